This design comes from an exercise in tuning for small area and a short achievable clock period on the open sky130 flow, not from production work. RTL that was checked went through simulation tests only; none was proved equivalent to the original. Order is by start time. A run may have started before the one above it ended, and the first run may already hold edits. Some runs may be left out. An edit can pass the tests and still lose a function that they never use. For runs 3 to 5, 7 and 9, only the layout was checked, not whether the RTL still works. Power and IR drop assume default switching activity.

$ cat flow/design.v
`timescale 1ns / 1ns
module regfile(
    input clk,
    input rst, 
    input [1:0] writeEn,
    input writeFlag,
    input [3:0] rdReg1,
    output [7:0] rdData1,
    output [7:0] rdData1Lo,
    input [3:0] rdReg2,
    output [7:0] rdData2,
    output [7:0] rdData2Lo,
    input [7:0] flagData,
    output [7:0] rdFlag,
    input [3:0] wrReg,
    input [15:0] wrData
);
    reg [7:0] regs [10:0];
    reg [7:0] flags;
    assign rdData1 = (rdReg1 < 4'd11) ? regs[rdReg1] : 8'h00;
    assign rdData1Lo = (rdReg1 < 4'd10) ? regs[rdReg1+1] : 8'h00;
    assign rdData2 = (rdReg2 < 4'd11) ? regs[rdReg2] : 8'h00;
    assign rdData2Lo = (rdReg2 < 4'd10) ? regs[rdReg2+1] : 8'h00;
    assign rdFlag = flags;
    always @(posedge clk) begin
        if (rst) begin
            for (int i = 0; i < 11; i=i+1) begin
                regs[i] <= 0;
            end
        end else begin
            case(writeEn)
                1: if (wrReg < 4'd11) regs[wrReg] <= wrData[7:0];
                2: begin
                    if (wrReg < 4'd11) regs[wrReg] <= wrData[15:8];
                    if (wrReg < 4'd10) regs[wrReg+1] <= wrData[7:0];
                end
                default: begin end
            endcase  
            if (writeFlag) begin
                flags <= flagData;
            end
        end
    end
endmodule
$ cat flow/run.sh
#!/bin/bash
# synth_recipe.tcl (not shown) runs the flow's synth.tcl, then flattens the netlist and writes it again
# the make line also repeats each setting of config.mk as NAME=value (left out here)
make -C /OpenROAD-flow-scripts/flow DESIGN_CONFIG=/design/flow/config.mk WORK_HOME=/design/flow/orfs CLKGATE_MAP_FILE= SYNTH_SCRIPT=/design/flow/synth_recipe.tcl finish
$ cat flow/config.mk
export PLATFORM = sky130hd
export DESIGN_NAME = regfile
export DESIGN_NICKNAME = regfile
export VERILOG_FILES = /design/flow/design.v
export SDC_FILE = /design/flow/constraint.sdc
export NUM_CORES = 4
export LEC_CHECK = 0
export CAP_MARGIN = 20
export CORE_MARGIN = 2
export CORE_UTILIZATION = 40
export SLEW_MARGIN = 20
$ cat flow/constraint.sdc
create_clock -name core_clock -period 6.0 [get_ports {clk}]
set_input_delay 1.2000 -clock core_clock [delete_from_list [all_inputs] [get_ports {clk}]]
set_output_delay 1.2000 -clock core_clock [all_outputs]
set_load 0.01 [all_outputs]
==> results of run 1 <==
[where the power goes]
group	total (mW)	switching, mW	internal [mW]
sequential	1.16	0.0636	1.09
combinational	0.567	0.291	0.276
clock	1.13	0.395	0.730
total	2.85	0.749	2.10
[cell usage after synthesis, drive strengths merged (3+ instances only)]
library cell	count
a211o	7
a21oi	7
and2	3
and4b	3
buf	45
clkbuf	27
edfxtp	136
ha	3
inv	5
mux2i	112
mux4	80
nand2	69
nand3	62
nand3b	14
nor2	5
nor2b	5
nor4b	5
o2111ai	16
o21ai	35
o22a	16
o22ai	72
or2	6
or3b	3
xnor2	5
xor2	3
[layout make-up]
class,count,area (µm²)
fill,2058,12290
inverter,5,18.77
multi-input combinational,549,5151
timing repair buffer,96,900.9
clock buffer,17,425.4
sequential,136,4084
tap,319,399.1
clock inverter,13,203.9
[cell families after synthesis]
kind of cell / synth area share
flops: 0.4280
buf+inv: 0.03671
fa+ha+maj: 0.003934
compound gates: 0.1156
mux: 0.3063
xor+xnor: 0.007343
simple gates: 0.1021
[flip-flops by register name (all words and copies together), names as in the netlist]
name,count
flags,8
regs,128
[per-stage QoR]
stage | worst slack (ps) | cell area [µm²] | hold WS, ps | util
after floorplan | 2026 | 9543 | 1299 | -
after CTS | 815.9 | 11180 | 1317 | 0.4764
after global placement | 787.8 | 10550 | 1760 | 0.4496
final | 734.0 | 11180 | 1333 | 0.4764
after detailed placement | 841.1 | 10550 | 1759 | 0.4496
after global routing | 675.1 | 11180 | 1313 | 0.4764
[worst max-delay path, cell delays in order]
cell	delay, ps
clkdlybuf4s50_1	520
buf_4	270
a31oi_1	850
o2111ai_1	490
nand3_1	170
clkdlybuf4s50_1	550
[worst min-delay path by stage]
stage / from / to / slack (ps) / cells after the start
final: flagData[4] / flags[4] / 1330 / 1
after floorplan: flagData[0] / flags[0] / 1300 / 0
after CTS: flagData[3] / flags[3] / 1320 / 1
after global routing: flagData[4] / flags[4] / 1310 / 1
after detailed placement: flagData[7] / flags[7] / 1760 / 1
after global placement: flagData[2] / flags[2] / 1760 / 1
[layer usage]
layer / GRT usage / share of wire / vias up
met5: 0 / 0 / -
met4: 0.1042 / 0.032 / 0
met3: 0.05770 / 0.12 / 69
met2: 0.3700 / 0.43 / 565
met1: 0.3777 / 0.42 / 3864
li1: - / - / 3218
==> key figures, run 1 <==
Routing
  – Final ANT Viol Nets: 0
  – WL final: 31.73 mm
  – First-iteration detailed-routing DRC count: roughly 900
  – Post-DR vias/cell: between 6 and 7
  – DR pass1 iterations: 6
  – Vias: 7716
  – Routed len/inst: between 20 and 30 µm
  – DRC Markers: 0

Clock tree
  – CTS tree: yes
  – Hold-fix buffer count after cts: 0
  – Root buffer cell: clkbuf_16
  – Setup Fix Bufs, Post-CTS: 0
  – H-Tree Depth: 4
  – Num CTS Buffers: 17
  – Sink Count: between 100 and 150
  – Post-CTS Resized: 0
  – Clock buffer depth: 2
  – Worst-path clk slew: approximately 60 ps

Layout
  – Layout cells sized above 1: 0.1826
  – Commonest non-fill, non-tap cell in the layout: edfxtp_1
  – N_diodes: 0
  – Total Nets Final: roughly 850
  – Most frequent cells in the layout: edfxtp_1 (136), mux2i_1 (112), mux4_2 (80)
  – Fin cells: between 1000 and 1500
  – Area growth from synthesis to layout: 17.19%

Synth
  – Gate count of the mapped netlist: 762
  – Syn_nets: around 810
  – FF+latch count, synth: between 100 and 150
  – Cell taking the most area after synthesis: edfxtp_1
  – Synth Flop Type: edfxtp_1
  – EDFF count, synth: roughly 140
  – Ys Warns: 1
  – Register area share after synthesis: 0.4280
  – Ranking of synthesized cells by area: edfxtp_1 (43%), mux4_2 (19%), mux2i_1 (12%)
  – Yosys top cell area share: 0.4280
  – Post-synth ARST share: 0
  – Library cells used by synthesis: 45
  – Mean area per synthesized cell: roughly 13 µm²
  – Mapped cell area: around 9500 µm²

Setup path
  – Crit path from: rdReg1[2]
  – Critical path peak fanout: 14
  – Worst setup path endpoint: rdData1Lo[7]
  – Critical Path Sink Type: output pin
  – Crit Path Class: input pin to output pin
  – CP Launch Type: input pin
  – Critical Path AT: just over 4000 ps
  – Crit path required time: between 4000 and 5000 ps

GRT
  – Vias in the first global route: 7249
  – Antenna violations before repair: 0
  – Global-route wire length before repair: roughly 47 mm
  – GR Util All Layers: 0.2575
  – Largest net degree at the start of global routing: 52
  – GR Overflow Total: 0

Die
  – Initial Utilization: 0.4066
  – Number of cell rows: 56
  – Die area: around 25000 µm²
  – Die Wd: roughly 160 µm
  – Top Ports: 81
  – Chip height: about 160 µm
  – Core area: ~23000 µm²

Placement
  – RD Place Congestion: 0.9563
  – Buffers on Ports: 80
  – HPWL Detailed: ~24 mm
  – Placed insts: 1105

Timing
  – Final setup violation count: 0
  – Tcrit/Tclk final: 0.8777
  – Slew @ Worst Pin: around 1000 ps
  – Final Hold Fails: 0
  – Fmax achieved: between 150 and 200 MHz
  – Period minus WS final: between 5000 and 6000 ps
  – Slew headroom: 0.3032
  – Setup TNS: 0 ps
  – Max-slew violations: 0
  – RSZ-0062 raised after global routing: false

Power and ir drop
  – P_leak: around 3.6 nW
  – Worst vdd ir: ~0.19 mV
  – Cell Pwr Density: approximately 250 nW/µm²
  – Pwr Total: around 2.8 mW

Outcome
  – Status: no timing/DRC/antenna violations

Run
  – Max-cap viol count: 0

Worst hold path
  – Hold Crit Class: input pin to flip-flop
==> run 2, diff against run 1 <==
==> flow/design.v (replaced) <==
`timescale 1ns / 1ns
module regfile(
    input clk,
    input rst,
    input [1:0] writeEn,
    input writeFlag,
    input [3:0] rdReg1,
    output [7:0] rdData1,
    output [7:0] rdData1Lo,
    input [3:0] rdReg2,
    output [7:0] rdData2,
    output [7:0] rdData2Lo,
    input [7:0] flagData,
    output [7:0] rdFlag,
    input [3:0] wrReg,
    input [15:0] wrData
);
    reg [7:0] ev [0:5];    
    reg [7:0] od [0:4];    
    reg [7:0] flags;
    wire single = (writeEn == 2'd1);
    wire pair   = (writeEn == 2'd2);
    wire [2:0] wj = wrReg[3:1];
    wire w0 = wrReg[0];
    wire       ev_hi  = pair & ~w0;
    wire       ev_wr  = (single & ~w0) | pair;
    wire [3:0] ev_idx = (pair & w0) ? ({1'b0, wj} + 4'd1) : {1'b0, wj};
    wire [7:0] ev_d   = ev_hi ? wrData[15:8] : wrData[7:0];
    wire       od_hi  = pair & w0;
    wire       od_wr  = (single & w0) | pair;
    wire [2:0] od_idx = wj;
    wire [7:0] od_d   = od_hi ? wrData[15:8] : wrData[7:0];
    integer k;
    always @(posedge clk) begin
        if (rst) begin
            for (k = 0; k < 6; k = k + 1) ev[k] <= 8'h00;
            for (k = 0; k < 5; k = k + 1) od[k] <= 8'h00;
        end else begin
            for (k = 0; k < 6; k = k + 1)
                if (ev_wr && ev_idx == k) ev[k] <= ev_d;
            for (k = 0; k < 5; k = k + 1)
                if (od_wr && od_idx == k) od[k] <= od_d;
            if (writeFlag) flags <= flagData;
        end
    end
    assign rdFlag = flags;
    function [15:0] rd_pair(input [3:0] a,
                            input [47:0] evf, input [39:0] odf);
        reg [3:0] je;
        reg [2:0] jo;
        reg [7:0] x, y;
        integer i;
        begin
            je = ({1'b0, a[3:1]}) + {3'b000, a[0]};
            jo = a[3:1];
            x = 8'h00;
            y = 8'h00;
            for (i = 0; i < 6; i = i + 1)
                x = x | (evf[8*i +: 8] & {8{je == i}});
            for (i = 0; i < 5; i = i + 1)
                y = y | (odf[8*i +: 8] & {8{jo == i}});
            rd_pair = a[0] ? {y, x} : {x, y};
        end
    endfunction
    wire [47:0] evf = {ev[5], ev[4], ev[3], ev[2], ev[1], ev[0]};
    wire [39:0] odf = {od[4], od[3], od[2], od[1], od[0]};
    assign {rdData1, rdData1Lo} = rd_pair(rdReg1, evf, odf);
    assign {rdData2, rdData2Lo} = rd_pair(rdReg2, evf, odf);
endmodule
==> key figures, run 2 <==
Layout
  – Largest Register: ev
  – Max reg flops: 48 (-63%)
  – Area growth from synthesis to layout: 21.26%
  – Layout cells sized above 1: 0.1328 (-0.04976)
  – N_diodes: 0 (unchanged)
  – Most frequent cells in the layout: dfxtp_1 (88), mux2i_1 (81), clkdlybuf4s50_1 (79)
  – Fin cells: 854 (-25%)
  – Total Nets Final: 715 (-16%)
  – Fill cells: 1370 (-33%)
  – Regs by FF count: ev: 48 flops, od: 40 flops, flags: 8 flops
  – Fin util: 0.4933 (+0.01688)
  – Commonest non-fill, non-tap cell in the layout: dfxtp_1

Timing
  – Period minus WS final: 5196 ps (-69.85 ps)
  – RSZ-0062 raised after global routing: false
  – Fin worst setup slack: 803.8 ps (+69.85 ps)
  – Slew @ Worst Pin: 1005 ps (-35.15 ps)
  – Fmax achieved: 192.5 MHz (+1.3%)
  – Final setup violation count: 0 (unchanged)
  – Final Hold Fails: 0 (unchanged)
  – Clk_skew: 0 ps
  – Setup TNS: 0 ps (unchanged)
  – Slew headroom: 0.3287 (+0.02544)
  – Tcrit/Tclk final: 0.8660 (-0.01164)
  – Max-slew violations: 0 (unchanged)

Power and ir drop
  – Cell Pwr Density: 213.2 nW/µm² (-16%)
  – Pwr Total: 1.517 mW (-47%)
  – Clock power share: 0.374 (-0.021)
  – Worst vdd ir: 0.1215 mV (-37%)
  – P_leak: 2.460 nW (-32%)
  – Sw power: 0.4129 mW (-45%)
  – Int Pwr: 1.104 mW (-47%)
  – Fraction of power consumed by sequential logic: 0.448 (+0.042)
  – Switching power share of the total: 0.2722 (+0.009318)
  – Part of the power in combinational logic: 0.178 (-0.021)

Placement
  – HPWL Detailed: 13.41 mm (-44%)
  – Buffers on Ports: 80 (unchanged)
  – Pre-CTS setup slack: 794.4 ps (-46.64 ps)
  – Placed insts: 838 (-24%)
  – RD Place Congestion: 0.8577 (-10%)

Clock tree
  – Num CTS Buffers: 9 (-8)
  – Setup Fix Bufs, Post-CTS: 0 (unchanged)
  – Root buffer cell: clkbuf_16
  – Post-CTS Resized: 0 (unchanged)
  – Clock buffer depth: 2 (unchanged)
  – H-Tree Depth: 3 (-1)
  – Sink Count: 96 (-29%)
  – Hold-fix buffer count after cts: 0 (unchanged)
  – Clock Latency Late Sink: 350 ps
  – CTS tree: yes
  – Worst-path clk slew: 60 ps (about the same)

Worst hold path
  – Hold Crit Class: flip-flop to flip-flop
  – Hold path start: ev[2][7]
  – WHS Path Cells: 2 (+1)
  – Worst hold endpoint: ev[2][7]

Routing
  – DR pass1 iterations: 5 (-1)
  – Vias: 5126 (-34%)
  – DRC Markers: 0 (unchanged)
  – Routed len/inst: 21.41 µm (-23%)
  – Final ANT Viol Nets: 0 (unchanged)
  – WL final: 18.28 mm (-42%)
  – First-iteration detailed-routing DRC count: 455 (-48%)
  – Post-DR vias/cell: 6.002 (-12%)

Synth
  – Synth Flop Type: dfxtp_1
  – Mean area per synthesized cell: 9.732 µm² (-22%)
  – Ys Warns: 3 (+2)
  – Yosys top cell area share: 0.3002 (-0.1277)
  – Cell taking the most area after synthesis: dfxtp_1
  – Syn_nets: 653 (-19%)
  – Ranking of synthesized cells by area: dfxtp_1 (30%), mux2i_1 (14%), mux4_2 (7.7%)
  – Library cells used by synthesis: 47 (+4.4%)
  – FF+latch count, synth: 96 (-29%)
  – Commonest cells in the netlist: dfxtp_1 (88), mux2i_1 (81), nor2_1 (57), nand2b_1 (49), nand3_1 (46)
  – EDFF count, synth: 8 (-94%)
  – Top-count cell post-synth: dfxtp_1
  – Mapped cell area: 5868 µm² (-39%)
  – Post-synth ARST share: 0 (unchanged)
  – Gate count of the mapped netlist: 603 (-21%)
  – Register area share after synthesis: 0.3412 (-0.08680)

Setup path
  – Crit Path Class: input pin to output pin
  – Crit path required time: 4800 ps (about the same)
  – R2R Path End: od[2][1]
  – Critical Path AT: 4000 ps (-70 ps)
  – Critical path peak fanout: 10 (-4)
  – Reg2Reg Setup Slack: around 5300 ps
  – Worst r2r path cells: 2
  – Reg2reg start: od[2][1]
  – CP Launch Type: input pin
  – Critical Path Sink Type: output pin

Run
  – Max-cap viol count: 0 (unchanged)

Die
  – Die Wd: 125.1 µm (-21%)
  – Top Ports: 81 (unchanged)
  – Core area: 14420 µm² (-39%)
  – Chip height: 125.1 µm (-21%)
  – Number of cell rows: 44 (-21%)
  – Die area: 15660 µm² (-38%)
  – Initial Utilization: 0.4068 (about the same)

GRT
  – Global-route wire length before repair: 28.36 mm (-39%)
  – GR Util All Layers: 0.2319 (-0.02569)
  – GR Overflow Total: 0 (unchanged)
  – Antenna violations before repair: 0 (unchanged)
  – Largest net degree at the start of global routing: 81 (+56%)
  – Vias in the first global route: 5022 (-31%)

Outcome
  – Status: no timing/DRC/antenna violations
-- run 2: cell count changes in the layout (fill, tap and decap cells not counted), sizes merged, moves of 17 or more --
cell,previous run,this run
o21ai,35,15
nand2,69,5
o22ai,72,12
mux2i,112,82
mux4,80,20
nand2b,2,49
a211oi,0,44
dfxtp,0,88
nor2,5,59
mux2,0,17
edfxtp,136,8
-- run 2: worst max-delay path, stage by stage --
cell,delay (ps)
clkdlybuf4s50_1,590
ha_1,330
or2_2,280
o21ai_1,80
buf_4,200
and2_0,450
a221o_1,300
clkdlybuf4s50_1,560
-- run 2: routing by layer --
metal	GRT usage	wire, µm	up-vias
li1	-	-	2381
met1	0.3202	8335	2521
met2	0.3686	8539	198
met3	0.03937	1047	26
met4	0.08039	361	0
met5	0	0	-
-- run 2: logic make-up after synthesis --
logic type / Yosys count / synth area share
buffers and inverters: 52 / 0.03689
XOR/XNOR: 1 / 0.001493
flip-flops: 96 / 0.3412
adder cells (fa/ha/maj): 9 / 0.01919
AND/OR/NAND/NOR: 199 / 0.1810
multiplexers: 119 / 0.2499
AO/OA/AOI/OAI: 127 / 0.1704
-- run 2: per-stage QoR --
step	hold WS (ps)	area, µm²
final	488.0	7116
after CTS	488.3	7093
after global routing	515.6	7116
after floorplan	455.2	5868
after global placement	475.7	6813
after detailed placement	480.0	6813
-- run 2: worst max path at each step --
stage / from / depth (start not counted) / to
final: rdReg1[2] / 8 / rdData1[6]
after global routing: rdReg1[2] / 8 / rdData1[6]
after CTS: rdReg2[1] / 5 / rdData2[0]
after detailed placement: rdReg2[1] / 5 / rdData2[0]
after global placement: rdReg2[0] / 5 / rdData2[5]
after floorplan: rdReg1[0] / 5 / rdData1[6]
-- run 2: power groups by stage --
| stage | logic [mW] | registers, mW | clock network [mW] |
|---|---|---|---|
| final | 0.270 | 0.680 | 0.567 |
| after detailed placement | 0.266 | 0.693 | 0 |
| after global routing | 0.289 | 0.681 | 0.598 |
| after CTS | 0.266 | 0.679 | 0.575 |
| after floorplan | 0.161 | 0.691 | 0 |
| after global placement | 0.261 | 0.693 | 0 |
-- run 2: layout make-up --
| class | count | area, µm² | share of cell area |
|---|---|---|---|
| multi-input combinational | 455 | 3672 | 0.5161 |
| sequential | 96 | 2002 | 0.2813 |
| timing repair buffer | 93 | 893.4 | 0.1255 |
| clock buffer | 11 | 232.7 | 0.03271 |
| tap | 184 | 230.2 | 0.03235 |
| clock inverter | 5 | 47.55 | 0.006682 |
| inverter | 10 | 37.54 | 0.005275 |
==> run 3, diff against run 2 <==
==> flow/design.v (replaced) <==
`timescale 1ns / 1ns
module regfile(
    input clk,
    input rst,
    input [1:0] writeEn,
    input writeFlag,
    input [3:0] rdReg1,
    output [7:0] rdData1,
    output [7:0] rdData1Lo,
    input [3:0] rdReg2,
    output [7:0] rdData2,
    output [7:0] rdData2Lo,
    input [7:0] flagData,
    output [7:0] rdFlag,
    input [3:0] wrReg,
    input [15:0] wrData
);
    reg [7:0] ev [0:5];    
    reg [7:0] od [0:4];    
    reg [7:0] flags;
    wire [5:0] ev_we, ev_hold;
    wire [4:0] od_we, od_hold;
    wire [7:0] ev_d, od_d;
    wire fl_we, fl_hold;
    wr_ctrl u_wctl(.rst(rst), .writeEn(writeEn), .wrReg(wrReg), .wrData(wrData),
                   .writeFlag(writeFlag),
                   .ev_we(ev_we), .ev_hold(ev_hold), .ev_d(ev_d),
                   .od_we(od_we), .od_hold(od_hold), .od_d(od_d),
                   .fl_we(fl_we), .fl_hold(fl_hold));
    wire [7:0] ev_nx [0:5];
    wire [7:0] od_nx [0:4];
    wire [7:0] fl_nx;
    genvar g;
    generate
        for (g = 0; g < 6; g = g + 1) begin : g_ev
            next8 u_nx(.q(ev[g]), .hold(ev_hold[g]), .d(ev_d), .we(ev_we[g]), .y(ev_nx[g]));
            always @(posedge clk) ev[g] <= ev_nx[g];
        end
        for (g = 0; g < 5; g = g + 1) begin : g_od
            next8 u_nx(.q(od[g]), .hold(od_hold[g]), .d(od_d), .we(od_we[g]), .y(od_nx[g]));
            always @(posedge clk) od[g] <= od_nx[g];
        end
    endgenerate
    next8 u_flnx(.q(flags), .hold(fl_hold), .d(flagData), .we(fl_we), .y(fl_nx));
    always @(posedge clk) flags <= fl_nx;
    assign rdFlag = flags;
    wire [47:0] evf = {ev[5], ev[4], ev[3], ev[2], ev[1], ev[0]};
    wire [39:0] odf = {od[4], od[3], od[2], od[1], od[0]};
    rd_port u_rd1(.a(rdReg1), .evf(evf), .odf(odf), .hi(rdData1), .lo(rdData1Lo));
    rd_port u_rd2(.a(rdReg2), .evf(evf), .odf(odf), .hi(rdData2), .lo(rdData2Lo));
endmodule
module wr_ctrl(
    input rst,
    input [1:0] writeEn,
    input [3:0] wrReg,
    input [15:0] wrData,
    input writeFlag,
    output [5:0] ev_we, output [5:0] ev_hold, output [7:0] ev_d,
    output [4:0] od_we, output [4:0] od_hold, output [7:0] od_d,
    output fl_we, output fl_hold
);
    wire single = ~writeEn[1] & writeEn[0];
    wire pair   = writeEn[1] & ~writeEn[0];
    wire w0 = wrReg[0];
    wire [5:0] dj;
    genvar i;
    generate
        for (i = 0; i < 6; i = i + 1) begin : g_d
            assign dj[i] = (wrReg[3:1] == i);
        end
    endgenerate
    wire ev_same = (single | pair) & ~w0 & ~rst;
    wire ev_next = pair & w0 & ~rst;
    wire od_same = ((single & w0) | pair) & ~rst;
    generate
        for (i = 0; i < 6; i = i + 1) begin : g_e
            wire hit = (dj[i] & ev_same) | ((i > 0) ? (dj[(i > 0) ? i - 1 : 0] & ev_next) : 1'b0);
            assign ev_we[i]   = hit;
            assign ev_hold[i] = ~(hit | rst);
        end
        for (i = 0; i < 5; i = i + 1) begin : g_o
            wire hit = dj[i] & od_same;
            assign od_we[i]   = hit;
            assign od_hold[i] = ~(hit | rst);
        end
    endgenerate
    assign ev_d = (pair & ~w0) ? wrData[15:8] : wrData[7:0];
    assign od_d = (pair & w0) ? wrData[15:8] : wrData[7:0];
    assign fl_we   = writeFlag & ~rst;
    assign fl_hold = ~fl_we;
endmodule
module next8(
    input [7:0] q,
    input hold,
    input [7:0] d,
    input we,
    output [7:0] y
);
    assign y = (q & {8{hold}}) | (d & {8{we}});
endmodule
module aosel6(input [5:0] s, input [47:0] d, output [7:0] y);
    assign y = (d[ 7: 0] & {8{s[0]}}) | (d[15: 8] & {8{s[1]}}) | (d[23:16] & {8{s[2]}})
             | (d[31:24] & {8{s[3]}}) | (d[39:32] & {8{s[4]}}) | (d[47:40] & {8{s[5]}});
endmodule
module aosel5(input [4:0] s, input [39:0] d, output [7:0] y);
    assign y = (d[ 7: 0] & {8{s[0]}}) | (d[15: 8] & {8{s[1]}}) | (d[23:16] & {8{s[2]}})
             | (d[31:24] & {8{s[3]}}) | (d[39:32] & {8{s[4]}});
endmodule
module rd_port(
    input [3:0] a,
    input [47:0] evf,
    input [39:0] odf,
    output [7:0] hi,
    output [7:0] lo
);
    wire [5:0] dj;
    wire [5:0] se;
    wire [4:0] so;
    genvar i;
    generate
        for (i = 0; i < 6; i = i + 1) begin : g_d
            assign dj[i] = (a[3:1] == i);
        end
        for (i = 0; i < 6; i = i + 1) begin : g_se
            if (i == 0) begin : g0
                assign se[i] = dj[0] & ~a[0];
            end else begin : gn
                assign se[i] = a[0] ? dj[i - 1] : dj[i];
            end
        end
        for (i = 0; i < 5; i = i + 1) begin : g_so
            assign so[i] = dj[i];
        end
    endgenerate
    wire [7:0] x, y;
    aosel6 u_x(.s(se), .d(evf), .y(x));
    aosel5 u_y(.s(so), .d(odf), .y(y));
    assign hi = a[0] ? y : x;
    assign lo = a[0] ? x : y;
endmodule
==> flow/flow/run.sh (new file) <==
#!/bin/bash
# Standard ORFS layout, with the port buffers made from plain buffers
# (buf_1, resized later as timing needs) instead of the default delay cells.
set -o pipefail
cp standard.sh standard.sh.log_copy 2>/dev/null
export BUFFER_PORTS_ARGS="-buffer_cell sky130_fd_sc_hd__buf_1"
bash standard.sh > standard_sh.log 2>&1
==> flow/standard.sh (new file) <==
#!/bin/bash
# synth_recipe.tcl (not shown) runs the flow's synth.tcl, then flattens the netlist and writes it again
# the make line also repeats each setting of config.mk as NAME=value (left out here)
make -C /OpenROAD-flow-scripts/flow DESIGN_CONFIG=/design/flow/config.mk WORK_HOME=/design/flow/orfs CLKGATE_MAP_FILE= SYNTH_SCRIPT=/design/flow/synth_recipe.tcl "${@:-finish}"
--- a/flow/config.mk
+++ b/flow/config.mk
@@ -9,3 +9,5 @@
 export CORE_MARGIN = 2
 export CORE_UTILIZATION = 40
 export SLEW_MARGIN = 20
+export SYNTH_HIERARCHICAL = 1
+export SYNTH_MINIMUM_KEEP_SIZE = 0
removed: flow/run.sh
==> key figures, run 3 <==
Outcome
  – Status: no timing/DRC/antenna violations

Synth
  – Gate count of the mapped netlist: 503 (-17%)
  – Cell taking the most area after synthesis: dfxtp_1
  – FF+latch count, synth: 96 (unchanged)
  – Post-synth ARST share: 0 (unchanged)
  – Library cells used by synthesis: 39 (-17%)
  – Syn_nets: 546 (-16%)
  – Commonest cells in the netlist: a22o_1 (96), dfxtp_1 (96), a22oi_1 (64), mux2_2 (48), buf_6 (24)
  – Yosys top cell area share: 0.3748 (+0.07460)
  – Ys Warns: 11 (+8)
  – Synth Flop Type: dfxtp_1
  – Mean area per synthesized cell: 10.19 µm² (+4.7%)
  – Register area share after synthesis: 0.3748 (+0.03367)
  – EDFF count, synth: 0 (-8)
  – Mapped cell area: 5127 µm² (-13%)
  – Ranking of synthesized cells by area: dfxtp_1 (37%), a22o_1 (16%), mux2_2 (11%)

Layout
  – N_diodes: 0 (unchanged)
  – Area growth from synthesis to layout: 6.930%
  – Cell area after layout: 5483 µm² (-23%)
  – Fin util: 0.4362 (-0.05708)
  – Layout cells sized above 1: 0.1506 (+0.01772)
  – Fin cells: 710 (-17%)
  – Regs by FF count: ev: 48 flops, od: 40 flops, flags: 8 flops
  – Most frequent cells in the layout: a22o_1 (96), dfxtp_1 (96), buf_1 (80)
  – Largest Register: ev
  – Total Nets Final: 576 (-19%)
  – Max reg flops: 48 (unchanged)

GRT
  – GR Overflow Total: 0 (unchanged)
  – Vias in the first global route: 4064 (-19%)
  – Largest net degree at the start of global routing: 22 (-73%)
  – Global-route wire length before repair: 22.95 mm (-19%)
  – GR Util All Layers: 0.2244 (-0.007428)
  – Antenna violations before repair: 0 (unchanged)

Setup path
  – Reg2reg start: ev[4][4]
  – Critical Path Sink Type: output pin
  – Worst r2r path cells: 1 (-1)
  – Reg2Reg Setup Slack: 5320 ps (+60 ps)
  – R2R Path End: ev[4][4]
  – CP Launch Type: input pin
  – Critical Path AT: 3370 ps (-630 ps)
  – Crit path required time: 4800 ps (about the same)
  – Crit Path Class: input pin to output pin
  – Critical path peak fanout: 13 (+3)

Placement
  – Buffers on Ports: 80 (unchanged)
  – Cell Area, Placed: 5176 µm² (-24%)
  – Pre-CTS setup slack: 1516 ps (+721.3 ps)
  – HPWL Detailed: 11.38 mm (-15%)
  – Placed insts: 693 (-17%)
  – RD Place Congestion: 0.8545 (-0.37%)

Die
  – Initial Utilization: 0.4080 (+0.001129)
  – Core area: 12570 µm² (-13%)
  – Chip height: 117.2 µm (-6.3%)
  – Die Wd: 117.2 µm (-6.3%)
  – Die area: 13740 µm² (-12%)
  – Number of cell rows: 41 (-6.8%)
  – Top Ports: 81 (unchanged)

Timing
  – Final Hold Fails: 0 (unchanged)
  – Clk_skew: 0 ps (unchanged)
  – Setup TNS: 0 ps (unchanged)
  – Max-slew violations: 0 (unchanged)
  – Period minus WS final: 4570 ps (-626.6 ps)
  – Fmax achieved: 218.8 MHz (+14%)
  – Tcrit/Tclk final: 0.7616 (-0.1044)
  – RSZ-0062 raised after global routing: false
  – Final setup violation count: 0 (unchanged)
  – Fin worst setup slack: 1430 ps (+626.6 ps)
  – Slew @ Worst Pin: 1151 ps (+145.5 ps)
  – Slew headroom: 0.2270 (-0.1017)

Routing
  – Final ANT Viol Nets: 0 (unchanged)
  – WL final: 15.25 mm (-17%)
  – Post-DR vias/cell: 6.389 (+6.4%)
  – DR pass1 iterations: 9 (+4)
  – Routed len/inst: 21.48 µm (+0.34%)
  – Vias: 4536 (-12%)
  – DRC Markers: 0 (unchanged)
  – First-iteration detailed-routing DRC count: 496 (+9.0%)

Worst hold path
  – WHS Path Cells: 1 (-1)
  – Worst hold endpoint: flags[2]
  – Hold path start: flags[2]
  – Hold Crit Class: flip-flop to flip-flop

Clock tree
  – Num CTS Buffers: 9 (unchanged)
  – Post-CTS Resized: 0 (unchanged)
  – Clock buffer depth: 2 (unchanged)
  – Setup Fix Bufs, Post-CTS: 0 (unchanged)
  – H-Tree Depth: 3 (unchanged)
  – Hold-fix buffer count after cts: 0 (unchanged)
  – Root buffer cell: clkbuf_16
  – Sink Count: 96 (unchanged)
  – Worst-path clk slew: 70 ps (about the same)
  – CTS tree: yes
  – Clock Latency Late Sink: 350 ps (about the same)

Power and ir drop
  – Worst vdd ir: 0.1432 mV (+18%)
  – Cell Pwr Density: 253.0 nW/µm² (+19%)
  – P_leak: 2.043 nW (-17%)

Run
  – Max-cap viol count: 0 (unchanged)
## run 3: worst max-delay path by stage
stage / start / to / slack (ps) / depth (start not counted)
final: rdReg2[0] / rdData2[5] / 1430 / 7
after global routing: rdReg2[0] / rdData2[1] / 1270 / 7
after detailed placement: rdReg2[0] / rdData2Lo[5] / 1520 / 7
after floorplan: rdReg1[1] / rdData1[0] / 2450 / 6
after CTS: rdReg2[0] / rdData2[5] / 1510 / 7
after global placement: rdReg1[0] / rdData1[2] / 1580 / 8
## run 3: final cells by class
cell class	instances	area, µm²
Inverter	5	18.77
Clock buffer	9	225.2
Clock inverter	7	63.81
Timing Repair Buffer	86	342.8
Multi-Input combinational cell	335	2695
Fill cell	1226	7086
Tap cell	172	215.2
Sequential cell	96	1922
## run 3: worst max-delay path: stages
cell     delay, ps
buf_1          440
xnor2_1        200
nor3_1         800
a22oi_1        220
nand3_1        200
mux2_2         170
buf_1          140
## run 3: cell families after synthesis
family          after synthesis  synth area share
compound gates              195            0.3145
flops                        96            0.3748
xor+xnor                      2          0.003417
simple gates                 88           0.09395
buf+inv                      72            0.1030
fa+ha+maj                     2          0.004880
mux                          48            0.1054
## run 3: through the flow
stage                     hold WS [ps]  power (mW)
after global routing             523.6       1.432
after detailed placement         482.0      0.8396
after global placement           468.2      0.8355
final                            494.6       1.387
after floorplan                  476.8      0.7987
after CTS                        501.4       1.389
## run 3: routing by layer
layer  global-route usage  wire length [µm]  up-vias  part of all wire
li1                     -                 -     2033                 -
met1               0.3177              6678     2215              0.44
met2               0.3406              6774      260              0.44
met3              0.04686              1462       28             0.096
met4              0.07451               336        0             0.022
met5                    0                 0        -                 0
## run 3: modules after synthesis, one instance, submodules excluded
module	flops+latches	cells	copies in the design	area, µm²
aosel5	0	28	2	186.4
next8	0	10	12	92.59
wr_ctrl	0	83	1	605.6
aosel6	0	38	2	250.2
rd_port	0	36	2	307.8
regfile	96	96	1	1922
## run 3: power by group
| group | switching (mW) | internal [mW] | leakage, nW | total (mW) |
|---|---|---|---|---|
| Combinational | 0.106 | 0.0543 | 1.13 | 0.160 |
| Clock | 0.268 | 0.290 | 0.136 | 0.558 |
| Sequential | 0.0133 | 0.655 | 0.778 | 0.669 |
| Total | 0.388 | 1.00 | 2.04 | 1.39 |
==> run 4, diff against run 3 <==
==> flow/flow/run.sh (replaced) <==
#!/bin/bash
# Standard ORFS layout, with the port buffers made from plain buffers
# (buf_1, resized later as timing needs) instead of the default delay cells.
set -o pipefail
export BUFFER_PORTS_ARGS="-buffer_cell sky130_fd_sc_hd__buf_1"
bash standard.sh > standard_sh.log 2>&1
--- a/flow/config.mk
+++ b/flow/config.mk
@@ -8,6 +8,7 @@
 export CAP_MARGIN = 20
 export CORE_MARGIN = 2
 export CORE_UTILIZATION = 40
+export SETUP_SLACK_MARGIN = 2.0
 export SLEW_MARGIN = 20
 export SYNTH_HIERARCHICAL = 1
 export SYNTH_MINIMUM_KEEP_SIZE = 0
==> key figures, run 4 <==
Setup path
  – Crit Path Class: input pin to output pin
  – Critical path peak fanout: 21 (+8)
  – Crit path required time: 4800 ps (about the same)
  – Critical Path Sink Type: output pin
  – CP Launch Type: input pin
  – Critical Path AT: 2790 ps (-580 ps)

Placement
  – HPWL Detailed: 11.38 mm (unchanged)
  – RD Place Congestion: 0.8545 (unchanged)
  – Buffers on Ports: 80 (unchanged)

Synth
  – Cell taking the most area after synthesis: dfxtp_1
  – Ys Warns: 11 (unchanged)
  – Library cells used by synthesis: 39 (unchanged)
  – Synth Flop Type: dfxtp_1
  – Syn_nets: 546 (unchanged)
  – Mean area per synthesized cell: 10.19 µm² (unchanged)
  – Gate count of the mapped netlist: 503 (unchanged)
  – Commonest cells in the netlist: a22o_1 (96), dfxtp_1 (96), a22oi_1 (64), mux2_2 (48), buf_6 (24)
  – Yosys top cell area share: 0.3748 (unchanged)
  – Post-synth ARST share: 0 (unchanged)
  – Register area share after synthesis: 0.3748 (unchanged)
  – Ranking of synthesized cells by area: dfxtp_1 (37%), a22o_1 (16%), mux2_2 (11%)
  – EDFF count, synth: 0 (unchanged)
  – Mapped cell area: 5127 µm² (unchanged)
  – FF+latch count, synth: 96 (unchanged)

Clock tree
  – Worst-path clk slew: 70 ps (about the same)
  – Clock Latency Late Sink: 350 ps (about the same)
  – CTS tree: yes
  – Num CTS Buffers: 9 (unchanged)
  – Sink Count: 96 (unchanged)
  – H-Tree Depth: 3 (unchanged)
  – Root buffer cell: clkbuf_16
  – Hold-fix buffer count after cts: 0 (unchanged)
  – Clock buffer depth: 2 (unchanged)

Routing
  – DR pass1 iterations: 8 (-1)
  – Routed len/inst: 22.07 µm (+2.8%)
  – Post-DR vias/cell: 6.422 (+0.52%)
  – WL final: 15.80 mm (+3.6%)
  – First-iteration detailed-routing DRC count: 526 (+6.0%)
  – Final ANT Viol Nets: 0 (unchanged)
  – DRC Markers: 0 (unchanged)
  – Vias: 4598 (+1.4%)

Layout
  – Regs by FF count: ev: 48 flops, od: 40 flops, flags: 8 flops
  – Max reg flops: 48 (unchanged)
  – Total Nets Final: 582 (+1.0%)
  – N_diodes: 0 (unchanged)
  – Register Area: 1922 µm² (unchanged)
  – Fill cells: 1184 (-3.4%)
  – Area occupied by multi-input gates: 2942 µm² (+9.1%)
  – Layout cells sized above 1: 0.2463 (+0.09577)
  – Largest Register: ev
  – Most frequent cells in the layout: a22o_1 (96), dfxtp_1 (96), a22oi_1 (61), buf_1 (61), mux2_2 (47)
  – Area growth from synthesis to layout: 14.37%

Timing
  – Slew headroom: 0.2900 (+0.06300)
  – Final Hold Fails: 0 (unchanged)
  – Max-slew violations: 0 (unchanged)
  – Final setup violation count: 0 (unchanged)
  – Setup TNS: 0 ps (unchanged)
  – Tcrit/Tclk final: 0.6652 (-0.09634)
  – RSZ-0062 raised after global routing: true
  – Slew @ Worst Pin: 1057 ps (-93.77 ps)
  – Period minus WS final: 3991 ps (-578.0 ps)
  – Hold WS: 494.6 ps (+0.03600 ps)
  – Clk_skew: 0 ps (unchanged)
  – Fmax achieved: 250.5 MHz (+14%)

Die
  – Chip height: 117.2 µm (unchanged)
  – Core area: 12570 µm² (unchanged)
  – Number of cell rows: 41 (unchanged)
  – Die Wd: 117.2 µm (unchanged)
  – Die area: 13740 µm² (unchanged)
  – Top Ports: 81 (unchanged)
  – Initial Utilization: 0.4080 (unchanged)

GRT
  – Vias in the first global route: 4125 (+1.5%)
  – Global-route wire length before repair: 23.34 mm (+1.7%)
  – Antenna violations before repair: 0 (unchanged)
  – GR Util All Layers: 0.2282 (+0.003719)
  – Largest net degree at the start of global routing: 22 (unchanged)
  – GR Overflow Total: 0 (unchanged)

Worst hold path
  – Hold Crit Class: flip-flop to flip-flop

Power and ir drop
  – Cell Pwr Density: 241.1 nW/µm² (-4.7%)
  – P_leak: 2.233 nW (+9.3%)
  – Worst vdd ir: 0.1441 mV (+0.68%)

Outcome
  – Status: no timing/DRC/antenna violations

Run
  – Max-cap viol count: 0 (unchanged)
==> run 4: logic make-up (layout without fill, tap and decap cells) <==
| family | after synthesis | count (layout) | share of synthesized area |
|---|---|---|---|
| flops | 96 | 96 | 0.3748 |
| fa+ha+maj | 2 | 2 | 0.004880 |
| xor+xnor | 2 | 2 | 0.003417 |
| buf+inv | 72 | 112 | 0.1030 |
| compound gates | 195 | 195 | 0.3145 |
| mux | 48 | 48 | 0.1054 |
| simple gates | 88 | 89 | 0.09395 |
==> run 4: final timing paths <==
path / start / end / slack, ps / cells after the start
worst min register to register: flags[2] / flags[2] / 490 / 1
worst min-delay path: flags[2] / flags[2] / 490 / 1
worst max register to register: ev[4][4] / ev[4][4] / 5320 / 1
worst max-delay path: rdReg1[0] / rdData1[2] / 2010 / 9
==> run 4: metrics by stage <==
step	power (mW)	util	area, µm²	setup WS, ps	cells
floorplan	0.7987	-	5127	2445	503
global placement	0.8355	0.4114	5171	1576	693
detailed placement	0.8396	0.4118	5176	1516	693
CTS	1.401	0.4480	5630	2004	710
global route	1.459	0.4666	5864	1954	716
finish	1.414	0.4666	5864	2009	716
==> run 4: report_power, final <==
part	internal, mW	total (mW)	switching, mW
clock	0.290	0.558	0.268
combinational	0.0683	0.187	0.119
sequential	0.655	0.669	0.0134
==> run 4: cell type report <==
| cell class | instances | area share |
|---|---|---|
| clock inverter | 7 | 0.01088 |
| timing repair buffer | 91 | 0.08150 |
| sequential | 96 | 0.3277 |
| tap | 172 | 0.03670 |
| inverter | 5 | 0.003200 |
| clock buffer | 9 | 0.03840 |
| multi-input combinational | 336 | 0.5016 |
==> run 4: critical path: stages <==
cell,delay (ps)
buf_1,100
buf_12,170
or3b_4,410
a21oi_4,150
buf_12,150
a22oi_1,80
nand3_1,190
mux2_2,190
clkbuf_2,130
==> run 4: modules after synthesis, one instance, submodules excluded <==
module | cells | area, µm²
next8 | 10 | 92.59
rd_port | 36 | 307.8
aosel6 | 38 | 250.2
wr_ctrl | 83 | 605.6
regfile | 96 | 1922
aosel5 | 28 | 186.4
==> run 4: repair_timing <==
| item | CTS | global route |
|---|---|---|
| pin swaps | 2 | 13 |
| gates cloned | 0 | 1 |
| setup endpoints to repair | 32 | 32 |
| buffers inserted | 1 | 4 |
| gates resized for setup | 35 | 38 |
==> run 4: per-layer routing <==
layer  routed length (µm)  part of all wire  track usage  up-vias
met5                    0                 0            0        -
met4                  279             0.018      0.08235        0
met3                 1562             0.099      0.04686       21
met2                 7179              0.45       0.3448      277
met1                 6782              0.43       0.3222     2256
li1                     -                 -            -     2044
==> run 5, diff against run 4 <==
--- a/flow/config.mk
+++ b/flow/config.mk
@@ -8,7 +8,7 @@
 export CAP_MARGIN = 20
 export CORE_MARGIN = 2
 export CORE_UTILIZATION = 40
-export SETUP_SLACK_MARGIN = 2.0
+export SETUP_SLACK_MARGIN = 3.0
 export SLEW_MARGIN = 20
 export SYNTH_HIERARCHICAL = 1
 export SYNTH_MINIMUM_KEEP_SIZE = 0
==> key figures, run 5 <==
Setup path
  – Critical Path Sink Type: output pin
  – Crit Path Class: input pin to output pin
  – Critical path peak fanout: 8 (-62%)
  – Crit path required time: 4800 ps (about the same)
  – Critical Path AT: 2630 ps (-160 ps)
  – CP Launch Type: input pin

Layout
  – Fill cells: 1069 (-9.7%)
  – Area growth from synthesis to layout: 31.82%
  – Largest Register: ev
  – Max reg flops: 48 (unchanged)
  – Cell area after layout: 6759 µm² (+15%)
  – Fin util: 0.5378 (+0.07118)
  – Regs by FF count: ev: 48 flops, od: 40 flops, flags: 8 flops
  – Layout cells sized above 1: 0.4092 (+0.1628)
  – Total Nets Final: 606 (+4.1%)
  – Most frequent cells in the layout: a22o_1 (96), dfxtp_1 (96), buf_1 (42)
  – N_diodes: 0 (unchanged)

Placement
  – Buffers on Ports: 80 (unchanged)
  – Pre-CTS setup slack: 1295 ps (-220.5 ps)
  – HPWL Detailed: 11.79 mm (+3.6%)
  – Cell Area, Placed: 5338 µm² (+3.1%)
  – RD Place Congestion: 0.9231 (+8.0%)

Clock tree
  – Clock Latency Late Sink: 350 ps (about the same)
  – Clock buffer depth: 2 (unchanged)
  – H-Tree Depth: 3 (unchanged)
  – CTS tree: yes
  – Num CTS Buffers: 9 (unchanged)
  – Root buffer cell: clkbuf_16
  – Sink Count: 96 (unchanged)
  – Worst-path clk slew: 60 ps (about the same)

Timing
  – Fin worst setup slack: 2167 ps (+158.4 ps)
  – Setup TNS: 0 ps (unchanged)
  – Hold WS: 486.4 ps (-8.249 ps)
  – Max-slew violations: 0 (unchanged)
  – Clk_skew: 0 ps (unchanged)
  – Tcrit/Tclk final: 0.6389 (-0.02639)
  – Fmax achieved: 260.9 MHz (+4.1%)
  – RSZ-0062 raised after global routing: true
  – Final Hold Fails: 0 (unchanged)
  – Slew headroom: 0.2303 (-0.05971)
  – Slew @ Worst Pin: 1155 ps (+97.69 ps)
  – Final setup violation count: 0 (unchanged)
  – Period minus WS final: 3833 ps (-158.4 ps)

Power and ir drop
  – Worst vdd ir: 0.1510 mV (+4.7%)
  – Part of the power in combinational logic: 0.158 (+0.025)
  – P_leak: 2.686 nW (+20%)
  – Switching power share of the total: 0.2644 (-0.01885)
  – Clock power share: 0.387 (-0.007)
  – Fraction of power consumed by sequential logic: 0.455 (-0.018)
  – Sw power: 0.3902 mW (-2.6%)
  – Cell Pwr Density: 218.4 nW/µm² (-9.4%)
  – Int Pwr: 1.086 mW (+7.1%)

GRT
  – GR Util All Layers: 0.2627 (+0.03459)
  – Vias in the first global route: 4648 (+13%)
  – GR Overflow Total: 0 (unchanged)
  – Antenna violations before repair: 0 (unchanged)
  – Global-route wire length before repair: 26.88 mm (+15%)
  – Largest net degree at the start of global routing: 22 (unchanged)

Synth
  – Gate count of the mapped netlist: 503 (unchanged)
  – Mapped cell area: 5127 µm² (unchanged)
  – Library cells used by synthesis: 39 (unchanged)
  – Synth Flop Type: dfxtp_1
  – Yosys top cell area share: 0.3748 (unchanged)
  – Register area share after synthesis: 0.3748 (unchanged)
  – Syn_nets: 546 (unchanged)
  – Cell taking the most area after synthesis: dfxtp_1
  – Post-synth ARST share: 0 (unchanged)
  – Mean area per synthesized cell: 10.19 µm² (unchanged)
  – Ranking of synthesized cells by area: dfxtp_1 (37%), a22o_1 (16%), mux2_2 (11%)
  – EDFF count, synth: 0 (unchanged)
  – FF+latch count, synth: 96 (unchanged)
  – Commonest cells in the netlist: a22o_1 (96), dfxtp_1 (96), a22oi_1 (64), mux2_2 (48), buf_6 (24)
  – Ys Warns: 11 (unchanged)

Worst hold path
  – Hold Crit Class: flip-flop to flip-flop

Die
  – Number of cell rows: 41 (unchanged)
  – Core area: 12570 µm² (unchanged)
  – Die Wd: 117.2 µm (unchanged)
  – Top Ports: 81 (unchanged)
  – Chip height: 117.2 µm (unchanged)
  – Die area: 13740 µm² (unchanged)
  – Initial Utilization: 0.4080 (unchanged)

Routing
  – DR pass1 iterations: 6 (-2)
  – Vias: 4832 (+5.1%)
  – Post-DR vias/cell: 6.539 (+1.8%)
  – DRC Markers: 0 (unchanged)
  – Routed len/inst: 24.19 µm (+9.6%)
  – Final ANT Viol Nets: 0 (unchanged)
  – WL final: 17.88 mm (+13%)
  – First-iteration detailed-routing DRC count: 493 (-6.3%)

Run
  – Max-cap viol count: 0 (unchanged)

Outcome
  – Status: no timing/DRC/antenna violations
==> run 5: cells by family after synthesis <==
family	synth area share
multiplexers	0.1054
adder cells (fa/ha/maj)	0.004880
flip-flops	0.3748
buffers and inverters	0.1030
AND/OR/NAND/NOR	0.09395
XOR/XNOR	0.003417
AO/OA/AOI/OAI	0.3145
==> run 5: timing repair <==
action	in CTS	in global routing
endpoints found under the setup margin	32	78
resized for setup	170	43
buffers inserted	19	5
gates cloned	2	0
hold buffers	0	0
pin swaps	42	19
==> run 5: final timing paths <==
path                            startpoint         end  slack, ps  cells after the start
worst max-delay path             rdReg2[0]  rdData2[5]       2170                      9
worst min-delay path              flags[6]    flags[6]        490                      1
worst max register to register    od[1][4]    od[1][4]       5290                      1
worst min register to register    flags[6]    flags[6]        490                      1
==> run 5: power by group through the flow <==
stage                     logic [mW]  registers (mW)  clock network, mW
after global placement         0.162           0.682                  0
after CTS                      0.216           0.670              0.579
after global routing           0.245           0.673              0.607
after detailed placement       0.165           0.683                  0
after floorplan                0.124           0.683                  0
final                          0.233           0.671              0.572
==> run 5: metal layers <==
layer | vias to the layer above | part of all wire | global-route usage
met1 | 2401 | 0.44 | 0.3701
met4 | 0 | 0.028 | 0.1051
li1 | 2090 | - | -
met5 | - | 0 | 0
met3 | 48 | 0.087 | 0.05355
met2 | 293 | 0.45 | 0.3935
==> run 5: cell type report <==
| type | count | area, µm² | area share |
|---|---|---|---|
| multi-input combinational | 336 | 3357 | 0.4967 |
| sequential | 96 | 1922 | 0.2843 |
| timing repair buffer | 115 | 957.2 | 0.1416 |
| clock buffer | 12 | 246.5 | 0.03647 |
| tap | 172 | 215.2 | 0.03184 |
| clock inverter | 3 | 42.54 | 0.006294 |
| inverter | 5 | 18.77 | 0.002777 |
==> run 5: Yosys stat by module (local to each module, per instance) <==
module | cell area (µm²) | flip-flops and latches
regfile | 1922 | 96
wr_ctrl | 605.6 | 0
rd_port | 307.8 | 0
aosel6 | 250.2 | 0
aosel5 | 186.4 | 0
next8 | 92.59 | 0
==> run 5: critical path: stages <==
cell and delay [ps]:
buf_12 100, buf_12 130, xnor2_4 230, nor3_2 90, buf_6 160, a22oi_2 180, nand3_2 120, mux2_4 300
buf_6 120
==> run 5: per-stage QoR <==
step | cells | power (mW)
finish | 739 | 1.476
global route | 739 | 1.525
CTS | 734 | 1.466
detailed placement | 698 | 0.8483
global placement | 697 | 0.8447
floorplan | 503 | 0.8074
==> run 6, diff against run 5 <==
==> flow/design.v (replaced) <==
`timescale 1ns / 1ns
module regfile(
    input clk,
    input rst,
    input [1:0] writeEn,
    input writeFlag,
    input [3:0] rdReg1,
    output [7:0] rdData1,
    output [7:0] rdData1Lo,
    input [3:0] rdReg2,
    output [7:0] rdData2,
    output [7:0] rdData2Lo,
    input [7:0] flagData,
    output [7:0] rdFlag,
    input [3:0] wrReg,
    input [15:0] wrData
);
    reg [7:0] regs [0:10];
    reg [7:0] flags;
    wire [10:0] we, hold;
    wire ev_hi, od_hi, fl_we, fl_hold;
    wr_dec u_wdec(.rst(rst), .writeEn(writeEn), .wrReg(wrReg), .writeFlag(writeFlag),
                  .we(we), .hold(hold), .ev_hi(ev_hi), .od_hi(od_hi),
                  .fl_we(fl_we), .fl_hold(fl_hold));
    wire [7:0] ev_d, od_d;
    genvar g, b;
    generate
        for (b = 0; b < 8; b = b + 1) begin : g_wd
            c_mux2 u_ev(.a0(wrData[b]), .a1(wrData[8+b]), .s(ev_hi), .y(ev_d[b]));
            c_mux2 u_od(.a0(wrData[b]), .a1(wrData[8+b]), .s(od_hi), .y(od_d[b]));
        end
        for (g = 0; g < 11; g = g + 1) begin : g_r
            wire [7:0] nx;
            for (b = 0; b < 8; b = b + 1) begin : g_b
                c_a22o u_nx(.a1(regs[g][b]), .a2(hold[g]),
                            .b1((g % 2 == 0) ? ev_d[b] : od_d[b]), .b2(we[g]), .y(nx[b]));
            end
            always @(posedge clk) regs[g] <= nx;
        end
    endgenerate
    wire [7:0] fl_nx;
    generate
        for (b = 0; b < 8; b = b + 1) begin : g_fl
            c_a22o u_nx(.a1(flags[b]), .a2(fl_hold), .b1(flagData[b]), .b2(fl_we), .y(fl_nx[b]));
        end
    endgenerate
    always @(posedge clk) flags <= fl_nx;
    assign rdFlag = flags;
    wire [87:0] rf;
    generate
        for (g = 0; g < 11; g = g + 1) begin : g_rf
            assign rf[8*g +: 8] = regs[g];
        end
    endgenerate
    rd_port u_rd1(.a(rdReg1), .rf(rf), .hi(rdData1), .lo(rdData1Lo));
    rd_port u_rd2(.a(rdReg2), .rf(rf), .hi(rdData2), .lo(rdData2Lo));
endmodule
module wr_dec(
    input rst,
    input [1:0] writeEn,
    input [3:0] wrReg,
    input writeFlag,
    output [10:0] we,
    output [10:0] hold,
    output ev_hi,
    output od_hi,
    output fl_we,
    output fl_hold
);
    wire single = ~writeEn[1] & writeEn[0];
    wire pair   = writeEn[1] & ~writeEn[0];
    wire w0 = wrReg[0];
    wire [5:0] dj;
    wire ev_same = (single | pair) & ~w0 & ~rst;
    wire ev_next = pair & w0 & ~rst;
    wire od_same = ((single & w0) | pair) & ~rst;
    genvar i;
    generate
        for (i = 0; i < 6; i = i + 1) begin : g_d
            assign dj[i] = (wrReg[3:1] == i);
        end
        for (i = 0; i < 11; i = i + 1) begin : g_w
            if (i % 2 == 1) begin : g_od
                assign we[i] = dj[i / 2] & od_same;
            end else if (i == 0) begin : g_e0
                assign we[i] = dj[0] & ev_same;
            end else begin : g_ev
                assign we[i] = (dj[i / 2] & ev_same) | (dj[i / 2 - 1] & ev_next);
            end
            assign hold[i] = ~(we[i] | rst);
        end
    endgenerate
    assign ev_hi = pair & ~w0;
    assign od_hi = pair & w0;
    assign fl_we   = writeFlag & ~rst;
    assign fl_hold = ~fl_we;
endmodule
module rd_port(
    input [3:0] a,
    input [87:0] rf,
    output [7:0] hi,
    output [7:0] lo
);
    wire [10:0] sel;
    genvar k, b;
    generate
        for (k = 0; k < 11; k = k + 1) begin : g_sel
            c_dec4 #(.K(k)) u_dec(.a(a), .y(sel[k]));
        end
        for (b = 0; b < 8; b = b + 1) begin : g_bit
            wire h0, h1, h2, h3, l0, l1, l2, l3;
            c_a222oi u_h0(.a1(sel[0]), .a2(rf[8*0+b]), .b1(sel[1]), .b2(rf[8*1+b]), .c1(sel[2]), .c2(rf[8*2+b]), .y(h0));
            c_a222oi u_h1(.a1(sel[3]), .a2(rf[8*3+b]), .b1(sel[4]), .b2(rf[8*4+b]), .c1(sel[5]), .c2(rf[8*5+b]), .y(h1));
            c_a222oi u_h2(.a1(sel[6]), .a2(rf[8*6+b]), .b1(sel[7]), .b2(rf[8*7+b]), .c1(sel[8]), .c2(rf[8*8+b]), .y(h2));
            c_a22oi  u_h3(.a1(sel[9]), .a2(rf[8*9+b]), .b1(sel[10]), .b2(rf[8*10+b]), .y(h3));
            c_nand4  u_h (.a(h0), .b(h1), .c(h2), .d(h3), .y(hi[b]));
            c_a222oi u_l0(.a1(sel[0]), .a2(rf[8*1+b]), .b1(sel[1]), .b2(rf[8*2+b]), .c1(sel[2]), .c2(rf[8*3+b]), .y(l0));
            c_a222oi u_l1(.a1(sel[3]), .a2(rf[8*4+b]), .b1(sel[4]), .b2(rf[8*5+b]), .c1(sel[5]), .c2(rf[8*6+b]), .y(l1));
            c_a222oi u_l2(.a1(sel[6]), .a2(rf[8*7+b]), .b1(sel[7]), .b2(rf[8*8+b]), .c1(sel[8]), .c2(rf[8*9+b]), .y(l2));
            c_nand2  u_l3(.a(sel[9]), .b(rf[8*10+b]), .y(l3));
            c_nand4  u_l (.a(l0), .b(l1), .c(l2), .d(l3), .y(lo[b]));
        end
    endgenerate
endmodule
module c_dec4 #(parameter K = 0) (input [3:0] a, output y);
    assign y = (a == K);
endmodule
module c_a222oi(input a1, input a2, input b1, input b2, input c1, input c2, output y);
    assign y = ~((a1 & a2) | (b1 & b2) | (c1 & c2));
endmodule
module c_a22oi(input a1, input a2, input b1, input b2, output y);
    assign y = ~((a1 & a2) | (b1 & b2));
endmodule
module c_a22o(input a1, input a2, input b1, input b2, output y);
    assign y = (a1 & a2) | (b1 & b2);
endmodule
module c_nand4(input a, input b, input c, input d, output y);
    assign y = ~(a & b & c & d);
endmodule
module c_nand2(input a, input b, output y);
    assign y = ~(a & b);
endmodule
module c_mux2(input a0, input a1, input s, output y);
    assign y = s ? a1 : a0;
endmodule
--- a/flow/config.mk
+++ b/flow/config.mk
@@ -8,7 +8,7 @@
 export CAP_MARGIN = 20
 export CORE_MARGIN = 2
 export CORE_UTILIZATION = 40
-export SETUP_SLACK_MARGIN = 3.0
+export SETUP_SLACK_MARGIN = 2.0
 export SLEW_MARGIN = 20
 export SYNTH_HIERARCHICAL = 1
 export SYNTH_MINIMUM_KEEP_SIZE = 0
==> key figures, run 6 <==
Layout
  – Largest Register: regs
  – Area growth from synthesis to layout: 18.71%
  – Max reg flops: 88 (+83%)
  – N_diodes: 0 (unchanged)
  – Layout cells sized above 1: 0.1848 (-0.2244)
  – Most frequent cells in the layout: a22o_1 (96), a222oi_1 (96), dfxtp_1 (96)
  – Fill cells: 1199 (+12%)
  – Regs by FF count: regs: 88 flops, flags: 8 flops
  – Total Nets Final: 590 (-2.6%)

Clock tree
  – H-Tree Depth: 3 (unchanged)
  – Num CTS Buffers: 9 (unchanged)
  – Sink Count: 96 (unchanged)
  – Hold-fix buffer count after cts: 0 (unchanged)
  – Worst-path clk slew: 70 ps (about the same)
  – Clock Latency Late Sink: 340 ps (about the same)
  – CTS tree: yes
  – Clock buffer depth: 2 (unchanged)
  – Setup Fix Bufs, Post-CTS: 0 (-19)
  – Root buffer cell: clkbuf_16

Routing
  – DRC Markers: 0 (unchanged)
  – Final ANT Viol Nets: 0 (unchanged)
  – Vias: 5640 (+17%)
  – Post-DR vias/cell: 7.790 (+19%)
  – First-iteration detailed-routing DRC count: 1443 (+190%)
  – WL final: 20.99 mm (+17%)
  – DR pass1 iterations: 11 (+5)
  – Routed len/inst: 28.99 µm (+20%)

Setup path
  – Critical path peak fanout: 16 (+8)
  – Crit Path Class: input pin to output pin
  – Crit path required time: 4800 ps (about the same)
  – Critical Path Sink Type: output pin
  – Worst setup path endpoint: rdData2[0]
  – R2R Path End: regs[9][5]
  – Reg2reg start: regs[9][5]
  – Critical Path AT: 2770 ps (+140 ps)
  – Crit path from: rdReg2[2]
  – Worst r2r path cells: 1 (unchanged)
  – Reg2Reg Setup Slack: 5240 ps (-50 ps)
  – CP Launch Type: input pin

GRT
  – GR Util All Layers: 0.3021 (+0.03935)
  – Antenna violations before repair: 0 (unchanged)
  – Largest net degree at the start of global routing: 22 (unchanged)
  – GR Overflow Total: 0 (unchanged)
  – Global-route wire length before repair: 30.28 mm (+13%)
  – Vias in the first global route: 5174 (+11%)

Synth
  – Ys Warns: 9 (-2)
  – Library cells used by synthesis: 34 (-13%)
  – Mapped cell area: 5070 µm² (-1.1%)
  – Mean area per synthesized cell: 11.39 µm² (+12%)
  – Ranking of synthesized cells by area: dfxtp_1 (38%), a222oi_1 (19%), a22o_1 (17%)
  – Syn_nets: 488 (-11%)
  – Register area share after synthesis: 0.3791 (+0.004255)
  – EDFF count, synth: 0 (unchanged)
  – Commonest cells in the netlist: a222oi_1 (96), a22o_1 (96), dfxtp_1 (96), nand4_1 (32), nand2_1 (18)
  – Post-synth ARST share: 0 (unchanged)
  – Gate count of the mapped netlist: 445 (-12%)
  – Yosys top cell area share: 0.3791 (+0.004255)
  – Synth Flop Type: dfxtp_1
  – FF+latch count, synth: 96 (unchanged)
  – Cell taking the most area after synthesis: dfxtp_1

Timing
  – Period minus WS final: 3972 ps (+139.1 ps)
  – Slew @ Worst Pin: 1227 ps (+72.80 ps)
  – Clk_skew: 0 ps (unchanged)
  – Setup TNS: 0 ps (unchanged)
  – Slew headroom: 0.1817 (-0.04853)
  – Max-slew violations: 0 (unchanged)
  – RSZ-0062 raised after global routing: false
  – Fmax achieved: 251.7 MHz (-3.5%)
  – Tcrit/Tclk final: 0.6620 (+0.02319)
  – Final setup violation count: 0 (unchanged)
  – Hold WS: 490.7 ps (+4.315 ps)
  – Final Hold Fails: 0 (unchanged)

Placement
  – HPWL Detailed: 13.25 mm (+12%)
  – Buffers on Ports: 80 (unchanged)
  – RD Place Congestion: 0.9551 (+3.5%)

Die
  – Core area: 12520 µm² (-0.41%)
  – Top Ports: 81 (unchanged)
  – Die Wd: 116.6 µm (-0.55%)
  – Initial Utilization: 0.4050 (-0.002926)
  – Die area: 13590 µm² (-1.1%)
  – Number of cell rows: 41 (unchanged)
  – Chip height: 116.6 µm (-0.55%)

Outcome
  – Status: no timing/DRC/antenna violations

Power and ir drop
  – Worst vdd ir: 0.1419 mV (-6.0%)
  – Cell Pwr Density: 241.0 nW/µm² (+10%)
  – P_leak: 2.019 nW (-25%)

Run
  – Max-cap viol count: 0 (unchanged)

Worst hold path
  – Hold Crit Class: flip-flop to flip-flop
[run 6: cell types whose count changed in the layout (fill, tap and decap cells not counted), sizes merged, moves of 8 or more]
cell,delta
mux2,-32
nor4b,+8
a222oi,+80
a22oi,-48
nand4,+32
nand3,-16
and4bb,+10
buf,-22
nor2,-8
[run 6: routing by layer]
metal  part of all wire  up-vias  GRT usage
li1                   -     2332          -
met1               0.38     2649     0.4026
met2               0.41      556     0.4481
met3               0.17      103    0.09289
met4              0.049        0     0.1404
met5                  0        -          0
[run 6: area by class of cell]
type	instances	area (µm²)	area share
tap	172	215.2	0.03576
inverter	6	22.52	0.003742
clock inverter	6	73.82	0.01227
timing repair buffer	95	422.9	0.07027
clock buffer	10	239.0	0.03971
multi-input combinational	339	3123	0.5189
sequential	96	1922	0.3193
[run 6: cell families (layout without fill, tap and decap cells)]
group	Yosys count	count (layout)	share of synthesized area
simple gates	98	98	0.1449
mux	16	16	0.04738
compound gates	223	223	0.4156
flops	96	96	0.3791
buf+inv	10	117	0.008142
fa+ha+maj	2	2	0.004935
[run 6: what timing repair did]
action	CTS	global route
gates cloned	0	0
endpoints found under the setup margin	29	30
resized for setup	4	6
[run 6: metrics by stage]
| stage | power, mW | instances | setup slack (ps) | util | instance area [µm²] |
|---|---|---|---|---|---|
| floorplan | 0.7771 | 445 | 2383 | - | 5070 |
| global placement | 0.8493 | 708 | 1989 | 0.4548 | 5693 |
| detailed placement | 0.8529 | 708 | 1931 | 0.4548 | 5693 |
| CTS | 1.447 | 724 | 1949 | 0.4802 | 6011 |
| global route | 1.489 | 724 | 2052 | 0.4808 | 6018 |
| finish | 1.450 | 724 | 2028 | 0.4808 | 6018 |
[run 6: how the worst min path moves through the flow]
| stage | start | end | slack (ps) | depth (start not counted) |
|---|---|---|---|---|
| 2_1_floorplan | regs[0][0] | regs[0][0] | 480 | 1 |
| 3_3_place_gp | flags[4] | flags[4] | 470 | 1 |
| 3_5_place_dp | flags[5] | flags[5] | 470 | 1 |
| 4_1_cts | flags[4] | flags[4] | 490 | 1 |
| 5_1_grt | flags[5] | flags[5] | 500 | 1 |
| 6_report | flags[5] | flags[5] | 490 | 1 |
[run 6: worst max-delay path, stage by stage]
cell,delay (ps)
clkbuf_2,200
and4bb_2,450
a222oi_1,520
nand4_1,210
buf_1,180
[run 6: where the power goes]
group,internal [mW],switching (mW)
clock,0.341,0.263
combinational,0.0567,0.114
sequential,0.656,0.0202
total,1.05,0.397
[run 6: modules after synthesis (local to each module, per instance), excerpt]
module    copies in the design  cells  flip-flops and latches  cell area [µm²]
wr_dec                       1     55                       0            355.3
c_a22oi                     16      1                       0            12.51
c_a22o                      96      1                       0            8.758
c_a222oi                    96      1                       0            10.01
c_mux2                      16      1                       0            15.01
regfile                      1     96                      96             1922
c_nand2                     16      1                       0            3.754
c_nand4                     32      1                       0            6.256
==> run 7, diff against run 6 <==
==> flow/design.v: back to that of run 3 <==
==> flow/flow/run.sh (replaced) <==
#!/bin/bash
# Standard ORFS layout with two changes:
#  - after synthesis, every combinational cell is set to the smallest drive
#    strength of its family (flow/downsize.py); repair upsizes where needed;
#  - port buffers are plain buffers (buf_1) instead of the default delay cells.
set -euo pipefail
export BUFFER_PORTS_ARGS="-buffer_cell sky130_fd_sc_hd__buf_1"
R=orfs/results/sky130hd/regfile/base
bash standard.sh synth > standard_synth.log 2>&1
python3 flow/downsize.py $R/1_2_yosys.v $FLOW_HOME/platforms/sky130hd/lib/sky130_fd_sc_hd__tt_025C_1v80.lib > downsize.log 2>&1
rm -f $R/1_synth.odb $R/1_synth.sdc
bash standard.sh finish > standard_finish.log 2>&1
==> flow/flow/downsize.py (new file) <==
#!/usr/bin/env python3
"""Set every combinational cell of a synthesized netlist to the smallest-area
drive strength of its own cell family (e.g. mux2_4 -> mux2_1), so that the
placement-stage repair sizes gates up only where timing or loads need it.
Flip-flops are left as synthesis made them. Usage: downsize.py netlist.v lib"""
import re, sys
net, lib = sys.argv[1], sys.argv[2]
txt = open(lib).read()
area = {}
for m in re.finditer(r'cell\s*\(\s*"?(sky130_fd_sc_hd__\w+)"?\s*\)\s*\{(.*?)\barea\s*:\s*([\d.]+)', txt, re.S):
    area[m.group(1)] = float(m.group(3))
dont = re.compile(r'lpflow|probe|clkbuf|clkinv|clkdly|dly|tap|fill|decap|conb|diode')
fam = {}
for c, a in area.items():
    m = re.match(r'(sky130_fd_sc_hd__\w+?)_(\d+)$', c)
    if not m or dont.search(c):
        continue
    fam.setdefault(m.group(1), []).append((a, int(m.group(2)), c))
best = {f: min(v)[2] for f, v in fam.items()}
src = open(net).read()
count = {}
def sub(m):
    c = m.group(0)
    mm = re.match(r'(sky130_fd_sc_hd__\w+?)_(\d+)$', c)
    if not mm or mm.group(1) not in best:
        return c
    if re.match(r'sky130_fd_sc_hd__(dfx|dfr|dfs|dfb|edf|sdf|sedf|dl)', c):
        return c
    b = best[mm.group(1)]
    if b != c:
        count[(c, b)] = count.get((c, b), 0) + 1
    return b
out = re.sub(r'\bsky130_fd_sc_hd__\w+_\d+\b', sub, src)
open(net, 'w').write(out)
for (a, b), n in sorted(count.items()):
    print(f'{n:5d}  {a} -> {b}')
--- a/flow/config.mk
+++ b/flow/config.mk
@@ -8,7 +8,8 @@
 export CAP_MARGIN = 20
 export CORE_MARGIN = 2
 export CORE_UTILIZATION = 40
-export SETUP_SLACK_MARGIN = 2.0
+export CTS_BUF_LIST = sky130_fd_sc_hd__clkbuf_4 sky130_fd_sc_hd__clkbuf_8
+export SETUP_SLACK_MARGIN = 2.5
 export SLEW_MARGIN = 20
 export SYNTH_HIERARCHICAL = 1
 export SYNTH_MINIMUM_KEEP_SIZE = 0
==> key figures, run 7 <==
Die
  – Number of cell rows: 40 (-2.4%)
  – Die area: 13000 µm² (-4.4%)
  – Core area: 11910 µm² (-4.8%)
  – Die Wd: 114.0 µm (-2.2%)
  – Chip height: 114.0 µm (-2.2%)
  – Initial Utilization: 0.4064 (+0.001370)
  – Top Ports: 81 (unchanged)

Run
  – Max-cap viol count: 0 (unchanged)

Worst hold path
  – Hold Crit Class: flip-flop to flip-flop

Timing
  – Final setup violation count: 0 (unchanged)
  – Tcrit/Tclk final: 0.6567 (-0.005367)
  – Period minus WS final: 3940 ps (-32.20 ps)
  – Setup TNS: 0 ps (unchanged)
  – Fmax achieved: 253.8 MHz (+0.82%)
  – RSZ-0062 raised after global routing: true
  – Slew headroom: 0.2593 (+0.07759)
  – Slew @ Worst Pin: 1103 ps (-124.9 ps)
  – Max-slew violations: 0 (unchanged)
  – Clk_skew: 0 ps (unchanged)
  – Final Hold Fails: 0 (unchanged)

Setup path
  – Critical path peak fanout: 8 (-8)
  – Crit Path Class: input pin to output pin
  – Crit path required time: 4800 ps (about the same)
  – Critical Path AT: 2740 ps (-30 ps)
  – Critical Path Sink Type: output pin
  – CP Launch Type: input pin

Power and ir drop
  – Clock power share: 0.349 (-0.067)
  – Fraction of power consumed by sequential logic: 0.486 (+0.020)
  – Cell Pwr Density: 208.3 nW/µm² (-14%)
  – Sw power: 0.3906 mW (-1.7%)
  – Part of the power in combinational logic: 0.165 (+0.047)
  – P_leak: 2.639 nW (+31%)
  – Worst vdd ir: 0.1154 mV (-19%)
  – Int Pwr: 0.9913 mW (-5.9%)
  – Switching power share of the total: 0.2827 (+0.008691)

Layout
  – Fin util: 0.5568 (+0.07602)
  – Regs by FF count: ev: 48 flops, od: 40 flops, flags: 8 flops
  – Largest Register: ev
  – N_diodes: 0 (unchanged)
  – Max reg flops: 48 (-45%)
  – Fin cells: 713 (-1.5%)
  – Layout cells sized above 1: 0.3516 (+0.1668)
  – Total Nets Final: 604 (+2.4%)
  – Area growth from synthesis to layout: 37.01%
  – Most frequent cells in the layout: a22o_1 (96), dfxtp_1 (96), buf_1 (40)

Routing
  – Routed len/inst: 25.02 µm (-14%)
  – First-iteration detailed-routing DRC count: 523 (-64%)
  – Final ANT Viol Nets: 0 (unchanged)
  – Post-DR vias/cell: 6.704 (-14%)
  – WL final: 17.84 mm (-15%)
  – DR pass1 iterations: 8 (-3)
  – DRC Markers: 0 (unchanged)
  – Vias: 4780 (-15%)

Synth
  – Syn_nets: 546 (+12%)
  – Gate count of the mapped netlist: 503 (+13%)
  – Mean area per synthesized cell: 9.624 µm² (-16%)
  – Ys Warns: 11 (+2)
  – Mapped cell area: 4841 µm² (-4.5%)

Placement
  – Buffers on Ports: 80 (unchanged)
  – HPWL Detailed: 11.63 mm (-12%)
  – RD Place Congestion: 0.9055 (-5.2%)
  – Placed insts: 670 (-5.4%)

GRT
  – GR Util All Layers: 0.2656 (-0.03653)
  – Vias in the first global route: 4643 (-10%)
  – Global-route wire length before repair: 26.28 mm (-13%)
  – GR Overflow Total: 0 (unchanged)
  – Largest net degree at the start of global routing: 22 (unchanged)
  – Antenna violations before repair: 0 (unchanged)

Clock tree
  – Hold-fix buffer count after cts: 0 (unchanged)
  – Root buffer cell: clkbuf_8
  – Clock buffer depth: 2 (unchanged)
  – Num CTS Buffers: 9 (unchanged)
  – Worst-path clk slew: 90 ps (+20 ps)
  – CTS tree: yes
  – Sink Count: 96 (unchanged)
  – H-Tree Depth: 3 (unchanged)
  – Clock Latency Late Sink: 370 ps (+30 ps)

Outcome
  – Status: no timing/DRC/antenna violations
-- run 7: changes by cell type in the layout (fill, tap and decap cells not counted), sizes merged, moves of 4 or more --
cell / previous run / this run
clkbuf: 16 / 10
a222oi: 96 / 16
and4bb: 10 / 0
mux2: 16 / 48
a22oi: 16 / 64
buf: 89 / 113
nand2b: 4 / 8
nand3: 0 / 16
nor4b: 8 / 0
nor2: 6 / 14
nor3: 7 / 13
nand4: 32 / 0
-- run 7: power by group through the flow --
stage / combinational (mW) / sequential, mW / clock [mW]
final: 0.228 / 0.671 / 0.483
after global routing: 0.239 / 0.674 / 0.515
after CTS: 0.198 / 0.670 / 0.491
after detailed placement: 0.160 / 0.683 / 0
after global placement: 0.157 / 0.683 / 0
after floorplan: 0.108 / 0.683 / 0
-- run 7: timing repair --
item | 4_1_cts | 5_1_grt
resized for setup | 148 | 58
buffers inserted | 16 | 10
gates cloned | 0 | 1
pin swaps | 39 | 36
endpoints found under the setup margin | 32 | 40
-- run 7: routing by layer --
metal  share of wire  vias to the layer above  GRT usage  wire (µm)
met4           0.035                        0     0.1268        626
met3           0.092                       55    0.05845       1634
li1                -                     2090          -          -
met1            0.42                     2327     0.3471       7415
met2            0.46                      308     0.4171       8161
met5               0                        -          0          0
-- run 7: layout make-up --
class / count / area (µm²)
fill: 977 / 5279
multi-input combinational: 335 / 3234
sequential: 96 / 1922
timing repair buffer: 114 / 1047
tap: 147 / 183.9
clock buffer: 9 / 123.9
clock inverter: 7 / 102.6
inverter: 5 / 18.77
-- run 7: path summary, 6_finish.rpt --
path / depth (start not counted) / slack [ps] / to / from
worst max-delay path: 7 / 2060 / rdData1Lo[1] / rdReg1[2]
worst min-delay path: 1 / 490 / flags[3] / flags[3]
worst max register to register: 1 / 5280 / ev[4][5] / ev[4][5]
worst min register to register: 1 / 490 / flags[3] / flags[3]
-- run 7: per-stage QoR --
step	instance area, µm²	setup WS [ps]	total power [mW]	hold WS [ps]
2_1_floorplan	5031	2504	0.7914	476.9
3_3_place_gp	5269	1288	0.8404	467.7
3_5_place_dp	5275	1259	0.8435	468.8
4_1_cts	6205	2132	1.358	496.8
5_1_grt	6633	1997	1.428	506.5
6_report	6633	2060	1.382	493.4
-- run 7: critical path: stages --
cell and delay, ps:
buf_12 110, and3b_2 270, buf_6 160, a222oi_1 360, nand2_1 210, mux2_4 310
buf_6 120
==> run 8, diff against run 7 <==
==> flow/design.v: back to that of run 6 <==
--- a/flow/config.mk
+++ b/flow/config.mk
@@ -8,8 +8,7 @@
 export CAP_MARGIN = 20
 export CORE_MARGIN = 2
 export CORE_UTILIZATION = 40
-export CTS_BUF_LIST = sky130_fd_sc_hd__clkbuf_4 sky130_fd_sc_hd__clkbuf_8
-export SETUP_SLACK_MARGIN = 2.5
+export SETUP_SLACK_MARGIN = 2.0
 export SLEW_MARGIN = 20
 export SYNTH_HIERARCHICAL = 1
 export SYNTH_MINIMUM_KEEP_SIZE = 0
==> key figures, run 8 <==
GRT
  – Largest net degree at the start of global routing: 22 (unchanged)
  – Vias in the first global route: 4886 (+5.2%)
  – GR Util All Layers: 0.3090 (+0.04344)
  – Global-route wire length before repair: 29.91 mm (+14%)
  – Antenna violations before repair: 0 (unchanged)
  – GR Overflow Total: 0 (unchanged)

Clock tree
  – CTS tree: yes
  – Root buffer cell: clkbuf_16
  – Clock buffer depth: 2 (unchanged)
  – Clock Latency Late Sink: 350 ps (-20 ps)
  – Num CTS Buffers: 9 (unchanged)
  – Setup Fix Bufs, Post-CTS: 0 (-16)
  – Sink Count: 96 (unchanged)
  – H-Tree Depth: 3 (unchanged)
  – Worst-path clk slew: 70 ps (-20 ps)

Setup path
  – Reg2reg start: regs[7][5]
  – Crit path required time: 4800 ps (about the same)
  – Critical path peak fanout: 16 (+8)
  – Crit Path Class: input pin to output pin
  – Top Family by Delay on Critical Path: simple AND/OR/NAND/NOR gates
  – Slowest stage delay, CP: 460 ps (+100 ps)
  – CP Launch Type: input pin
  – Reg2Reg Setup Slack: 5260 ps (-20 ps)
  – Crit path from: rdReg1[2]
  – Critical Path AT: 2690 ps (-50 ps)
  – Critical Path Sink Type: output pin
  – CP max stage cell: a222oi_1
  – Worst path buffer plus inverter count: 2 (-1)
  – CP cell instances: clkbuf_2 -> and4bb_2 -> a222oi_1 -> nand4_1 -> buf_1

Layout
  – Total Nets Final: 589 (-2.5%)
  – Most frequent cells in the layout: a22o_1 (96), a222oi_1 (96), dfxtp_1 (96)
  – Fill cells: 1124 (+15%)
  – N_diodes: 0 (unchanged)
  – Layout cells sized above 1: 0.1180 (-0.2336)
  – Max reg flops: 88 (+83%)
  – Cell area after layout: 5796 µm² (-13%)
  – Largest Register: regs
  – Area growth from synthesis to layout: 20.25%
  – Fin cells: 698 (-2.1%)
  – Regs by FF count: regs: 88 flops, flags: 8 flops

Placement
  – Buffers on Ports: 80 (unchanged)
  – Pre-CTS setup slack: 1891 ps (+631.5 ps)
  – Placed insts: 682 (+1.8%)
  – Cell Area, Placed: 5494 µm² (+4.2%)
  – HPWL Detailed: 13.21 mm (+14%)
  – RD Place Congestion: 1.004 (+11%)

Timing
  – Clk_skew: 0 ps (unchanged)
  – Setup TNS: 0 ps (unchanged)
  – Final Hold Fails: 0 (unchanged)
  – Final setup violation count: 0 (unchanged)
  – Period minus WS final: 3894 ps (-46.10 ps)
  – Slew @ Worst Pin: 1253 ps (+150.5 ps)
  – Max-slew violations: 0 (unchanged)
  – Tcrit/Tclk final: 0.6490 (-0.007683)
  – Slew headroom: 0.1646 (-0.09469)
  – RSZ-0062 raised after global routing: false
  – Fin worst setup slack: 2106 ps (+46.10 ps)
  – Fmax achieved: 256.8 MHz (+1.2%)

Power and ir drop
  – Sw power: 0.4000 mW (+2.4%)
  – Cell Pwr Density: 242.1 nW/µm² (+16%)
  – Clock power share: 0.406 (+0.057)
  – Worst vdd ir: 0.1126 mV (-2.4%)
  – Int Pwr: 1.003 mW (+1.2%)
  – Part of the power in combinational logic: 0.113 (-0.052)
  – Fraction of power consumed by sequential logic: 0.481 (-0.005)
  – Pwr Total: 1.403 mW (+1.5%)
  – Switching power share of the total: 0.2850 (+0.002376)
  – P_leak: 1.947 nW (-26%)

Die
  – Top Ports: 81 (unchanged)
  – Core area: 11860 µm² (-0.42%)
  – Number of cell rows: 40 (unchanged)
  – Chip height: 113.8 µm (-0.21%)
  – Die Wd: 113.8 µm (-0.21%)
  – Initial Utilization: 0.4063 (about the same)
  – Die area: 12940 µm² (-0.42%)

Routing
  – Routed len/inst: 29.35 µm (+17%)
  – WL final: 20.49 mm (+15%)
  – DR pass1 iterations: 14 (+6)
  – Vias: 5572 (+17%)
  – Final ANT Viol Nets: 0 (unchanged)
  – DRC Markers: 0 (unchanged)
  – Post-DR vias/cell: 7.983 (+19%)
  – First-iteration detailed-routing DRC count: 1617 (+210%)

Synth
  – Mean area per synthesized cell: 10.83 µm² (+13%)
  – Mapped cell area: 4820 µm² (-0.44%)
  – Gate count of the mapped netlist: 445 (-12%)
  – Ys Warns: 9 (-2)
  – Syn_nets: 488 (-11%)

Worst hold path
  – Hold Crit Class: flip-flop to flip-flop
  – Hold path start: flags[4]

Run
  – Max-cap viol count: 0 (unchanged)

Outcome
  – Status: no timing/DRC/antenna violations
run 8: stage by stage:
stage	hold WS [ps]	utilization
global route	510.4	0.4886
finish	491.1	0.4886
floorplan	475.4	-
global placement	467.4	0.4629
detailed placement	468.8	0.4632
CTS	490.1	0.4878
run 8: power by group through the flow:
stage / sequential, mW / combinational (mW) / clock [mW]
3_5_place_dp: 0.689 / 0.152 / 0
3_3_place_gp: 0.688 / 0.148 / 0
2_1_floorplan: 0.687 / 0.0779 / 0
6_report: 0.675 / 0.158 / 0.570
5_1_grt: 0.677 / 0.166 / 0.599
4_1_cts: 0.674 / 0.152 / 0.575
run 8: area by class of cell:
class | count | area (µm²) | area share
timing repair buffer | 94 | 415.4 | 0.07168
multi-input combinational | 339 | 2963 | 0.5112
tap | 147 | 183.9 | 0.03174
clock inverter | 6 | 50.05 | 0.008636
clock buffer | 10 | 239.0 | 0.04123
sequential | 96 | 1922 | 0.3316
inverter | 6 | 22.52 | 0.003886
run 8: repair_timing:
| action | 4_1_cts | 5_1_grt |
|---|---|---|
| endpoints found under the setup margin | 32 | 31 |
| resized for setup | 10 | 8 |
| hold buffers | 0 | 0 |
run 8: worst paths after layout:
path / end / depth (start not counted)
min: flags[4] / 1
min reg2reg: flags[4] / 1
max reg2reg: regs[7][5] / 1
max: rdData1[4] / 5
run 8: metal layers:
metal  GRT usage  up-vias  wire length [µm]
met2      0.4507      564              8480
met4      0.1317        0               844
li1            -     2326                 -
met1      0.4321     2602              7911
met5           0        -                 0
met3     0.08130       80              3250
==> run 9, diff against run 8 <==
--- a/flow/design.v
+++ b/flow/design.v
@@ -101,29 +101,34 @@
     output [7:0] hi,
     output [7:0] lo
 );
-    wire [10:0] sel;
-    genvar k, b;
+    wire [5:0] se;    
+    wire [4:0] so;    
+    genvar i, b;
     generate
-        for (k = 0; k < 11; k = k + 1) begin : g_sel
-            c_dec4 #(.K(k)) u_dec(.a(a), .y(sel[k]));
+        for (i = 0; i < 6; i = i + 1) begin : g_se
+            c_dec_ev #(.I(i)) u_dec(.a(a), .y(se[i]));
+        end
+        for (i = 0; i < 5; i = i + 1) begin : g_so
+            c_dec_od #(.I(i)) u_dec(.a(a[3:1]), .y(so[i]));
         end
         for (b = 0; b < 8; b = b + 1) begin : g_bit
-            wire h0, h1, h2, h3, l0, l1, l2, l3;
-            c_a222oi u_h0(.a1(sel[0]), .a2(rf[8*0+b]), .b1(sel[1]), .b2(rf[8*1+b]), .c1(sel[2]), .c2(rf[8*2+b]), .y(h0));
-            c_a222oi u_h1(.a1(sel[3]), .a2(rf[8*3+b]), .b1(sel[4]), .b2(rf[8*4+b]), .c1(sel[5]), .c2(rf[8*5+b]), .y(h1));
-            c_a222oi u_h2(.a1(sel[6]), .a2(rf[8*6+b]), .b1(sel[7]), .b2(rf[8*7+b]), .c1(sel[8]), .c2(rf[8*8+b]), .y(h2));
-            c_a22oi  u_h3(.a1(sel[9]), .a2(rf[8*9+b]), .b1(sel[10]), .b2(rf[8*10+b]), .y(h3));
-            c_nand4  u_h (.a(h0), .b(h1), .c(h2), .d(h3), .y(hi[b]));
-            c_a222oi u_l0(.a1(sel[0]), .a2(rf[8*1+b]), .b1(sel[1]), .b2(rf[8*2+b]), .c1(sel[2]), .c2(rf[8*3+b]), .y(l0));
-            c_a222oi u_l1(.a1(sel[3]), .a2(rf[8*4+b]), .b1(sel[4]), .b2(rf[8*5+b]), .c1(sel[5]), .c2(rf[8*6+b]), .y(l1));
-            c_a222oi u_l2(.a1(sel[6]), .a2(rf[8*7+b]), .b1(sel[7]), .b2(rf[8*8+b]), .c1(sel[8]), .c2(rf[8*9+b]), .y(l2));
-            c_nand2  u_l3(.a(sel[9]), .b(rf[8*10+b]), .y(l3));
-            c_nand4  u_l (.a(l0), .b(l1), .c(l2), .d(l3), .y(lo[b]));
+            wire x0, x1, y0, y1, x, y;
+            c_a222oi u_x0(.a1(se[0]), .a2(rf[8*0+b]), .b1(se[1]), .b2(rf[8*2+b]), .c1(se[2]), .c2(rf[8*4+b]), .y(x0));
+            c_a222oi u_x1(.a1(se[3]), .a2(rf[8*6+b]), .b1(se[4]), .b2(rf[8*8+b]), .c1(se[5]), .c2(rf[8*10+b]), .y(x1));
+            c_nand2  u_x (.a(x0), .b(x1), .y(x));
+            c_a222oi u_y0(.a1(so[0]), .a2(rf[8*1+b]), .b1(so[1]), .b2(rf[8*3+b]), .c1(so[2]), .c2(rf[8*5+b]), .y(y0));
+            c_a22oi  u_y1(.a1(so[3]), .a2(rf[8*7+b]), .b1(so[4]), .b2(rf[8*9+b]), .y(y1));
+            c_nand2  u_y (.a(y0), .b(y1), .y(y));
+            c_mux2   u_hi(.a0(x), .a1(y), .s(a[0]), .y(hi[b]));
+            c_mux2   u_lo(.a0(y), .a1(x), .s(a[0]), .y(lo[b]));
         end
     endgenerate
 endmodule
-module c_dec4 #(parameter K = 0) (input [3:0] a, output y);
-    assign y = (a == K);
+module c_dec_ev #(parameter I = 0) (input [3:0] a, output y);
+    assign y = (a == 2 * I) | ((I > 0) && (a == 2 * I - 1));
+endmodule
+module c_dec_od #(parameter I = 0) (input [2:0] a, output y);
+    assign y = (a == I);
 endmodule
 module c_a222oi(input a1, input a2, input b1, input b2, input c1, input c2, output y);
     assign y = ~((a1 & a2) | (b1 & b2) | (c1 & c2));
--- a/flow/config.mk
+++ b/flow/config.mk
@@ -8,6 +8,8 @@
 export CAP_MARGIN = 20
 export CORE_MARGIN = 2
 export CORE_UTILIZATION = 40
+export CTS_BUF_LIST = sky130_fd_sc_hd__clkbuf_4 sky130_fd_sc_hd__clkbuf_8
+export PLACE_DENSITY = 0.45
 export SETUP_SLACK_MARGIN = 2.0
 export SLEW_MARGIN = 20
 export SYNTH_HIERARCHICAL = 1
==> key figures, run 9 <==
Setup path
  – R2R Path End: regs[2][4]
  – Crit path required time: 4800 ps (about the same)
  – Reg2Reg Setup Slack: 5310 ps (+50 ps)
  – Critical path peak fanout: 8 (-8)
  – Reg2reg start: regs[2][4]
  – Worst r2r path cells: 1 (unchanged)
  – Critical Path Sink Type: output pin
  – Crit Path Class: input pin to output pin
  – CP Launch Type: input pin
  – Critical Path AT: 2970 ps (+280 ps)

Routing
  – DRC Markers: 0 (unchanged)
  – First-iteration detailed-routing DRC count: 500 (-69%)
  – DR pass1 iterations: 7 (-7)
  – Final ANT Viol Nets: 0 (unchanged)
  – Routed len/inst: 23.87 µm (-19%)
  – Vias: 4520 (-19%)
  – Post-DR vias/cell: 6.628 (-17%)
  – WL final: 16.28 mm (-21%)

Placement
  – HPWL Detailed: 12.03 mm (-8.9%)
  – Buffers on Ports: 80 (unchanged)
  – RD Place Congestion: 1.007 (+0.25%)
  – Pre-CTS setup slack: 1215 ps (-676.3 ps)
  – Placed insts: 660 (-3.2%)
  – Cell Area, Placed: 5177 µm² (-5.8%)

Clock tree
  – Num CTS Buffers: 9 (unchanged)
  – Root buffer cell: clkbuf_8
  – Worst-path clk slew: 90 ps (+20 ps)
  – H-Tree Depth: 3 (unchanged)
  – Clock buffer depth: 2 (unchanged)
  – Sink Count: 96 (unchanged)
  – CTS tree: yes
  – Clock Latency Late Sink: 370 ps (+20 ps)

GRT
  – Global-route wire length before repair: 24.82 mm (-17%)
  – Vias in the first global route: 4136 (-15%)
  – GR Util All Layers: 0.2566 (-0.05242)
  – GR Overflow Total: 0 (unchanged)
  – Largest net degree at the start of global routing: 22 (unchanged)
  – Antenna violations before repair: 0 (unchanged)

Timing
  – Final setup violation count: 0 (unchanged)
  – Tcrit/Tclk final: 0.6954 (+0.04646)
  – Period minus WS final: 4173 ps (+278.8 ps)
  – Slew @ Worst Pin: 1060 ps (-193.0 ps)
  – Slew headroom: 0.2878 (+0.1232)
  – Fmax achieved: 239.7 MHz (-6.7%)
  – Setup TNS: 0 ps (unchanged)
  – Max-slew violations: 0 (unchanged)
  – Fin worst setup slack: 1827 ps (-278.8 ps)
  – Final Hold Fails: 0 (unchanged)
  – Hold WS: 488.6 ps (-2.520 ps)
  – RSZ-0062 raised after global routing: true
  – Clk_skew: 0 ps (unchanged)

Layout
  – Fin util: 0.5166 (+0.02797)
  – Layout cells sized above 1: 0.1948 (+0.07684)
  – N_diodes: 0 (unchanged)
  – Most frequent cells in the layout: a22o_1 (96), dfxtp_1 (96), buf_1 (54)
  – Register Area: 1922 µm² (unchanged)
  – Fill cells: 1063 (-5.4%)
  – Max reg flops: 88 (unchanged)
  – Area growth from synthesis to layout: 27.22%
  – Fin cells: 682 (-2.3%)
  – Area occupied by multi-input gates: 2880 µm² (-2.8%)
  – Cell area after layout: 5848 µm² (+0.91%)
  – Total Nets Final: 578 (-1.9%)
  – Largest Register: regs
  – Regs by FF count: regs: 88 flops, flags: 8 flops

Die
  – Die Wd: 111.2 µm (-2.3%)
  – Chip height: 111.2 µm (-2.3%)
  – Top Ports: 81 (unchanged)
  – Die area: 12370 µm² (-4.5%)
  – Core area: 11320 µm² (-4.6%)
  – Initial Utilization: 0.4061 (about the same)
  – Number of cell rows: 39 (-2.5%)

Power and ir drop
  – Pwr Total: 1.267 mW (-9.7%)
  – Worst vdd ir: 0.1185 mV (+5.2%)
  – P_leak: 2.347 nW (+21%)
  – Cell Pwr Density: 216.7 nW/µm² (-10%)

Worst hold path
  – Hold Crit Class: flip-flop to flip-flop
  – Hold path start: flags[4]
  – WHS Path Cells: 1 (unchanged)
  – Worst hold endpoint: flags[4]

Outcome
  – Status: no timing/DRC/antenna violations

Synth
  – Syn_nets: 470 (-3.7%)
  – Ys Warns: 9 (unchanged)
  – Mean area per synthesized cell: 10.77 µm² (-0.60%)
  – Mapped cell area: 4597 µm² (-4.6%)
  – Gate count of the mapped netlist: 427 (-4.0%)

Run
  – Max-cap viol count: 0 (unchanged)
[run 9: cell types whose count changed in the layout (fill, tap and decap cells not counted), sizes merged, moves of 4 or more]
cell	change
a222oi	-48
and4bb	-10
buf	+7
mux2	+32
nand2	+18
nand4	-32
nor3	+4
nor3b	+10
nor4b	-8
xnor2	+6
[run 9: layer usage]
metal | global-route usage | up-vias | share of wire
li1 | - | 2039 | -
met1 | 0.3797 | 2218 | 0.46
met2 | 0.3813 | 238 | 0.44
met3 | 0.04757 | 25 | 0.076
met4 | 0.07243 | 0 | 0.023
met5 | 0 | - | 0
[run 9: critical path, cell delays in order]
cell and delay [ps]:
buf_12 110, buf_12 120, xnor2_4 120, nor3b_2 70, buf_6 140, a222oi_1 570, nand2_1 190, mux2_4 320
buf_6 120
[run 9: area by class of cell]
class                           count  share of cell area
Clock buffer                       11             0.02589
Clock inverter                      4            0.006205
Inverter                            6            0.003851
Multi-Input combinational cell    321              0.4925
Sequential cell                    96              0.3286
Tap cell                          143             0.03059
Timing Repair Buffer              101              0.1123
[run 9: report_power, final]
group / switching (mW) / leakage (nW) / internal [mW]
Clock: 0.232 / 0.0943 / 0.177
Sequential: 0.0141 / 0.778 / 0.655
Combinational: 0.115 / 1.47 / 0.0739
Total: 0.361 / 2.35 / 0.906
[run 9: worst max path at each step]
stage,from,slack (ps),to,cells past startpoint
2_1_floorplan,rdReg1[1],2400,rdData1Lo[0],4
3_3_place_gp,rdReg2[0],1260,rdData2Lo[5],9
3_5_place_dp,rdReg2[0],1210,rdData2Lo[5],9
4_1_cts,rdReg2[0],1910,rdData2[5],9
5_1_grt,rdReg2[1],1850,rdData2[5],8
6_report,rdReg2[0],1830,rdData2[5],9
[run 9: what timing repair did]
action | 4_1_cts | 5_1_grt
endpoints found under the setup margin | 32 | 32
hold endpoints to repair | 0 | 0
setup buffers | 7 | 0
hold buffers | 0 | 0
pin swaps | 21 | 28
gates resized for setup | 80 | 30
gates cloned | 0 | 0
==> run 10, diff against run 9 <==
==> flow/design.v: back to that of run 6 <==
--- a/flow/config.mk
+++ b/flow/config.mk
@@ -8,9 +8,7 @@
 export CAP_MARGIN = 20
 export CORE_MARGIN = 2
 export CORE_UTILIZATION = 40
-export CTS_BUF_LIST = sky130_fd_sc_hd__clkbuf_4 sky130_fd_sc_hd__clkbuf_8
-export PLACE_DENSITY = 0.45
-export SETUP_SLACK_MARGIN = 2.0
+export SETUP_SLACK_MARGIN = 1.5
 export SLEW_MARGIN = 20
 export SYNTH_HIERARCHICAL = 1
 export SYNTH_MINIMUM_KEEP_SIZE = 0
==> key figures, run 10 <==
Setup path
  – Reg2Reg Setup Slack: 5270 ps (-40 ps)
  – Crit path required time: 4800 ps (about the same)
  – Worst r2r path cells: 1 (unchanged)
  – Crit path from: rdReg1[2]
  – Reg2reg start: regs[1][2]
  – Critical Path AT: 3060 ps (+90 ps)
  – Critical Path Sink Type: output pin
  – Crit Path Class: input pin to output pin
  – Critical path peak fanout: 16 (+8)
  – CP Launch Type: input pin

Clock tree
  – Post-CTS Resized: 0 (-100%)
  – Hold-fix buffer count after cts: 0 (unchanged)
  – Worst-path clk slew: 60 ps (-30 ps)
  – Clock buffer depth: 2 (unchanged)
  – H-Tree Depth: 3 (unchanged)
  – Num CTS Buffers: 9 (unchanged)
  – Sink Count: 96 (unchanged)
  – Clock Latency Late Sink: 350 ps (-20 ps)
  – Setup Fix Bufs, Post-CTS: 0 (-7)
  – CTS tree: yes
  – Root buffer cell: clkbuf_16

Timing
  – Hold WS: 487.0 ps (-1.592 ps)
  – Setup TNS: 0 ps (unchanged)
  – Max-slew violations: 0 (unchanged)
  – Slew @ Worst Pin: 1282 ps (+221.5 ps)
  – Tcrit/Tclk final: 0.7102 (+0.01475)
  – Clk_skew: 0 ps (unchanged)
  – Fmax achieved: 234.7 MHz (-2.1%)
  – Period minus WS final: 4261 ps (+88.52 ps)
  – Slew headroom: 0.1456 (-0.1422)
  – RSZ-0062 raised after global routing: false
  – Final Hold Fails: 0 (unchanged)
  – Final setup violation count: 0 (unchanged)
  – Fin worst setup slack: 1739 ps (-88.52 ps)

Die
  – Chip height: 113.8 µm (+2.3%)
  – Top Ports: 81 (unchanged)
  – Initial Utilization: 0.4063 (about the same)
  – Die area: 12940 µm² (+4.7%)
  – Number of cell rows: 40 (+2.6%)
  – Core area: 11860 µm² (+4.8%)
  – Die Wd: 113.8 µm (+2.3%)

Synth
  – Gate count of the mapped netlist: 445 (+4.2%)
  – Ys Warns: 9 (unchanged)
  – Mapped cell area: 4820 µm² (+4.8%)
  – Syn_nets: 488 (+3.8%)
  – Mean area per synthesized cell: 10.83 µm² (+0.60%)

Placement
  – HPWL Detailed: 13.57 mm (+13%)
  – RD Place Congestion: 1.027 (+2.0%)
  – Pre-CTS setup slack: 1857 ps (+641.9 ps)
  – Buffers on Ports: 80 (unchanged)

Layout
  – N_diodes: 0 (unchanged)
  – Total Nets Final: 591 (+2.2%)
  – Layout cells sized above 1: 0.08152 (-0.1133)
  – Most frequent cells in the layout: a22o_1 (96), a222oi_1 (96), dfxtp_1 (96)
  – Regs by FF count: regs: 88 flops, flags: 8 flops
  – Largest Register: regs
  – Area growth from synthesis to layout: 19.78%
  – Fin util: 0.4867 (-0.02987)
  – Max reg flops: 88 (unchanged)

Power and ir drop
  – P_leak: 1.950 nW (-17%)
  – Pwr Total: 1.377 mW (+8.7%)
  – Worst vdd ir: 0.1121 mV (-5.4%)
  – Cell Pwr Density: 238.5 nW/µm² (+10%)

Routing
  – Vias: 5538 (+23%)
  – Routed len/inst: 29.81 µm (+25%)
  – Final ANT Viol Nets: 0 (unchanged)
  – WL final: 20.84 mm (+28%)
  – DRC Markers: 0 (unchanged)
  – First-iteration detailed-routing DRC count: 1748 (+250%)
  – Post-DR vias/cell: 7.923 (+20%)
  – DR pass1 iterations: 15 (+8)

GRT
  – Largest net degree at the start of global routing: 22 (unchanged)
  – Antenna violations before repair: 0 (unchanged)
  – Vias in the first global route: 5056 (+22%)
  – Global-route wire length before repair: 30.79 mm (+24%)
  – GR Util All Layers: 0.3177 (+0.06108)
  – GR Overflow Total: 0 (unchanged)

Worst hold path
  – Hold path start: flags[2]
  – WHS Path Cells: 1 (unchanged)
  – Hold Crit Class: flip-flop to flip-flop

Run
  – Max-cap viol count: 0 (unchanged)

Outcome
  – Status: no timing/DRC/antenna violations
run 10: cell types whose count changed in the layout (fill, tap and decap cells not counted), moves of 9 or more:
cell	change
nand2_1	-16
and4bb_1	+10
buf_6	-15
clkbuf_16	+9
nand4_1	+32
clkbuf_8	-10
mux2_4	-20
buf_1	+26
mux2_1	-12
a222oi_1	+48
run 10: path summary, 6_finish.rpt:
check / to
max: rdData1Lo[0]
min: flags[2]
max reg2reg: regs[1][2]
min reg2reg: flags[2]
run 10: metrics by stage:
step / instances / instance area [µm²]
after floorplan: 445 / 4820
after global placement: 684 / 5495
after detailed placement: 684 / 5495
after CTS: 699 / 5769
after global routing: 699 / 5773
final: 699 / 5773
run 10: final cells by class:
class	count	area (µm²)
sequential	96	1922
tap	147	183.9
fill	1107	6088
clock buffer	11	242.7
multi-input combinational	339	2950
clock inverter	4	31.28
timing repair buffer	96	420.4
inverter	6	22.52
run 10: metal layers:
| metal | vias to the layer above | track usage | part of all wire |
|---|---|---|---|
| met1 | 2609 | 0.4525 | 0.39 |
| met4 | 0 | 0.1561 | 0.047 |
| li1 | 2325 | - | - |
| met3 | 81 | 0.05845 | 0.15 |
| met5 | - | 0 | 0 |
| met2 | 523 | 0.4623 | 0.42 |
run 10: power breakdown:
part	leakage [nW]	switching, mW	total, mW	internal [mW]
combinational	1.04	0.111	0.159	0.0475
sequential	0.778	0.0202	0.676	0.656
clock	0.136	0.251	0.543	0.292
total	1.95	0.382	1.38	0.995
run 10: worst max-delay path: stages:
cell	delay (ps)
buf_1	370
and4bb_1	840
a222oi_1	250
nand4_1	210
buf_1	170
==> run 11, diff against run 10 <==
--- a/flow/config.mk
+++ b/flow/config.mk
@@ -8,7 +8,9 @@
 export CAP_MARGIN = 20
 export CORE_MARGIN = 2
 export CORE_UTILIZATION = 40
-export SETUP_SLACK_MARGIN = 1.5
+export CTS_BUF_LIST = sky130_fd_sc_hd__clkbuf_4 sky130_fd_sc_hd__clkbuf_8
+export PLACE_DENSITY = 0.45
+export SETUP_SLACK_MARGIN = 2.0
 export SLEW_MARGIN = 20
 export SYNTH_HIERARCHICAL = 1
 export SYNTH_MINIMUM_KEEP_SIZE = 0
==> key figures, run 11 <==
Timing
  – RSZ-0062 raised after global routing: false
  – Slew @ Worst Pin: 1153 ps (-128.2 ps)
  – Final Hold Fails: 0 (unchanged)
  – Fmax achieved: 260.3 MHz (+11%)
  – Setup TNS: 0 ps (unchanged)
  – Period minus WS final: 3842 ps (-419.3 ps)
  – Slew headroom: 0.2283 (+0.08263)
  – Tcrit/Tclk final: 0.6403 (-0.06989)
  – Max-slew violations: 0 (unchanged)
  – Clk_skew: 0 ps (unchanged)
  – Fin worst setup slack: 2158 ps (+419.3 ps)
  – Final setup violation count: 0 (unchanged)

GRT
  – Global-route wire length before repair: 30.32 mm (-1.5%)
  – Antenna violations before repair: 0 (unchanged)
  – Largest net degree at the start of global routing: 22 (unchanged)
  – GR Util All Layers: 0.3191 (+0.001433)
  – GR Overflow Total: 0 (unchanged)
  – Vias in the first global route: 5010 (-0.91%)

Routing
  – Final ANT Viol Nets: 0 (unchanged)
  – DR pass1 iterations: 14 (-1)
  – Routed len/inst: 30.33 µm (+1.7%)
  – Post-DR vias/cell: 7.902 (-0.26%)
  – WL final: 21.35 mm (+2.5%)
  – DRC Markers: 0 (unchanged)
  – Vias: 5563 (+0.45%)
  – First-iteration detailed-routing DRC count: 1423 (-19%)

Die
  – Number of cell rows: 40 (unchanged)
  – Chip height: 113.8 µm (unchanged)
  – Die area: 12940 µm² (unchanged)
  – Top Ports: 81 (unchanged)
  – Initial Utilization: 0.4063 (unchanged)
  – Core area: 11860 µm² (unchanged)
  – Die Wd: 113.8 µm (unchanged)

Setup path
  – Critical path peak fanout: 16 (unchanged)
  – CP cell instances: clkbuf_2 -> and4bb_2 -> a222oi_1 -> nand4_1 -> buf_1
  – Reg2Reg Setup Slack: 5270 ps (about the same)
  – Slowest stage delay, CP: 450 ps (-390 ps)
  – Critical Path Sink Type: output pin
  – CP max stage cell: and4bb_2
  – Critical Path AT: 2640 ps (-420 ps)
  – Crit Path Class: input pin to output pin
  – CP Launch Type: input pin
  – Crit path required time: 4800 ps (about the same)

Clock tree
  – Root buffer cell: clkbuf_8
  – Num CTS Buffers: 9 (unchanged)
  – H-Tree Depth: 3 (unchanged)
  – Sink Count: 96 (unchanged)
  – Hold-fix buffer count after cts: 0 (unchanged)
  – CTS tree: yes
  – Clock Latency Late Sink: 370 ps (+20 ps)
  – Clock buffer depth: 2 (unchanged)
  – Worst-path clk slew: 80 ps (+20 ps)
  – Setup Fix Bufs, Post-CTS: 0 (unchanged)

Worst hold path
  – Hold Crit Class: flip-flop to flip-flop

Layout
  – Most frequent cells in the layout: a22o_1 (96), a222oi_1 (96), dfxtp_1 (96)
  – Total Nets Final: 596 (+0.85%)
  – Layout cells sized above 1: 0.1257 (+0.04415)
  – Regs by FF count: regs: 88 flops, flags: 8 flops
  – Largest Register: regs
  – Fin util: 0.4841 (-0.002637)
  – Max reg flops: 88 (unchanged)
  – N_diodes: 0 (unchanged)
  – Area growth from synthesis to layout: 19.13%

Synth
  – Gate count of the mapped netlist: 445 (unchanged)
  – Mapped cell area: 4820 µm² (unchanged)
  – Mean area per synthesized cell: 10.83 µm² (unchanged)
  – Ys Warns: 9 (unchanged)
  – Syn_nets: 488 (unchanged)

Placement
  – Buffers on Ports: 80 (unchanged)
  – Pre-CTS setup slack: 1902 ps (+45.78 ps)
  – RD Place Congestion: 0.8835 (-14%)
  – HPWL Detailed: 12.92 mm (-4.8%)

Outcome
  – Status: no timing/DRC/antenna violations

Run
  – Max-cap viol count: 0 (unchanged)

Power and ir drop
  – Cell Pwr Density: 220.8 nW/µm² (-7.4%)
  – Worst vdd ir: 0.1404 mV (+25%)
  – P_leak: 1.938 nW (-0.62%)
## run 11: per-layer routing
layer / global-route usage / up-vias / share of wire
met2: 0.4623 / 483 / 0.42
met5: 0 / - / 0
met3: 0.07439 / 99 / 0.12
met4: 0.1764 / 0 / 0.047
li1: - / 2332 / -
met1: 0.4382 / 2649 / 0.41
## run 11: final timing paths
path / cells after the start / end / start
min reg2reg: 1 / flags[0] / flags[0]
max reg2reg: 1 / regs[6][1] / regs[6][1]
min: 1 / flags[0] / flags[0]
max: 5 / rdData1[3] / rdReg1[3]
## run 11: critical path: cells and delay by family
family	cells	cell delay, ps
compound gates	1	440
buf+inv	2	370
simple gates	2	620
## run 11: layout make-up
cell class,count,area [µm²]
clock buffer,12,152.6
clock inverter,3,42.54
fill,1103,6120
inverter,6,22.52
multi-input combinational,339,2950
sequential,96,1922
tap,147,183.9
timing repair buffer,101,467.9
## run 11: timing repair
| item | in CTS | in global routing |
|---|---|---|
| endpoints found under the setup margin | 32 | 23 |
| resized for setup | 10 | 8 |
| endpoints found under the hold margin | 0 | 0 |
## run 11: through the flow
stage,instance area (µm²),hold slack (ps),instances,total power [mW]
2_1_floorplan,4882,475.4,445,0.7651
3_3_place_gp,5519,467.4,689,0.8406
3_5_place_dp,5523,469.9,689,0.8427
4_1_cts,5720,493.1,704,1.269
5_1_grt,5742,512.4,704,1.309
6_report,5742,488.4,704,1.268
## run 11: power by group
part	switching (mW)	internal, mW
logic	0.111	0.0504
registers	0.0194	0.655
clock network	0.220	0.211
==> run 12, diff against run 11 <==
--- a/flow/config.mk
+++ b/flow/config.mk
@@ -10,7 +10,7 @@
 export CORE_UTILIZATION = 40
 export CTS_BUF_LIST = sky130_fd_sc_hd__clkbuf_4 sky130_fd_sc_hd__clkbuf_8
 export PLACE_DENSITY = 0.45
-export SETUP_SLACK_MARGIN = 2.0
+export SETUP_SLACK_MARGIN = 2.2
 export SLEW_MARGIN = 20
 export SYNTH_HIERARCHICAL = 1
 export SYNTH_MINIMUM_KEEP_SIZE = 0
==> key figures, run 12 <==
Routing
  – DR WL met3: 2.772 mm (+4.8%)
  – DR pass1 iterations: 13 (-1)
  – Vias: 5570 (+0.13%)
  – WL final: 21.29 mm (-0.28%)
  – Final ANT Viol Nets: 0 (unchanged)
  – M1 wire length: 8.560 mm (-2.2%)
  – DRC Markers: 0 (unchanged)
  – Top Layer Used: met4
  – First-iteration detailed-routing DRC count: 1437 (+0.98%)
  – Met2 WL: 9.030 mm (+0.96%)
  – Post-DR vias/cell: 7.912 (+0.13%)
  – Routed len/inst: 30.24 µm (-0.28%)

Timing
  – Hold WS: 488.4 ps (-0.04000 ps)
  – Tcrit/Tclk final: 0.6296 (-0.01076)
  – Clk_skew: 0 ps (unchanged)
  – Slew headroom: 0.2349 (+0.006617)
  – Setup TNS: 0 ps (unchanged)
  – Final setup violation count: 0 (unchanged)
  – Fmax achieved: 264.7 MHz (+1.7%)
  – Slew @ Worst Pin: 1143 ps (-9.888 ps)
  – Period minus WS final: 3777 ps (-64.58 ps)
  – Final Hold Fails: 0 (unchanged)
  – Max-slew violations: 0 (unchanged)
  – Fin worst setup slack: 2223 ps (+64.58 ps)
  – RSZ-0062 raised after global routing: true

Clock tree
  – Hold-fix buffer count after cts: 0 (unchanged)
  – Root buffer cell: clkbuf_8
  – Num CTS Buffers: 9 (unchanged)
  – Clock buffer depth: 2 (unchanged)
  – Clock Latency Late Sink: 380 ps (about the same)
  – Sink Count: 96 (unchanged)
  – Worst-path clk slew: 80 ps (about the same)
  – CTS tree: yes
  – Setup Fix Bufs, Post-CTS: 0 (unchanged)
  – H-Tree Depth: 3 (unchanged)

Placement
  – RD Place Congestion: 0.8835 (unchanged)
  – Pre-CTS setup slack: 1902 ps (unchanged)
  – Buffers on Ports: 80 (unchanged)
  – HPWL Detailed: 12.92 mm (unchanged)
  – Placed insts: 689 (unchanged)

Synth
  – Mean area per synthesized cell: 10.83 µm² (unchanged)
  – Ys Warns: 9 (unchanged)
  – Syn_nets: 488 (unchanged)
  – Mapped cell area: 4820 µm² (unchanged)
  – Gate count of the mapped netlist: 445 (unchanged)

Power and ir drop
  – Cell Pwr Density: 220.3 nW/µm² (-0.21%)
  – Worst vdd ir: 0.1402 mV (-0.11%)
  – P_leak: 1.933 nW (-0.24%)

Layout
  – Regs by FF count: regs: 88 flops, flags: 8 flops
  – Area growth from synthesis to layout: 19.60%
  – Most frequent cells in the layout: a22o_1 (96), a222oi_1 (96), dfxtp_1 (96)
  – Layout cells sized above 1: 0.1293 (+0.003591)
  – Fill cells: 1107 (+0.36%)
  – Total Nets Final: 596 (unchanged)
  – N_diodes: 0 (unchanged)
  – Fin util: 0.4860 (+0.001898)
  – Area occupied by multi-input gates: 2973 µm² (+0.76%)
  – Max reg flops: 88 (unchanged)
  – Largest Register: regs
  – Fin cells: 704 (unchanged)
  – Register Area: 1922 µm² (unchanged)

Outcome
  – Status: no timing/DRC/antenna violations

Setup path
  – CP max stage cell: and4bb_2
  – Critical path peak fanout: 16 (unchanged)
  – Top Family by Delay on Critical Path: simple AND/OR/NAND/NOR gates
  – Worst path buffer plus inverter count: 2 (unchanged)
  – Crit path required time: 4800 ps (about the same)
  – Crit Path Class: input pin to output pin
  – Slowest stage delay, CP: 700 ps (+250 ps)
  – CP Launch Type: input pin
  – Critical Path AT: 2580 ps (-60 ps)
  – CP cell instances: buf_2 -> and4bb_2 -> a22oi_1 -> nand4_1 -> buf_1
  – Critical Path Sink Type: output pin

GRT
  – Vias in the first global route: 5036 (+0.52%)
  – Global-route wire length before repair: 30.35 mm (+0.12%)
  – GR Util All Layers: 0.3192 (about the same)
  – Largest net degree at the start of global routing: 22 (unchanged)
  – GR Overflow Total: 0 (unchanged)
  – Antenna violations before repair: 0 (unchanged)

Die
  – Core area: 11860 µm² (unchanged)
  – Top Ports: 81 (unchanged)
  – Number of cell rows: 40 (unchanged)
  – Die Wd: 113.8 µm (unchanged)
  – Initial Utilization: 0.4063 (unchanged)
  – Die area: 12940 µm² (unchanged)
  – Chip height: 113.8 µm (unchanged)

Run
  – Max-cap viol count: 0 (unchanged)

Worst hold path
  – Hold Crit Class: flip-flop to flip-flop
run 12: cell types whose count changed in the layout (fill, tap and decap cells not counted):
cell      previous run  this run
and4bb_1             2         0
and4bb_2             8         4
and4bb_4             0         6
buf_2                0         8
clkbuf_2             8         0
run 12: where the power goes:
group | leakage [nW] | switching, mW | total (mW) | internal, mW
clock | 0.0993 | 0.221 | 0.432 | 0.211
sequential | 0.778 | 0.0194 | 0.675 | 0.655
combinational | 1.06 | 0.112 | 0.164 | 0.0516
total | 1.93 | 0.352 | 1.27 | 0.917
run 12: routing by layer:
metal	vias up	track usage
met5	-	0
li1	2335	-
met3	92	0.07970
met1	2634	0.4382
met2	509	0.4611
met4	0	0.1715
run 12: through the flow:
stage	power [mW]	area, µm²
finish	1.270	5764
global route	1.311	5764
CTS	1.270	5734
detailed placement	0.8427	5523
global placement	0.8406	5519
floorplan	0.7651	4882
run 12: layout make-up:
cell class | instances | area share
inverter | 6 | 0.003907
timing repair buffer | 101 | 0.08118
tap | 147 | 0.03191
clock inverter | 3 | 0.007380
multi-input combinational | 339 | 0.5157
sequential | 96 | 0.3334
clock buffer | 12 | 0.02648
run 12: path summary, 6_finish.rpt:
check                                start  slack (ps)          to  cells past startpoint
worst min register to register    flags[0]         490    flags[0]                      1
worst max register to register  regs[1][7]        5270  regs[1][7]                      1
worst min-delay path              flags[0]         490    flags[0]                      1
worst max-delay path             rdReg2[2]        2220  rdData2[5]                      5
run 12: what timing repair did:
action | 4_1_cts | 5_1_grt
setup endpoints to repair | 32 | 16
resized for setup | 20 | 6
pin swaps | 0 | 2
==> run 13, diff against run 12 <==
--- a/flow/config.mk
+++ b/flow/config.mk
@@ -10,7 +10,7 @@
 export CORE_UTILIZATION = 40
 export CTS_BUF_LIST = sky130_fd_sc_hd__clkbuf_4 sky130_fd_sc_hd__clkbuf_8
 export PLACE_DENSITY = 0.45
-export SETUP_SLACK_MARGIN = 2.2
+export SETUP_SLACK_MARGIN = 1.8
 export SLEW_MARGIN = 20
 export SYNTH_HIERARCHICAL = 1
 export SYNTH_MINIMUM_KEEP_SIZE = 0
==> key figures, run 13 <==
Layout
  – Area growth from synthesis to layout: 19.37%
  – Fin cells: 701 (-0.43%)
  – Layout cells sized above 1: 0.09928 (-0.02999)
  – Regs by FF count: regs: 88 flops, flags: 8 flops
  – Cell area after layout: 5753 µm² (-0.20%)
  – Max reg flops: 88 (unchanged)
  – Total Nets Final: 593 (-0.50%)
  – Largest Register: regs
  – Most frequent cells in the layout: a22o_1 (96), a222oi_1 (96), dfxtp_1 (96)
  – N_diodes: 0 (unchanged)
  – Fin util: 0.4850 (-0.0009490)

Timing
  – Clk_skew: 0 ps (unchanged)
  – Final setup violation count: 0 (unchanged)
  – Max-slew violations: 0 (unchanged)
  – Slew @ Worst Pin: 1078 ps (-65.91 ps)
  – Final Hold Fails: 0 (unchanged)
  – Slew headroom: 0.2816 (+0.04675)
  – Fmax achieved: 239.0 MHz (-9.7%)
  – RSZ-0062 raised after global routing: false
  – Setup TNS: 0 ps (unchanged)
  – Tcrit/Tclk final: 0.6973 (+0.06771)
  – Period minus WS final: 4184 ps (+406.3 ps)

Setup path
  – Worst setup path endpoint: rdData2Lo[6]
  – Worst r2r path cells: 1 (unchanged)
  – Most used cell, CP: buf_1
  – CP cell instances: buf_1 -> and4b_1 -> a222oi_1 -> nand4_1 -> buf_1
  – Crit path required time: 4800 ps (about the same)
  – Slowest stage delay, CP: 880 ps (+180 ps)
  – Reg2reg start: regs[1][2]
  – Crit Path Class: input pin to output pin
  – Critical Path AT: 2980 ps (+400 ps)
  – Critical path peak fanout: 16 (unchanged)
  – R2R Path End: regs[1][2]
  – Crit path from: rdReg2[1]
  – Reg2Reg Setup Slack: 5260 ps (about the same)
  – CP max stage cell: and4b_1
  – CP Launch Type: input pin
  – Critical Path Sink Type: output pin

Die
  – Die Wd: 113.8 µm (unchanged)
  – Chip height: 113.8 µm (unchanged)
  – Top Ports: 81 (unchanged)
  – Number of cell rows: 40 (unchanged)
  – Core area: 11860 µm² (unchanged)
  – Initial Utilization: 0.4063 (unchanged)
  – Die area: 12940 µm² (unchanged)

Synth
  – Mapped cell area: 4820 µm² (unchanged)
  – Mean area per synthesized cell: 10.83 µm² (unchanged)
  – Syn_nets: 488 (unchanged)
  – Gate count of the mapped netlist: 445 (unchanged)
  – Ys Warns: 9 (unchanged)

Clock tree
  – Sink Count: 96 (unchanged)
  – Clock Latency Late Sink: 360 ps (-20 ps)
  – H-Tree Depth: 3 (unchanged)
  – Setup Fix Bufs, Post-CTS: 0 (unchanged)
  – CTS tree: yes
  – Root buffer cell: clkbuf_8
  – Clock buffer depth: 2 (unchanged)
  – Num CTS Buffers: 9 (unchanged)
  – Worst-path clk slew: 90 ps (about the same)

Routing
  – DRC Markers: 0 (unchanged)
  – DR pass1 iterations: 11 (-2)
  – Routed len/inst: 29.37 µm (-2.9%)
  – First-iteration detailed-routing DRC count: 1560 (+8.6%)
  – Final ANT Viol Nets: 0 (unchanged)
  – WL final: 20.59 mm (-3.3%)
  – Vias: 5475 (-1.7%)
  – Post-DR vias/cell: 7.810 (-1.3%)

GRT
  – GR Util met1: 0.4506 (+0.01238)
  – Routing usage on met2: 0.4591 (-0.001996)
  – Antenna violations before repair: 0 (unchanged)
  – Most used routing layer: met2
  – Vias in the first global route: 4908 (-2.5%)
  – M3 GR Usage: 0.07014 (-0.009564)
  – Largest net degree at the start of global routing: 22 (unchanged)
  – Global-route wire length before repair: 30.30 mm (-0.18%)
  – GR Overflow Total: 0 (unchanged)
  – GR Util All Layers: 0.3105 (-0.008764)

Placement
  – HPWL Detailed: 13.27 mm (+2.7%)
  – Cell Area, Placed: 5509 µm² (-0.25%)
  – RD Place Congestion: 0.8730 (-1.2%)
  – Buffers on Ports: 80 (unchanged)
  – Placed insts: 686 (-0.44%)

Power and ir drop
  – Worst vdd ir: 0.1052 mV (-25%)
  – Cell Pwr Density: 234.3 nW/µm² (+6.4%)
  – P_leak: 1.930 nW (-0.14%)
  – Pwr Total: 1.348 mW (+6.2%)

Run
  – Max-cap viol count: 0 (unchanged)

Outcome
  – Status: no timing/DRC/antenna violations

Worst hold path
  – Hold Crit Class: flip-flop to flip-flop
  – Hold path start: flags[1]
[run 13: changes by cell type in the layout (fill, tap and decap cells not counted), sizes merged]
cell      before  now
buf          101   98
bufinv         1    3
clkbuf        12   10
clkinvlp       1    0
inv            6    7
[run 13: layer usage]
metal  share of wire  routed length [µm]  vias up
li1                -                   -     2328
met1            0.42                8687     2623
met2            0.43                8760      462
met3            0.13                2611       62
met4           0.026                 530        0
met5               0                   0        -
[run 13: critical path: cells and delay by family]
family / cells / cell delay, ps
AND/OR/NAND/NOR: 2 / 1060
buffers and inverters: 2 / 550
AO/OA/AOI/OAI: 1 / 180
[run 13: layout make-up]
cell class / count / area, µm²
clock buffers: 10 / 137.6
repair buffers: 98 / 435.4
flip-flops and latches: 96 / 1922
clock inverters: 5 / 103.9
fillers: 1159 / 6108
inverters: 6 / 22.52
multi-input cells: 339 / 2948
well taps: 147 / 183.9
[run 13: how the worst min path moves through the flow]
stage	end	slack, ps	depth (start not counted)
floorplan	regs[0][0]	480	1
global placement	flags[2]	470	1
detailed placement	flags[4]	470	1
CTS	flags[4]	490	1
global route	flags[0]	510	1
finish	flags[1]	490	1
[run 13: metrics by stage]
stage	hold WS [ps]	setup slack (ps)
6_report	488.8	1816
3_3_place_gp	465.9	1924
2_1_floorplan	475.4	1807
4_1_cts	494.1	1887
3_5_place_dp	471.6	1901
5_1_grt	509.1	1800
[run 13: repair_timing]
item                       4_1_cts  5_1_grt
setup endpoints to repair        0       32
gates resized for setup          0        6
hold endpoints to repair         0        0
hold buffers                     0        0
[run 13: power breakdown]
group | switching [mW] | internal (mW) | total [mW]
Combinational | 0.109 | 0.0482 | 0.157
Sequential | 0.0197 | 0.655 | 0.675
Clock | 0.229 | 0.287 | 0.516
==> run 14, diff against run 13 <==
--- a/flow/config.mk
+++ b/flow/config.mk
@@ -10,7 +10,7 @@
 export CORE_UTILIZATION = 40
 export CTS_BUF_LIST = sky130_fd_sc_hd__clkbuf_4 sky130_fd_sc_hd__clkbuf_8
 export PLACE_DENSITY = 0.45
-export SETUP_SLACK_MARGIN = 1.8
+export SETUP_SLACK_MARGIN = 2.3
 export SLEW_MARGIN = 20
 export SYNTH_HIERARCHICAL = 1
 export SYNTH_MINIMUM_KEEP_SIZE = 0
==> key figures, run 14 <==
Outcome
  – Status: no timing/DRC/antenna violations

Layout
  – Regs by FF count: regs: 88 flops, flags: 8 flops
  – Fin cells: 711 (+1.4%)
  – Most frequent cells in the layout: a22o_1 (96), a222oi_1 (96), dfxtp_1 (96)
  – N_diodes: 0 (unchanged)
  – Layout cells sized above 1: 0.1454 (+0.04611)
  – Area growth from synthesis to layout: 22.85%
  – Total Nets Final: 603 (+1.7%)
  – Cell area after layout: 5921 µm² (+2.9%)
  – Max reg flops: 88 (unchanged)
  – Fill cells: 1099 (-5.2%)
  – Largest Register: regs

Timing
  – Hold WS: 488.3 ps (-0.4930 ps)
  – Period minus WS final: 3748 ps (-435.4 ps)
  – Final Hold Fails: 0 (unchanged)
  – Final setup violation count: 0 (unchanged)
  – Max-slew violations: 0 (unchanged)
  – Slew @ Worst Pin: 1165 ps (+87.52 ps)
  – Setup TNS: 0 ps (unchanged)
  – Tcrit/Tclk final: 0.6247 (-0.07257)
  – RSZ-0062 raised after global routing: true
  – Clk_skew: 0 ps (unchanged)
  – Slew headroom: 0.2204 (-0.06122)
  – Fmax achieved: 266.8 MHz (+12%)

GRT
  – Global-route wire length before repair: 30.43 mm (+0.44%)
  – Antenna violations before repair: 0 (unchanged)
  – GR Util All Layers: 0.3198 (+0.009327)
  – GR Overflow Total: 0 (unchanged)
  – Largest net degree at the start of global routing: 22 (unchanged)
  – Vias in the first global route: 5018 (+2.2%)

Clock tree
  – Clock Latency Late Sink: 380 ps (+20 ps)
  – Worst-path clk slew: 80 ps (about the same)
  – Hold-fix buffer count after cts: 0 (unchanged)
  – Clock buffer depth: 2 (unchanged)
  – Root buffer cell: clkbuf_8
  – Sink Count: 96 (unchanged)
  – Num CTS Buffers: 9 (unchanged)
  – H-Tree Depth: 3 (unchanged)
  – CTS tree: yes

Setup path
  – Critical path peak fanout: 16 (unchanged)
  – Worst path buffer plus inverter count: 3 (+1)
  – Critical Path AT: 2550 ps (-430 ps)
  – CP cell instances: buf_4 -> nor4_2 -> buf_6 -> a222oi_1 -> nand4_1 -> buf_1
  – Critical Path Sink Type: output pin
  – Crit path required time: 4800 ps (about the same)
  – CP max stage cell: a222oi_1
  – Slowest stage delay, CP: 490 ps (-390 ps)
  – Crit Path Class: input pin to output pin
  – CP Launch Type: input pin
  – Top Family by Delay on Critical Path: buffers and inverters

Worst hold path
  – Hold Crit Class: flip-flop to flip-flop

Die
  – Core area: 11860 µm² (unchanged)
  – Initial Utilization: 0.4063 (unchanged)
  – Top Ports: 81 (unchanged)
  – Die Wd: 113.8 µm (unchanged)
  – Number of cell rows: 40 (unchanged)
  – Die area: 12940 µm² (unchanged)
  – Chip height: 113.8 µm (unchanged)

Routing
  – Routed len/inst: 31.95 µm (+8.8%)
  – Post-DR vias/cell: 8.060 (+3.2%)
  – Vias: 5731 (+4.7%)
  – WL final: 22.72 mm (+10%)
  – DRC Markers: 0 (unchanged)
  – DR pass1 iterations: 12 (+1)
  – First-iteration detailed-routing DRC count: 1375 (-12%)
  – Final ANT Viol Nets: 0 (unchanged)

Power and ir drop
  – P_leak: 1.992 nW (+3.2%)
  – Int Pwr: 0.9231 mW (-6.8%)
  – Switching power share of the total: 0.2824 (+0.01705)
  – Sw power: 0.3633 mW (+1.5%)
  – Clock power share: 0.339 (-0.044)
  – Part of the power in combinational logic: 0.137 (+0.021)
  – Worst vdd ir: 0.1400 mV (+33%)
  – Cell Pwr Density: 217.3 nW/µm² (-7.3%)
  – Fraction of power consumed by sequential logic: 0.525 (+0.024)

Placement
  – RD Place Congestion: 0.8835 (+1.2%)
  – Buffers on Ports: 80 (unchanged)
  – Cell Area, Placed: 5523 µm² (+0.25%)
  – Placed insts: 689 (+0.44%)
  – HPWL Detailed: 12.92 mm (-2.6%)

Synth
  – Gate count of the mapped netlist: 445 (unchanged)
  – Ys Warns: 9 (unchanged)
  – Mapped cell area: 4820 µm² (unchanged)
  – Mean area per synthesized cell: 10.83 µm² (unchanged)
  – Syn_nets: 488 (unchanged)

Run
  – Max-cap viol count: 0 (unchanged)
run 14: through the flow:
step                worst slack [ps]  total power, mW    util
floorplan                       2383           0.7651       -
global placement                1920           0.8406  0.4653
detailed placement              1902           0.8427  0.4656
CTS                             2302            1.271  0.4853
global route                    2265            1.322  0.4992
finish                          2252            1.286  0.4992
run 14: final cells by class:
class / count / area (µm²) / share of cell area
inverters: 6 / 22.52 / 0.003804
well taps: 147 / 183.9 / 0.03107
flip-flops and latches: 96 / 1922 / 0.3246
clock inverters: 3 / 42.54 / 0.007185
repair buffers: 103 / 536.8 / 0.09066
clock buffers: 12 / 152.6 / 0.02578
multi-input cells: 344 / 3060 / 0.5169
run 14: per-layer routing:
metal | vias to the layer above | GRT usage | share of wire
met3 | 107 | 0.08077 | 0.14
met4 | 0 | 0.1813 | 0.053
met5 | - | 0 | 0
met2 | 549 | 0.4567 | 0.42
met1 | 2716 | 0.4389 | 0.39
li1 | 2359 | - | -
run 14: path summary, 6_finish.rpt:
kind                            slack [ps]  startpoint            to  cells past startpoint
worst max-delay path                  2250   rdReg2[0]  rdData2Lo[1]                      6
worst min-delay path                   490    flags[0]      flags[0]                      1
worst max register to register        5270  regs[2][7]    regs[2][7]                      1
worst min register to register         490    flags[0]      flags[0]                      1
run 14: power groups by stage:
stage | combinational, mW | sequential, mW | clock [mW]
6_report | 0.176 | 0.675 | 0.435
5_1_grt | 0.184 | 0.677 | 0.461
4_1_cts | 0.158 | 0.674 | 0.440
3_5_place_dp | 0.154 | 0.688 | 0
3_3_place_gp | 0.153 | 0.688 | 0
2_1_floorplan | 0.0779 | 0.687 | 0
run 14: repair_timing:
action,CTS,global route
resized for setup,25,36
pin swaps,1,20
setup endpoints to repair,32,26
setup buffers,0,1
gates cloned,0,6
==> run 15, diff against run 14 <==
--- a/flow/config.mk
+++ b/flow/config.mk
@@ -10,7 +10,7 @@
 export CORE_UTILIZATION = 40
 export CTS_BUF_LIST = sky130_fd_sc_hd__clkbuf_4 sky130_fd_sc_hd__clkbuf_8
 export PLACE_DENSITY = 0.45
-export SETUP_SLACK_MARGIN = 2.3
+export SETUP_SLACK_MARGIN = 2.4
 export SLEW_MARGIN = 20
 export SYNTH_HIERARCHICAL = 1
 export SYNTH_MINIMUM_KEEP_SIZE = 0
==> key figures, run 15 <==
Clock tree
  – Clock buffer depth: 2 (unchanged)
  – Root buffer cell: clkbuf_8
  – H-Tree Depth: 3 (unchanged)
  – Clock Latency Late Sink: 350 ps (-30 ps)
  – CTS tree: yes
  – Sink Count: 96 (unchanged)
  – Worst-path clk slew: 90 ps (about the same)
  – Num CTS Buffers: 9 (unchanged)
  – Hold-fix buffer count after cts: 0 (unchanged)

Synth
  – Ys Warns: 9 (unchanged)
  – Gate count of the mapped netlist: 445 (unchanged)
  – Syn_nets: 488 (unchanged)
  – Mean area per synthesized cell: 10.83 µm² (unchanged)
  – Mapped cell area: 4820 µm² (unchanged)

Placement
  – HPWL Detailed: 13.24 mm (+2.5%)
  – Placed insts: 686 (-0.44%)
  – Cell Area, Placed: 5519 µm² (about the same)
  – Pre-CTS setup slack: 1736 ps (-166.8 ps)
  – Buffers on Ports: 80 (unchanged)
  – RD Place Congestion: 0.9057 (+2.5%)

Routing
  – Routed len/inst: 32.40 µm (+1.4%)
  – DRC Markers: 0 (unchanged)
  – Vias: 5659 (-1.3%)
  – First-iteration detailed-routing DRC count: 1505 (+9.5%)
  – DR pass1 iterations: 12 (unchanged)
  – Final ANT Viol Nets: 0 (unchanged)
  – Post-DR vias/cell: 7.948 (-1.4%)
  – WL final: 23.07 mm (+1.6%)

Power and ir drop
  – Worst vdd ir: 0.1258 mV (-10%)
  – Pwr Total: 1.281 mW (-0.42%)
  – P_leak: 2.026 nW (+1.7%)
  – Cell Pwr Density: 212.3 nW/µm² (-2.3%)

Setup path
  – Crit path from: rdReg1[1]
  – Crit path required time: 4800 ps (about the same)
  – CP Launch Type: input pin
  – Critical path peak fanout: 14 (-2)
  – Critical Path AT: 2420 ps (-130 ps)
  – Critical Path Sink Type: output pin
  – Reg2Reg Setup Slack: 5270 ps (about the same)
  – CP max stage cell: a222oi_1
  – CP cell instances: buf_6 -> and4bb_4 -> a222oi_1 -> nand4_1 -> buf_1
  – Slowest stage delay, CP: 420 ps (-70 ps)
  – Reg2reg start: regs[3][3]
  – Crit Path Class: input pin to output pin

GRT
  – GR Util All Layers: 0.3440 (+0.02420)
  – Vias in the first global route: 5052 (+0.68%)
  – GR Overflow Total: 0 (unchanged)
  – Largest net degree at the start of global routing: 22 (unchanged)
  – Global-route wire length before repair: 32.46 mm (+6.7%)
  – Antenna violations before repair: 0 (unchanged)

Layout
  – N_diodes: 0 (unchanged)
  – Total Nets Final: 604 (+0.17%)
  – Largest Register: regs
  – Cell area after layout: 6033 µm² (+1.9%)
  – Layout cells sized above 1: 0.1434 (-0.002027)
  – Fin util: 0.5087 (+0.009494)
  – Most frequent cells in the layout: a22o_1 (96), a222oi_1 (96), dfxtp_1 (96)
  – Max reg flops: 88 (unchanged)
  – Area growth from synthesis to layout: 25.18%
  – Regs by FF count: regs: 88 flops, flags: 8 flops
  – Fin cells: 712 (+0.14%)

Timing
  – Fmax achieved: 276.3 MHz (+3.6%)
  – Clk_skew: 0 ps (unchanged)
  – Fin worst setup slack: 2381 ps (+129.3 ps)
  – Tcrit/Tclk final: 0.6032 (-0.02154)
  – Max-slew violations: 0 (unchanged)
  – Final Hold Fails: 0 (unchanged)
  – Setup TNS: 0 ps (unchanged)
  – Slew headroom: 0.2290 (+0.008632)
  – RSZ-0062 raised after global routing: true
  – Period minus WS final: 3619 ps (-129.3 ps)
  – Slew @ Worst Pin: 1156 ps (-8.645 ps)
  – Final setup violation count: 0 (unchanged)
  – Hold WS: 490.0 ps (+1.633 ps)

Die
  – Die area: 12940 µm² (unchanged)
  – Die Wd: 113.8 µm (unchanged)
  – Number of cell rows: 40 (unchanged)
  – Initial Utilization: 0.4063 (unchanged)
  – Top Ports: 81 (unchanged)
  – Core area: 11860 µm² (unchanged)
  – Chip height: 113.8 µm (unchanged)

Outcome
  – Status: no timing/DRC/antenna violations

Worst hold path
  – Hold path start: flags[3]
  – Hold Crit Class: flip-flop to flip-flop

Run
  – Max-cap viol count: 0 (unchanged)
run 15: cell type report:
class,count,area [µm²]
fillers,1090,5828
multi-input cells,345,3090
flip-flops and latches,96,1922
repair buffers,103,624.3
well taps,147,183.9
clock buffers,10,131.4
clock inverters,5,58.81
inverters,6,22.52
run 15: power by group:
| group | switching, mW | internal, mW |
|---|---|---|
| clock | 0.226 | 0.195 |
| combinational | 0.120 | 0.0642 |
| sequential | 0.0198 | 0.655 |
run 15: worst max-delay path, delay by kind of cell:
kind	cells	cell delay [ps]
buf+inv	2	310
simple gates	2	480
compound gates	1	420
run 15: worst paths after layout:
path	depth (start not counted)	to
worst max register to register	1	regs[3][3]
worst min register to register	1	flags[3]
worst min-delay path	1	flags[3]
worst max-delay path	5	rdData1[2]
run 15: timing repair:
item,in CTS,in global routing
pin swaps,23,28
buffers inserted,4,0
endpoints found under the setup margin,32,31
gates cloned,6,1
resized for setup,50,27
run 15: metal layers:
| metal | wire (µm) | GRT usage | vias to the layer above |
|---|---|---|---|
| met2 | 9748 | 0.5126 | 511 |
| met3 | 3233 | 0.1148 | 86 |
| met5 | 0 | 0 | - |
| met4 | 1098 | 0.1447 | 0 |
| li1 | - | - | 2365 |
| met1 | 8990 | 0.4574 | 2697 |

[afterwards: timing with drivers on the ports]
The results above use ideal ports. As a check the final layouts listed here were re-extracted and re-timed, cells and wires unchanged.
Step 1 sets driving cells, clkbuf_16 on the clock port and buf_2 on the other inputs (assumed; they add their load-dependent delay and slew).
Step 2 times the ports against the registers' clock, not the clock port: input delays grow and output delays shrink by t, the midpoint of the rising clock arrivals with the driver on.
Slacks: no drivers / after step 1 / after step 2; pairs: no drivers / after step 1.
run	t, ns	slack for setup (ns)	worst setup path at the end
run 1	0.458	0.734 / 0.703 / 0.703	input to output
run 2	0.397	0.804 / 0.768 / 0.768	input to output
run 3	0.383	1.430 / 1.406 / 1.406	input to output
run 4	0.385	2.009 / 1.986 / 1.986	input to output
run 5	0.384	2.167 / 2.103 / 2.103	input to output
run 6	0.379	2.028 / 2.003 / 2.003	input to output
run 7	0.407	2.060 / 1.994 / 1.994	input to output
run 8	0.386	2.106 / 2.082 / 2.082	input to output
run 9	0.405	1.827 / 1.777 / 1.777	input to output
run 10	0.384	1.739 / 1.706 / 1.706	input to output
run 11	0.411	2.158 / 2.134 / 2.134	input to output
run 12	0.412	2.223 / 2.203 / 2.203	input to output
run 13	0.397	1.816 / 1.791 / 1.791	input to output
run 14	0.416	2.252 / 2.226 / 2.226	input to output
run 15	0.389	2.381 / 2.311 / 2.311	input to output
After both steps every run listed still meets setup and hold. For run 15, which loses most, drivers alone change the setup slack by -0.070 ns; drivers and shift together by -0.070 ns.
